This design comes from an exercise in tuning for small area on the open sky130 flow, not from production work.
At most, simulation tests tie the RTL to the original design; equivalence was not proved.
The runs stand in the order in which they began. Some may have run side by side, so a run need not build on the results above it, and the first need not be the original design.
Some runs may be left out. An edit can pass the tests and still lose a function that they never use.
Function not checked in runs 5 to 10: the RTL went through the layout flow alone.
In runs 9 to 13, 15 and 16 the design's own scripts or RTL, not TritonCTS, make the clock network.
The flow treats the clock pin as an ideal source. Dropping or thinning the clock tree relies on that and would not hold on a real chip.

--- run.sh ---
#!/bin/bash
# synth_recipe.tcl (not shown) runs the flow's synth.tcl, then flattens the netlist and writes it again
# the make line also repeats each setting of config.mk as NAME=value (left out here)
make -C /OpenROAD-flow-scripts/flow DESIGN_CONFIG=/design/flow/config.mk WORK_HOME=/design/flow/orfs CLKGATE_MAP_FILE= SYNTH_SCRIPT=/design/flow/synth_recipe.tcl finish
--- config.mk ---
export PLATFORM = sky130hd
export DESIGN_NAME = uart_tx
export DESIGN_NICKNAME = uart_tx
export VERILOG_FILES = /design/flow/design.v
export SDC_FILE = /design/flow/constraint.sdc
export NUM_CORES = 4
export LEC_CHECK = 0
export CAP_MARGIN = 20
export CORE_MARGIN = 2
export CORE_UTILIZATION = 40
export SLEW_MARGIN = 20
--- constraint.sdc ---
create_clock -name core_clock -period 10.0 [get_ports {clock}]
set_input_delay 2.0000 -clock core_clock [delete_from_list [all_inputs] [get_ports {clock}]]
set_output_delay 2.0000 -clock core_clock [all_outputs]
set_load 0.01 [all_outputs]
--- design.v ---
module uart(
    input clk, reset, txStart, result,
    input [2:0] imageID,
    input [3:0] acc_1, acc_2, acc_3,
    input [3:0] bb1_1, bb1_2, bb1_3, bb1_4, bb1_5, bb1_6,
    input [3:0] bb2_1, bb2_2, bb2_3, bb2_4, bb2_5, bb2_6,
    output reg txOut, txDone
);
parameter cpb = 868;
parameter   idle = 2'b00, start = 2'b01,
            send = 2'b10, stop = 2'b11;
parameter   c0 = 8'b00110000, c1 = 8'b00110001, 
            c2 = 8'b00110010, c3 = 8'b00110011,
            c4 = 8'b00110100, c5 = 8'b00110101,
            c6 = 8'b00110110, c7 = 8'b00110111,
            c8 = 8'b00111000, c9 = 8'b00111001,
            cHash = 8'b00100011, cDash = 8'b00101101,
            cDot = 8'b00101110, cLine = 8'b00001010;
reg [9:0] counter;
reg [7:0] msg;
reg [4:0] dataIndex, imgid, tresult;
reg [3:0] track;
reg [2:0] bitIndex;
reg [1:0] state;
function [7:0] asciiChooser(input [3:0] number); begin
    case(number)
        0: asciiChooser = c0;
        1: asciiChooser = c1;
        2: asciiChooser = c2;
        3: asciiChooser = c3;
        4: asciiChooser = c4;
        5: asciiChooser = c5;
        6: asciiChooser = c6;
        7: asciiChooser = c7;
        8: asciiChooser = c8;
        9: asciiChooser = c9;
        default: asciiChooser = c0;
    endcase
end
endfunction
always @(posedge clk) begin
    if(reset) begin
        counter = 0; msg = 0; dataIndex = 0; imgid = 0; txDone = 0;
        track = 0; state = 0; bitIndex = 0; tresult = 0; txOut = 0;
    end
    else if(txStart && !txDone) begin
        counter = counter + 1'b1;
        case(state)
            idle: begin
                counter = counter + 1'b1;
                if (counter < cpb) txOut = 1;
                else begin
                    counter = 0; state = start;
                end
                tresult = result; imgid = imageID;
            end
            start: begin
                if(counter < cpb) txOut = 0;
                else if(counter > cpb-1) begin
                    counter = 0; state = send;
                end
            end
            send: begin
                case(dataIndex)
                    0:  msg = cHash;
                    1:  msg = asciiChooser(imageID);  
                    2:  msg = cDash;
                    3:  msg = asciiChooser(result);  
                    4:  msg = cDash;
                    5:  msg = asciiChooser(acc_1);  
                    6:  msg = asciiChooser(acc_2);
                    7:  msg = cDot;
                    8:  msg = asciiChooser(acc_3);
                    9:  msg = cDash;
                    10: msg = asciiChooser(bb1_1);  
                    11: msg = asciiChooser(bb1_2);
                    12: msg = asciiChooser(bb1_3);
                    13: msg = cDash;
                    14: msg = asciiChooser(bb1_4);  
                    15: msg = asciiChooser(bb1_5);
                    16: msg = asciiChooser(bb1_6);
                    17: msg = cDash;
                    18: msg = asciiChooser(bb2_1);  
                    19: msg = asciiChooser(bb2_2);
                    20: msg = asciiChooser(bb2_3);
                    21: msg = cDash;
                    22: msg = asciiChooser(bb2_4);  
                    23: msg = asciiChooser(bb2_5);
                    24: msg = asciiChooser(bb2_6);
                    25: msg = cHash;
                    26: msg = cLine;
                    default: msg = cHash;
                endcase
                if(counter < cpb) txOut = msg[bitIndex];
                else if(bitIndex < 8) begin
                    counter = 0;
                    if(bitIndex != 7) bitIndex = bitIndex + 1'b1;
                    else begin
                        counter = 0; bitIndex = 0; state = stop;
                        dataIndex = dataIndex + 1'b1;
                    end
                    if(dataIndex == 27) begin
                        dataIndex = 0; txDone = 1;
                    end
                end
            end
            stop: begin
                if(counter < cpb) txOut = 1;
                else begin
                    counter = 0; state = idle;
                end
            end
        endcase
    end
end
endmodule
module uart_tx(
    input clock, reset, result, compute,
    input [2:0] imgID,
    input [9:0] accuracy,
    input [8:0] bbx1, bby1, bbx2, bby2,
    output tx, txComplete
);
parameter init = 2'b00, choose = 2'b01, convert = 2'b10, done = 2'b11;
reg [9:0] no;
reg [3:0] acc1, acc2, acc3, trackVar, mod;
reg [3:0] bb11, bb12, bb13, bb14, bb15, bb16;
reg [3:0] bb21, bb22, bb23, bb24, bb25, bb26;
reg [2:0] counter, track;
reg [1:0] state;
reg txTransmit;
always @(posedge clock) begin
    if(reset) begin state = init; txTransmit <= 0; end
    else if(compute) begin
        case(state)
            init: begin
                no = 15; acc1 <= 0; acc2 <= 0; acc3 <= 0; trackVar = 0; mod = 0;
                bb11 <= 0; bb12 <= 0; bb13 <= 0; bb14 <= 0; bb15 <= 0; bb16 <= 0;
                bb21 <= 0; bb22 <= 0; bb23 <= 0; bb24 <= 0; bb25 <= 0; bb26 <= 0;
                counter = 0; state = choose; track = 0; txTransmit <= 0;
            end
            choose: begin
                case(track)
                    0: no = accuracy;
                    1: no = bbx1;
                    2: no = bby1;
                    3: no = bbx2;
                    4: no = bby2;
                    default: state = done;
                endcase
                if(track <= 4) state = convert;
                else state = done;
            end
            convert: begin
                if(counter != 3) begin
                    mod = no%10; no = no/10; counter = counter + 1'b1;
                    case(trackVar)
                        0:  acc1 <= mod;
                        1:  acc2 <= mod;
                        2:  acc3 <= mod;
                        3:  bb11 <= mod; 
                        4:  bb12 <= mod;
                        5:  bb13 <= mod;
                        6:  bb14 <= mod;
                        7:  bb15 <= mod;
                        8:  bb16 <= mod;
                        9:  bb21 <= mod;
                        10: bb22 <= mod;
                        11: bb23 <= mod;
                        12: bb24 <= mod;
                        13: bb25 <= mod;
                        14: bb26 <= mod;
                        default: state = done;
                    endcase
                    trackVar = trackVar + 1'b1;
                end
                else begin
                    counter = 0; track = track + 1'b1; state = choose;
                end
            end
            done: begin
                txTransmit <= 1;
            end
        endcase
    end
end
wire txOut, txDone;
uart uart_inst(
    clock, reset, txTransmit,
    result, imgID, acc3, acc2, acc1,
    bb13, bb12, bb11, bb16, bb15, bb14,
    bb23, bb22, bb21, bb26, bb25, bb24,
    txOut, txDone
);
assign tx = txOut;
assign txComplete = txDone;
endmodule
==> results of run 1 <==
through the flow:
stage               instance area, µm²  setup slack, ns   util  std cells  hold WS [ns]
floorplan                         9860             4.39      -       1086         0.464
global placement                 10600             3.41  0.437       1400         0.495
CTS                              11200             3.18  0.461       1433         0.519
global route                     11200             2.63  0.461       1433         0.542
finish                           11200             3.14  0.461       1433         0.517
detailed placement               10600             3.23  0.437       1401         0.505
routing by layer:
| layer | global-route usage | vias up | share of wire |
|---|---|---|---|
| met2 | 0.321 | 206 | 0.46 |
| met4 | 0.0519 | 0 | 0.013 |
| met5 | 0 | - | 0 |
| met3 | 0.0334 | 25 | 0.044 |
| met1 | 0.266 | 3897 | 0.48 |
| li1 | - | 4116 | - |
worst reg2reg max path, cell delays in order (launching register included):
cell       delay [ns]
edfxtp_1         0.58
nor2_2           0.30
inv_1            0.13
ha_1             0.43
and2b_4          0.26
a2111oi_2        0.37
o22ai_1          0.23
a31oi_1          0.30
o31ai_2          0.16
o41ai_1          0.67
xnor2_1          0.19
o32ai_1          0.12
o21bai_2         0.26
or3_1            0.49
xnor2_1          0.28
inv_1            0.10
ha_1             0.20
a21oi_1          0.21
a2111o_1         0.66
inv_1            0.53
worst max path at each step:
stage / start / end / slack, ns / depth (start not counted)
floorplan: no[8] / acc1[2] / 4.39 / 19
global placement: no[7] / bb24[3] / 3.41 / 19
detailed placement: no[7] / bb15[3] / 3.23 / 19
CTS: no[7] / bb15[3] / 3.18 / 19
global route: no[7] / bb13[3] / 2.63 / 19
finish: no[7] / bb26[3] / 3.14 / 19
layout make-up:
cell class | instances | area, µm²
Timing Repair Buffer | 66 | 631
Clock buffer | 18 | 429
Multi-Input combinational cell | 797 | 5280
Fill cell | 2346 | 13100
Inverter | 49 | 184
Sequential cell | 165 | 4100
Tap cell | 324 | 405
Clock inverter | 14 | 159
cells in the final DEF (no fill, tap or decap), types with 17 or more instances in the layout:
master	count
a21o_1	18
a21oi_1	41
a31oi_1	29
clkbuf_16	17
clkdlybuf4s50_1	54
dfxtp_1	85
edfxtp_1	80
ha_1	32
inv_1	48
nand2_1	93
nand3_1	44
nand3b_1	34
nor2_1	86
nor3_1	22
o211ai_1	26
o21ai_0	71
o31ai_1	38
logic make-up after synthesis:
kind of cell               Yosys count  share of synthesized area
muxes                               18                     0.0203
DFF                                165                      0.416
and+or+nand+nor                    370                      0.191
buffers and inverters              124                     0.0492
AOI/OAI and AO/OA                  349                      0.257
adders and majority gates           33                     0.0418
xor gates and xnor gates            27                     0.0247
==> impl_summary.txt, run 1 <==
----------------------------------------------------
[Status]
  Run status ... finished clean

[Worst hold path]
  Endpoint of the worst hold path ... uart_inst.txOut
  Cell count of the worst hold path ... 2
  Class of the most critical hold timing path ... reg2reg
  Hold wc startpoint ... uart_inst.txOut

[CTS]
  Number of H-tree branching levels ... 4
  Worst-skew pair later-pin latency ... 0.44 ns
  Clock tree from TritonCTS ... yes
  Sink count of the clock tree ... 165
  Clk buf depth ... 2
  Library cell used as clock root buffer ... clkbuf_16
  Cts repair resizes ... 0
  TritonCTS buffer count ... 17
  Clk slew on worst S/H paths ... 0.07 ns
  Number of hold buffers added after CTS ... 0
  Post-CTS setup buffer count ... 0

[Worst setup path]
  Critical Path, Cell by Cell ... nor2_2 -> inv_1 -> ha_1 -> and2b_4 -> a2111oi_2 -> o22ai_1 -> a31oi_1 -> o31ai_2 -> o41ai_1 -> xnor2_1 -> o32ai_1 -> o21bai_2 -> or3_1 -> xnor2_1 -> inv_1 -> ha_1 -> a21oi_1 -> a2111o_1 -> inv_1
  WP buf/inv ... 3
  Nature of the critical path endpoint ... flop
  Reg2Reg Capture Point ... bb26[3]
  R2R setup slack ... 3.14 ns
  Beginning of the worst register-to-register path ... no[7]
  Arrival time reported for the critical path endpoint ... 6.91 ns
  CP delay by family, top ... compound AO/OA/AOI/OAI gates
  Cell with the most instances on the worst path ... inv_1
  Setup CP Type ... reg2reg
  Worst EP required ... 10.05 ns
  Crit path max fanout ... 16
  CP Launch Type ... flop
  Cell at the slowest stage of the critical path ... o41ai_1
  Largest incremental delay on the critical path ... 0.67 ns
  Reg2reg path depth ... 19

[Detailed routing]
  Initial detailed-routing violation count ... 627
  Post-route ant nets ... 0
  Routed length per placed instance ... 17.6 µm
  First-pass iteration count of the detailed router ... 5
  Number of vias per cell ... 5.75
  Drc violations ... 0
  Total number of vias ... 8244
  Routed wire length ... 25300 µm

[Synth]
  Number of distinct library cell variants in the gate-level netlist after synthesis ... 95
  Sequential share of the synthesized area ... 0.416
  Gate Count Post-Synth ... 1086
  Most instantiated cells after synthesis ... 93 x nand2_1, 86 x nor2_1, 85 x dfxtp_1
  Post-synthesis instance area ... 9860 µm²
  Share of the synthesized area in the top cell type ... 0.244
  #FFs+latches synth ... 165
  Cell type contributing the most total cell area after synthesis ... edfxtp_1
  Top cells by area, synth ... edfxtp_1 24%, dfxtp_1 17%, ha_1 4.1%, o21ai_0 3.6%, nand2_1 3.5%
  Synthesized netlist net count ... 1171
  Yosys Warn Count ... 2
  Most common cell in the synthesized netlist ... nand2_1
  Number of enable flip-flop cells after synthesis ... 80
  Async set or reset register ratio after synthesis ... 0
  Avg Cell Area, Syn ... 9.08 µm²
  Flip-flop cell with the highest count after synthesis ... dfxtp_1

[Die]
  Effective utilization at floorplan ... 0.407
  Die X-Extent ... 161 µm
  Total die area ... 25900 µm²
  Y dimension of the die ... 161 µm
  Std cell rows ... 57
  Core Area ... 24200 µm²
  I/O Pins ... 55

[Layout]
  ANT cells ... 0
  Synthesis-to-layout area growth ... 13.5%
  Nets ... 1181
  Proportion of layout cells with a drive suffix above 1 ... 0.0775

[GRT]
  Pin count of the biggest net entering global routing ... 42
  GRT Residual Overflow ... 0
  Vias in the first global route ... 7670
  GR Util All Layers ... 0.195
  Antenna violations before repair ... 0
  First-pass GRT wire length ... 40400 µm

[Job]
  Number of maximum-capacitance constraint violations ... 0

[STA]
  Max-slew headroom ... 0.284
  Hold Vio Cnt, Final ... 0
  Number of max-slew violations in the final report ... 0
  Setup TNS ... 0 ns
  Post-route clock period utilization ... 0.686
  Final setup vio count ... 0
  Shortest period the worst path allows ... 6.86 ns
  F_max ... 146 MHz
  Pin slew with the least headroom to its limit ... 1.07 ns
  RSZ-0062 raised after global routing ... false
  Final clock skew ... 0.0144 ns

[Place]
  IO Port Bufs ... 54
  Routability Congestion ... 0.908
  HPWL reported at the end of detailed placement ... 17500 µm

----------------------------------------------------
Power of run 1 is not shown: the default activity estimate is doubtful for this run.
==> run 2: changes to the inputs <==
==> design.v (replaced) <==
module uart_tx(
    input clock, reset, result, compute,
    input [2:0] imgID,
    input [9:0] accuracy,
    input [8:0] bbx1, bby1, bbx2, bby2,
    output tx, txComplete
);
reg go, done, txo;
reg [4:0] cc;       
reg [3:0] sl;       
reg [9:0] bc;       
reg [9:0] n;        
reg [3:0] d;        
reg [8:0] w1, w2, w3, w4;
wire term = bc[9] & bc[8] & bc[6] & bc[5] & bc[1] & bc[0];    
wire isH = (cc == 5) | (cc == 10) | (cc == 14) | (cc == 18) | (cc == 22);
wire isT = (cc == 6) | (cc == 11) | (cc == 15) | (cc == 19) | (cc == 23);
wire isO = (cc == 8) | (cc == 12) | (cc == 16) | (cc == 20) | (cc == 24);
wire [9:0] cst = isH ? 10'd100 : isT ? 10'd10 : 10'd1;
wire [10:0] diff = {1'b0, n} - {1'b0, cst};
wire ge = ~diff[10];
reg [7:0] msg;
always @* begin
    case (cc)
        0, 25:  msg = 8'h23;
        1:      msg = {5'b00110, imgID};
        3:      msg = {7'b0011000, result};
        7:      msg = 8'h2e;
        26:     msg = 8'h0a;
        2, 4, 9, 13, 17, 21: msg = 8'h2d;
        default: msg = {4'b0011, d};
    endcase
end
reg bitval;
always @* begin
    case (sl)
        0, 10:  bitval = 1'b1;
        1:      bitval = 1'b0;
        default: bitval = msg[sl[2:0] - 3'd2];
    endcase
end
reg [8:0] wsel;
always @* begin
    case (cc[3:2])
        2'b10: wsel = w1;
        2'b11: wsel = w2;
        2'b00: wsel = w3;
        default: wsel = w4;
    endcase
end
always @(posedge clock) begin
    if (reset) begin
        go <= 1'b0; done <= 1'b0; txo <= 1'b0;
        cc <= 5'd0; sl <= 4'd0; bc <= 10'd434;
    end else if (!go) begin
        if (compute) begin
            cc <= cc + 5'd1;
            if (cc == 5'd1)  n  <= accuracy;
            if (cc == 5'd6)  w1 <= bbx1;
            if (cc == 5'd11) w2 <= bby1;
            if (cc == 5'd16) w3 <= bbx2;
            if (cc == 5'd21) w4 <= bby2;
            if (cc == 5'd27) begin go <= 1'b1; cc <= 5'd0; end
        end
    end else if (!done) begin
        if (term) begin
            if (sl == 4'd10) begin
                sl <= 4'd0; cc <= cc + 5'd1; bc <= 10'd434;
            end else begin
                sl <= sl + 4'd1; bc <= 10'd0;
            end
            if (sl == 4'd9 && cc == 5'd26) done <= 1'b1;
        end else begin
            bc <= bc + 10'd1;
            txo <= bitval;
        end
        if (sl == 4'd10) begin
            d <= 4'd0;
            if (isO) n <= {1'b0, wsel};
        end else if (sl == 4'd0 && (isH | isT | isO) && ge) begin
            n <= diff[9:0];
            d <= (d == 4'd9) ? 4'd0 : d + 4'd1;
        end
    end
end
assign tx = txo;
assign txComplete = done;
endmodule
==> run 2 against run 1 <==
  * Synthesized cell count is 65% lower
  * Wire length is 62% lower
  * Core utilization is 3.7 points higher
  * Non-clock buffer count is 9 lower
  * Register-to-register slack better by 2.2 ns
  * First-iteration DRC count is 69% lower
  * Highest routed layer unchanged
  * Final cell count is 61% lower
==> impl_summary.txt, run 2 <==
----------------------------------------------------
[CTS]
  Library cell used as clock root buffer ... clkbuf_8
  Post-CTS setup buffer count ... 0
  Worst-skew pair later-pin latency ... 0.37 ns
  Clk slew on worst S/H paths ... 0.09 ns
  TritonCTS buffer count ... 9
  Clock tree from TritonCTS ... yes
  Clk buf depth ... 2
  Number of hold buffers added after CTS ... 0
  Cts repair resizes ... 0
  Number of H-tree branching levels ... 3
  Sink count of the clock tree ... 72

[STA]
  F_max ... 213 MHz
  Setup TNS ... 0 ns
  Pin slew with the least headroom to its limit ... 0.976 ns
  Post-route clock period utilization ... 0.469
  Max-slew headroom ... 0.349
  Shortest period the worst path allows ... 4.69 ns
  Final clock skew ... 0.0159 ns
  Hold Vio Cnt, Final ... 0
  Final setup vio count ... 0
  RSZ-0062 raised after global routing ... false
  Number of max-slew violations in the final report ... 0

[GRT]
  GR Util All Layers ... 0.195
  Vias in the first global route ... 3011
  GRT Residual Overflow ... 0
  Pin count of the biggest net entering global routing ... 28
  Antenna violations before repair ... 0
  First-pass GRT wire length ... 15600 µm

[Place]
  Routability Congestion ... 0.885
  HPWL reported at the end of detailed placement ... 6780 µm
  IO Port Bufs ... 54

[Synth]
  Number of distinct library cell variants in the gate-level netlist after synthesis ... 61
  Cell type contributing the most total cell area after synthesis ... edfxtp_1
  Yosys Warn Count ... 1
  Sequential share of the synthesized area ... 0.491
  Post-synthesis instance area ... 3960 µm²
  Share of the synthesized area in the top cell type ... 0.379
  Flip-flop cell with the highest count after synthesis ... edfxtp_1
  Gate Count Post-Synth ... 379
  Most common cell in the synthesized netlist ... edfxtp_1
  Most instantiated cells after synthesis ... 50 x edfxtp_1, 42 x nor2_1, 31 x a21oi_1
  #FFs+latches synth ... 72
  Synthesized netlist net count ... 448
  Avg Cell Area, Syn ... 10.4 µm²
  Number of enable flip-flop cells after synthesis ... 50
  Top cells by area, synth ... edfxtp_1 38%, dfxtp_1 11%, mux4_2 5.1%, ha_1 4.7%, nor2_1 4.0%
  Async set or reset register ratio after synthesis ... 0

[Detailed routing]
  Routed length per placed instance ... 16.9 µm
  Total number of vias ... 3127
  Routed wire length ... 9530 µm
  Drc violations ... 0
  First-pass iteration count of the detailed router ... 5
  Number of vias per cell ... 5.53
  Initial detailed-routing violation count ... 192
  Post-route ant nets ... 0

[Layout]
  Nets ... 496
  Leading cell type in the layout, fill and taps excluded ... clkdlybuf4s50_1
  Regs by FF count ... bc: 10 flops, n: 10 flops
  Synthesis-to-layout area growth ... 22.1%
  Proportion of layout cells with a drive suffix above 1 ... 0.0995
  Commonest cells after routing, fill and taps aside ... 54 x clkdlybuf4s50_1, 50 x edfxtp_1, 42 x nor2_1
  ANT cells ... 0
  Total of fill cells in the finished design ... 873

[Die]
  Std cell rows ... 36
  Effective utilization at floorplan ... 0.409
  Core Area ... 9680 µm²
  Y dimension of the die ... 103 µm
  Total die area ... 10700 µm²
  I/O Pins ... 55
  Die X-Extent ... 103 µm

[Status]
  Run status ... finished clean

[Worst setup path]
  WP buf/inv ... 2
  Setup CP Type ... reg2reg
  Cell at the slowest stage of the critical path ... dfxtp_1
  CP Launch Type ... flop
  Largest incremental delay on the critical path ... 0.97 ns
  Nature of the critical path endpoint ... flop
  Worst EP required ... 10.07 ns
  Critical Path, Cell by Cell ... nand3b_1 -> a21oi_1 -> a311oi_1 -> nand2b_1 -> inv_1 -> fa_1 -> nor2b_1 -> o2111a_1 -> o41ai_1 -> a2111oi_0 -> o21ai_0 -> a221oi_1 -> buf_4
  CP delay by family, top ... compound AO/OA/AOI/OAI gates
  Arrival time reported for the critical path endpoint ... 4.76 ns
  Crit path max fanout ... 27

[Job]
  Number of maximum-capacitance constraint violations ... 0

[Worst hold path]
  Class of the most critical hold timing path ... reg2reg

----------------------------------------------------
[run 2: final timing paths]
kind	startpoint	endpoint	slack (ns)	cells past startpoint
setup / recovery	cc[2]	n[6]	5.31	13
hold / removal	bc[4]	bc[4]	0.50	2
setup reg to reg	cc[2]	n[6]	5.31	13
hold reg to reg	bc[4]	bc[4]	0.50	2
[run 2: final cells by class]
| cell class | count | area, µm² | area share |
|---|---|---|---|
| clock buffer | 9 | 124 | 0.0256 |
| clock inverter | 7 | 71.3 | 0.0148 |
| inverter | 15 | 56.3 | 0.0117 |
| multi-input combinational | 272 | 1910 | 0.395 |
| sequential | 72 | 1940 | 0.402 |
| tap | 133 | 166 | 0.0344 |
| timing repair buffer | 57 | 563 | 0.117 |
[run 2: stage by stage]
stage | instances | worst slack (ns) | area, µm² | util | hold WS [ns]
after global placement | 548 | 5.62 | 4600 | 0.475 | 0.479
final | 565 | 5.31 | 4830 | 0.499 | 0.501
after floorplan | 379 | 5.56 | 3960 | - | 0.458
after CTS | 564 | 5.39 | 4800 | 0.495 | 0.503
after detailed placement | 548 | 5.39 | 4600 | 0.475 | 0.481
after global routing | 565 | 5.03 | 4830 | 0.499 | 0.542
[run 2: worst reg2reg max path: stages, from the launching register on]
cell       delay [ns]
dfxtp_1          0.97
nand3b_1         0.33
a21oi_1          0.12
a311oi_1         0.43
nand2b_1         0.22
inv_1            0.07
fa_1             0.41
nor2b_1          0.21
o2111a_1         0.24
o41ai_1          0.09
a2111oi_0        0.59
o21ai_0          0.19
a221oi_1         0.28
buf_4            0.26
[run 2: cell families after synthesis]
logic type	after synthesis	share of synthesized area
compound gates	93	0.157
flops	72	0.491
simple gates	143	0.182
fa+ha+maj	16	0.0525
mux	12	0.0594
xor+xnor	8	0.0177
buf+inv	35	0.0405
[run 2: layer usage]
metal,GRT usage,share of wire,vias to the layer above
met3,0.0491,0.057,14
met5,0,0,-
met2,0.316,0.47,82
met1,0.261,0.46,1493
met4,0.0557,0.015,0
li1,-,-,1538
Power of run 2 is not shown: the default activity estimate is doubtful for this run.
==> run 3: changes to the inputs <==
==> flow/run.sh (new file) <==
#!/bin/bash
# Standard layout, but with the smallest buffer on the ports.
export BUFFER_PORTS_ARGS="-buffer_cell sky130_fd_sc_hd__buf_1"
bash standard.sh > standard.log 2>&1
==> standard.sh (new file) <==
#!/bin/bash
# synth_recipe.tcl (not shown) runs the flow's synth.tcl, then flattens the netlist and writes it again
# the make line also repeats each setting of config.mk as NAME=value (left out here)
make -C /OpenROAD-flow-scripts/flow DESIGN_CONFIG=/design/flow/config.mk WORK_HOME=/design/flow/orfs CLKGATE_MAP_FILE= SYNTH_SCRIPT=/design/flow/synth_recipe.tcl "${@:-finish}"
--- a/config.mk
+++ b/config.mk
@@ -7,5 +7,5 @@
 export LEC_CHECK = 0
 export CAP_MARGIN = 20
 export CORE_MARGIN = 2
-export CORE_UTILIZATION = 40
+export CORE_UTILIZATION = 70
 export SLEW_MARGIN = 20
removed: run.sh
==> run 3 against run 2 <==
  * Synthesized cell count unchanged
  * Critical path depth unchanged
  * Core utilization up 31 points
  * Final cell count down 11%
  * Area after synthesis unchanged
  * Cell area down 8.8%
  * Critical path type unchanged
  * Setup slack worse by 0.030 ns
  * Largest cell class unchanged
  * Register-to-register slack worse by 0.03 ns
  * Clock-buffer cell count up 4
==> impl_summary.txt, run 3 <==
----------------------------------------------------
[STA]
  F_max ... 212 MHz
  RSZ-0062 raised after global routing ... false
  Shortest period the worst path allows ... 4.72 ns
  Post-route clock period utilization ... 0.472
  Max-slew headroom ... 0.313
  Setup TNS ... 0 ns
  Final clock skew ... 0.0110 ns
  Hold Vio Cnt, Final ... 0
  Pin slew with the least headroom to its limit ... 1.03 ns
  Number of max-slew violations in the final report ... 0
  Final setup vio count ... 0

[CTS]
  Clk slew on worst S/H paths ... 0.08 ns
  Post-CTS setup buffer count ... 0
  TritonCTS buffer count ... 9
  Worst-skew pair later-pin latency ... 0.35 ns
  Clk buf depth ... 2
  Number of hold buffers added after CTS ... 0
  Library cell used as clock root buffer ... clkbuf_8
  Clock tree from TritonCTS ... yes
  Cts repair resizes ... 0
  Sink count of the clock tree ... 72
  Number of H-tree branching levels ... 3

[Worst setup path]
  R2R setup slack ... 5.28 ns
  Critical Path, Cell by Cell ... nand3b_1 -> a21oi_1 -> a311oi_1 -> nand2b_1 -> inv_1 -> fa_1 -> nor2b_1 -> o2111a_1 -> o41ai_1 -> a2111oi_0 -> o21ai_0 -> a221oi_1 -> buf_4
  WP buf/inv ... 2
  Crit path max fanout ... 27
  Worst EP required ... 10.05 ns
  CP delay by family, top ... compound AO/OA/AOI/OAI gates
  Cell at the slowest stage of the critical path ... dfxtp_1
  Setup CP Type ... reg2reg
  Arrival time reported for the critical path endpoint ... 4.77 ns
  CP Launch Type ... flop
  Largest incremental delay on the critical path ... 0.96 ns
  Nature of the critical path endpoint ... flop

[GRT]
  GRT Residual Overflow ... 0
  First-pass GRT wire length ... 14800 µm
  Vias in the first global route ... 3010
  GR Util All Layers ... 0.314
  Antenna violations before repair ... 0
  Pin count of the biggest net entering global routing ... 28

[Layout]
  Commonest cells after routing, fill and taps aside ... 53 x buf_1, 50 x edfxtp_1, 42 x nor2_1
  Total of fill cells in the finished design ... 342
  Proportion of layout cells with a drive suffix above 1 ... 0.0949
  Synthesis-to-layout area growth ... 11.3%
  Regs by FF count ... bc: 10 flops, n: 10 flops
  Leading cell type in the layout, fill and taps excluded ... buf_1
  ANT cells ... 0
  Area of combinational cells with multiple inputs ... 1920 µm²
  Nets ... 496
  Register Area ... 1940 µm²

[Synth]
  Share of the synthesized area in the top cell type ... 0.379
  Async set or reset register ratio after synthesis ... 0
  Avg Cell Area, Syn ... 10.4 µm²
  Sequential share of the synthesized area ... 0.491
  Flip-flop cell with the highest count after synthesis ... edfxtp_1
  Synthesized netlist net count ... 448
  Most common cell in the synthesized netlist ... edfxtp_1
  Number of enable flip-flop cells after synthesis ... 50
  Cell type contributing the most total cell area after synthesis ... edfxtp_1
  Yosys Warn Count ... 1
  Post-synthesis instance area ... 3960 µm²
  #FFs+latches synth ... 72
  Number of distinct library cell variants in the gate-level netlist after synthesis ... 61
  Gate Count Post-Synth ... 379
  Top cells by area, synth ... edfxtp_1 38%, dfxtp_1 11%, mux4_2 5.1%, ha_1 4.7%, nor2_1 4.0%
  Most instantiated cells after synthesis ... 50 x edfxtp_1, 42 x nor2_1, 31 x a21oi_1

[Job]
  Number of maximum-capacitance constraint violations ... 0

[Die]
  Effective utilization at floorplan ... 0.723
  I/O Pins ... 55
  Y dimension of the die ... 79.2 µm
  Die X-Extent ... 79.2 µm
  Core Area ... 5470 µm²
  Std cell rows ... 27
  Total die area ... 6270 µm²

[Detailed routing]
  Routed wire length ... 9350 µm
  WL met2 ... 4590 µm
  Number of vias per cell ... 6.59
  Met3 wirelength from detailed routing ... 795 µm
  Drc violations ... 0
  Total number of vias ... 3320
  Met1 Routed Length ... 3700 µm
  First-pass iteration count of the detailed router ... 6
  Initial detailed-routing violation count ... 335
  Max Used Layer ... met4
  Post-route ant nets ... 0
  Routed length per placed instance ... 18.5 µm

[Place]
  IO Port Bufs ... 54
  Routability Congestion ... 0.904
  HPWL reported at the end of detailed placement ... 6490 µm

[Worst hold path]
  Class of the most critical hold timing path ... reg2reg

[Status]
  Run status ... finished clean

----------------------------------------------------
run 3: layer usage:
metal  global-route usage  vias to the layer above
met4                0.129                        0
li1                     -                     1535
met1                0.419                     1563
met2                0.507                      189
met5                    0                        -
met3               0.0614                       33
run 3: area by class of cell:
type | instances | share of cell area
Clock buffer | 13 | 0.0361
Sequential cell | 72 | 0.441
Clock inverter | 3 | 0.00369
Tap cell | 72 | 0.0204
Timing Repair Buffer | 57 | 0.0514
Inverter | 15 | 0.0128
Multi-Input combinational cell | 272 | 0.435
run 3: per-stage QoR:
step	cell area [µm²]	util	setup slack [ns]	hold slack [ns]	cells
2_1_floorplan	3960	-	5.56	0.458	379
3_3_place_gp	4190	0.766	5.71	0.477	488
3_5_place_dp	4190	0.766	5.44	0.484	488
4_1_cts	4370	0.798	5.45	0.497	504
5_1_grt	4410	0.805	5.00	0.526	504
6_report	4410	0.805	5.28	0.498	504
run 3: worst paths after layout:
path                              end  start  cells after the start
worst max-delay path             n[8]  cc[2]                     13
worst min-delay path            bc[2]  bc[2]                      2
worst max register to register   n[8]  cc[2]                     13
worst min register to register  bc[2]  bc[2]                      2
run 3: kinds of logic after synthesis:
family,after synthesis,synth area share
and+or+nand+nor,143,0.182
AOI/OAI and AO/OA,93,0.157
DFF,72,0.491
buffers and inverters,35,0.0405
adders and majority gates,16,0.0525
muxes,12,0.0594
xor gates and xnor gates,8,0.0177
run 3: tightest hold or removal path, cell delays in order (launching register included):
cell	delay [ns]
dfxtp_1	0.34
nand2_1	0.07
a21oi_1	0.05
Power of run 3 is not shown: the default activity estimate is doubtful for this run.
==> run 4: changes to the inputs <==
==> flow/run.sh (replaced) <==
#!/bin/bash
# Standard layout with the smallest port buffers and a lighter clock tree.
export BUFFER_PORTS_ARGS="-buffer_cell sky130_fd_sc_hd__buf_1"
export CTS_ARGS="-sink_clustering_enable -repair_clock_nets -sink_clustering_size 30 -sink_clustering_max_diameter 100 -buf_list sky130_fd_sc_hd__clkbuf_4 -dont_use_dummy_load"
bash standard.sh > standard.log 2>&1
--- a/config.mk
+++ b/config.mk
@@ -5,7 +5,8 @@
 export SDC_FILE = /design/flow/constraint.sdc
 export NUM_CORES = 4
 export LEC_CHECK = 0
+export ABC_AREA = 1
 export CAP_MARGIN = 20
 export CORE_MARGIN = 2
-export CORE_UTILIZATION = 70
+export CORE_UTILIZATION = 85
 export SLEW_MARGIN = 20
==> run 4 against run 3 <==
  * Still clean on timing, DRC and antenna
  * Global-route usage is 13 points higher
  * Register-to-register slack better by 0.95 ns
  * Wire length rose by 22%
  * Critical path type unchanged
==> impl_summary.txt, run 4 <==
----------------------------------------------------
[Synth]
  Cell type contributing the most total cell area after synthesis ... edfxtp_1
  Post-synthesis instance area ... 4050 µm²
  Most instantiated cells after synthesis ... 99 x nand2_1, 52 x inv_1, 50 x edfxtp_1
  Share of the synthesized area in the top cell type ... 0.371
  #FFs+latches synth ... 72
  Number of enable flip-flop cells after synthesis ... 50
  Synthesized netlist net count ... 544
  Yosys Warn Count ... 1
  Most common cell in the synthesized netlist ... nand2_1
  Avg Cell Area, Syn ... 8.52 µm²
  Top cells by area, synth ... edfxtp_1 37%, dfxtp_1 11%, nand2_1 9.2%, inv_1 4.8%, ha_1 4.6%
  Number of distinct library cell variants in the gate-level netlist after synthesis ... 39
  Flip-flop cell with the highest count after synthesis ... edfxtp_1
  Sequential share of the synthesized area ... 0.480
  Gate Count Post-Synth ... 475
  Async set or reset register ratio after synthesis ... 0

[Worst setup path]
  R2R setup slack ... 6.23 ns
  Nature of the critical path endpoint ... flop
  Beginning of the worst register-to-register path ... cc[0]
  Setup CP Type ... reg2reg
  Largest incremental delay on the critical path ... 0.64 ns
  Reg2Reg Capture Point ... n[7]
  Critical Path, Cell by Cell ... ha_1 -> inv_1 -> nor2_1 -> ha_1 -> nor4_2 -> nor2_1 -> inv_1 -> ha_1 -> inv_1 -> nor3_1 -> nand3_1 -> nand4_1 -> nand3_1 -> nand2_1 -> nand3_1 -> nor2_1
  Cell at the slowest stage of the critical path ... nor2_1
  Arrival time reported for the critical path endpoint ... 3.82 ns
  Worst EP required ... 10.05 ns
  CP Launch Type ... flop
  Crit path max fanout ... 10
  Reg2reg path depth ... 16

[CTS]
  Clk buf depth ... 2
  Number of hold buffers added after CTS ... 0
  TritonCTS buffer count ... 9
  Library cell used as clock root buffer ... clkbuf_4
  Post-CTS setup buffer count ... 0
  Clock tree from TritonCTS ... yes
  Worst-skew pair later-pin latency ... 0.43 ns
  Cts repair resizes ... 0
  Number of H-tree branching levels ... 3
  Clk slew on worst S/H paths ... 0.09 ns
  Sink count of the clock tree ... 72

[Worst hold path]
  Hold wc startpoint ... bc[0]
  Cell count of the worst hold path ... 2
  Endpoint of the worst hold path ... bc[0]
  Class of the most critical hold timing path ... reg2reg

[Layout]
  Commonest cells after routing, fill and taps aside ... 99 x nand2_1, 54 x buf_1, 52 x inv_1
  Proportion of layout cells with a drive suffix above 1 ... 0.0890
  Final design area excluding fillers ... 4330 µm²
  Leading cell type in the layout, fill and taps excluded ... nand2_1
  Nets ... 599
  Regs by FF count ... bc: 10 flops, n: 10 flops
  ANT cells ... 0
  Synthesis-to-layout area growth ... 6.98%

[GRT]
  Antenna violations before repair ... 0
  First-pass GRT wire length ... 17600 µm
  GRT Residual Overflow ... 0
  Pin count of the biggest net entering global routing ... 20
  GR Util All Layers ... 0.448
  Vias in the first global route ... 3779

[STA]
  Setup TNS ... 0 ns
  Final clock skew ... 0.0339 ns
  Pin slew with the least headroom to its limit ... 0.867 ns
  Hold Vio Cnt, Final ... 0
  Number of max-slew violations in the final report ... 0
  F_max ... 265 MHz
  Max-slew headroom ... 0.417
  Final setup margin ... 6.23 ns
  RSZ-0062 raised after global routing ... false
  Final setup vio count ... 0
  Post-route clock period utilization ... 0.377
  Shortest period the worst path allows ... 3.77 ns

[Detailed routing]
  Routed length per placed instance ... 19.6 µm
  Initial detailed-routing violation count ... 682
  Total number of vias ... 4018
  Post-route ant nets ... 0
  Routed wire length ... 11400 µm
  Number of vias per cell ... 6.90
  First-pass iteration count of the detailed router ... 7
  Drc violations ... 0

[Place]
  Setup slack at placement ... 5.99 ns
  Routability Congestion ... 0.946
  HPWL reported at the end of detailed placement ... 7850 µm
  IO Port Bufs ... 54
  Placed Instance Area ... 4260 µm²

[Die]
  Effective utilization at floorplan ... 0.869
  Core Area ... 4660 µm²
  Std cell rows ... 25
  Die X-Extent ... 73.0 µm
  Total die area ... 5330 µm²
  I/O Pins ... 55
  Y dimension of the die ... 73.0 µm

[Job]
  Number of maximum-capacitance constraint violations ... 0

[Status]
  Run status ... finished clean

----------------------------------------------------
[run 4: cell types whose count changed in the layout (fill, tap and decap cells not counted), moves of 11 or more]
cell      before  now
nand2_1       30   99
inv_1         15   52
nand3_1       14   33
nand4_1        1   15
clkbuf_8      11    0
[run 4: stage by stage]
step | std cells | utilization | hold slack, ns
global route | 582 | 0.929 | 0.531
finish | 582 | 0.929 | 0.527
detailed placement | 573 | 0.914 | 0.505
CTS | 582 | 0.928 | 0.517
floorplan | 475 | - | 0.456
global placement | 573 | 0.914 | 0.474
[run 4: area by class of cell]
class,count,area [µm²]
Clock buffer,9,67.6
Timing Repair Buffer,55,210
Inverter,62,239
Tap cell,54,67.6
Fill cell,156,329
Sequential cell,72,1940
Multi-Input combinational cell,330,1810
[run 4: logic make-up after synthesis]
family / synth area share
xor+xnor: 0.0151
flops: 0.480
fa+ha+maj: 0.0513
compound gates: 0.101
simple gates: 0.276
buf+inv: 0.0773
[run 4: critical path: cells and delay by family (launching register included)]
| kind | cells | cell delay (ns) |
|---|---|---|
| simple gates | 10 | 2.04 |
| fa+ha+maj | 3 | 0.61 |
| flops | 1 | 0.35 |
| buf+inv | 3 | 0.39 |
[run 4: worst max path at each step]
stage               endpoint  slack [ns]  startpoint
floorplan              w4[0]        6.21       reset
global placement       w2[1]        6.14       reset
detailed placement     w2[2]        5.99       reset
CTS                     n[7]        6.32       cc[0]
global route            n[8]        6.00       cc[2]
finish                  n[7]        6.23       cc[0]
[run 4: metal layers]
metal / vias up / part of all wire / track usage
met5: - / 0 / 0
met1: 1754 / 0.34 / 0.503
met3: 129 / 0.12 / 0.120
li1: 1714 / - / -
met4: 0 / 0.082 / 0.335
met2: 421 / 0.46 / 0.727
Power of run 4 is not shown: the default activity estimate is doubtful for this run.
==> run 5: changes to the inputs <==
==> design.v (replaced) <==
module uart_tx(
    input clock, reset, result, compute,
    input [2:0] imgID,
    input [9:0] accuracy,
    input [8:0] bbx1, bby1, bbx2, bby2,
    output tx, txComplete
);
localparam CONV = 4'd5, DONE = 4'd4, IDLE = 4'd6, START = 4'd7, STOP = 4'd0;
localparam [4:0] R = 27;
localparam [4:0] K_ACC = R+1, K_X1 = R+6, K_Y1 = R+11, K_X2 = R+16, K_Y2 = R+21, K_GO = R+27;
localparam [4:0] C0 = R+28, C1 = R+29, C2 = R+30, C3 = R+31, C4 = R+32,
    C5 = R+33, C6 = R+34, C7 = R+35, C8 = R+36, C9 = R+37, C10 = R+38,
    C11 = R+39, C12 = R+40, C13 = R+41, C14 = R+42, C15 = R+43, C16 = R+44,
    C17 = R+45, C18 = R+46, C19 = R+47, C20 = R+48, C21 = R+49, C22 = R+50,
    C23 = R+51, C24 = R+52, C25 = R+53, C26 = R+54;
reg txo;
reg [4:0] cc;
reg [3:0] sl;
reg [9:0] bc;       
reg [9:0] n;        
reg [3:0] d;        
reg [8:0] w1, w2, w3, w4;
localparam [9:0] BC_FULL = 10'd128, BC_HALF = 10'd224;
wire term = (bc[9:3] == 7'b1011110) & (bc[1:0] == 2'b01);
wire [9:0] bc_next = {bc[8:0], bc[9] ^ bc[6]};
wire isH = (cc == C5) | (cc == C10) | (cc == C14) | (cc == C18) | (cc == C22);
wire isT = (cc == C6) | (cc == C11) | (cc == C15) | (cc == C19) | (cc == C23);
wire isO = (cc == C8) | (cc == C12) | (cc == C16) | (cc == C20) | (cc == C24);
wire [9:0] cst = isH ? 10'd100 : 10'd10;
wire dig = isH | isT;
wire [10:0] diff = {1'b0, n} - {1'b0, cst};
wire ge = ~diff[10];
reg [7:0] msg;
always @* begin
    case (cc)
        C0, C25: msg = 8'h23;
        C1:      msg = {5'b00110, imgID};
        C3:      msg = {7'b0011000, result};
        C7:      msg = 8'h2e;
        C26:     msg = 8'h0a;
        C2, C4, C9, C13, C17, C21: msg = 8'h2d;
        C8, C12, C16, C20, C24: msg = {4'b0011, n[3:0]};
        default: msg = {4'b0011, d};
    endcase
end
wire bitval = sl[3] ? msg[sl[2:0]] : (sl != START);
reg [8:0] wsel;
always @* begin
    case (cc)
        C8:  wsel = w1;
        C12: wsel = w2;
        C16: wsel = w3;
        default: wsel = w4;
    endcase
end
always @(posedge clock) begin
    if (reset) begin
        txo <= 1'b0; cc <= R; sl <= CONV; bc <= BC_HALF;
    end else if (sl == CONV) begin
        if (compute) begin
            cc <= cc + 5'd1;
            if (cc == K_ACC) n  <= accuracy;
            if (cc == K_X1)  w1 <= bbx1;
            if (cc == K_Y1)  w2 <= bby1;
            if (cc == K_X2)  w3 <= bbx2;
            if (cc == K_Y2)  w4 <= bby2;
            if (cc == K_GO)  sl <= IDLE;
        end
    end else if (sl != DONE) begin
        if (term) begin
            if (sl == STOP) begin
                sl <= IDLE; cc <= cc + 5'd1; bc <= BC_HALF;
            end else begin
                sl <= sl + 4'd1; bc <= BC_FULL;
            end
            if (sl == 4'd15 && cc == C26) sl <= DONE;
        end else begin
            bc <= bc_next;
            txo <= bitval;
        end
        if (sl == STOP) begin
            d <= 4'd0;
            if (isO) n <= {1'b0, wsel};
        end else if (sl == IDLE && dig && ge) begin
            n <= diff[9:0];
            d <= (d == 4'd9) ? 4'd0 : d + 4'd1;
        end
    end
end
assign tx = txo;
assign txComplete = (sl == DONE);
endmodule
==> flow/run.sh (replaced) <==
#!/bin/bash
# The standard layout (standard.sh) with three changes:
#  - synthesis maps the logic with an area-oriented ABC script,
#  - the port buffers are the smallest buffer, buf_1,
#  - the clock tree uses clkbuf_4 buffers and no dummy loads.
set -e
W=$PWD
export AREA_ABC_SCRIPT=$W/flow/area.abc
export BUFFER_PORTS_ARGS="-buffer_cell sky130_fd_sc_hd__buf_1"
export CTS_ARGS="-sink_clustering_enable -repair_clock_nets -sink_clustering_size 30 -sink_clustering_max_diameter 100 -buf_list ${CTS_BUFS:-sky130_fd_sc_hd__clkbuf_4} -dont_use_dummy_load"
bash standard.sh SYNTH_SCRIPT=$W/flow/synth.tcl finish > $W/standard.log 2>&1
==> flow/area.abc (new file) <==
strash
&get -n
&fraig -x
&put
scorr
dc2
strash
&get -n
&dch -f
&nf -a -R 1000
&put
==> flow/synth.tcl (new file) <==
# The standard flow's synthesis script (synth_recipe.tcl), with ABC's mapping script
# replaced by an area-oriented one (flow/area.abc).
proc synth {args} { yosys synth -nofsm -noshare {*}$args }
proc abc {args} {
  set i [lsearch $args -script]
  if {$i >= 0} { lset args [expr {$i+1}] $::env(AREA_ABC_SCRIPT) }
  yosys abc {*}$args
}
source $::env(SCRIPTS_DIR)/synth.tcl
# left out here: clear keep_hierarchy, flatten, clean up, hide names made inside functions, write 1_2_yosys.v
--- a/config.mk
+++ b/config.mk
@@ -5,7 +5,6 @@
 export SDC_FILE = /design/flow/constraint.sdc
 export NUM_CORES = 4
 export LEC_CHECK = 0
-export ABC_AREA = 1
 export CAP_MARGIN = 20
 export CORE_MARGIN = 2
 export CORE_UTILIZATION = 85
==> run 5 against run 4 <==
  * The flow now stops in global routing (5_1_grt)
  * Synthesized cell count decreased by 33%
  * Area after synthesis decreased by 16%
==> impl_summary.txt, run 5 <==
----------------------------------------------------
[Status]
  Run status ... stopped before the end
  Stop stage ... global routing (5_1_grt)
  First error message ... [ERROR GRT-0232] Routing congestion too high. Check the congestion heatmap in the GUI.

[Synth]
  Cell type contributing the most total cell area after synthesis ... edfxtp_1
  Flip-flop cell with the highest count after synthesis ... edfxtp_1
  Number of enable flip-flop cells after synthesis ... 50
  Yosys Warn Count ... 1
  Gate Count Post-Synth ... 319
  Share of the synthesized area in compound gates (AO/OA/AOI/OAI) ... 0.180
  Mux contribution to synthesized area ... 0
  Post-synthesis instance area ... 3410 µm²
  Most instantiated cells after synthesis ... 50 x edfxtp_1, 44 x nand2_1, 31 x a21oi_1
  Post-synthesis share of cell area spent on and, or, nand and nor gates ... 0.149
  Top cells by area, synth ... edfxtp_1 44%, dfxtp_1 12%, ha_1 6.2%, nand2_1 4.8%, a21oi_1 4.5%
  #FFs+latches synth ... 70
  Share of the synthesized area in the top cell type ... 0.440
  Async set or reset register ratio after synthesis ... 0
  Main combinational cell family by area after synthesis ... compound AO/OA/AOI/OAI gates
  Sequential share of the synthesized area ... 0.558
  Number of distinct library cell variants in the gate-level netlist after synthesis ... 36
  Synthesized netlist net count ... 390
  Avg Cell Area, Syn ... 10.7 µm²
  Most common cell in the synthesized netlist ... edfxtp_1
  Xor and xnor fraction of the mapped netlist area ... 0.0308
  Arithmetic-cell share of the synthesized area counting full adders, half adders and majority gates ... 0.0682

[CTS]
  Library cell used as clock root buffer ... clkbuf_4
  Clk buf depth ... 2
  Post-CTS setup buffer count ... 0
  Number of hold buffers added after CTS ... 0
  Sink count of the clock tree ... 70
  TritonCTS buffer count ... 9
  Number of H-tree branching levels ... 3
  Cts repair resizes ... 0

[Place]
  IO Port Bufs ... 54
  Dpl cells ... 425
  HPWL reported at the end of detailed placement ... 7030 µm
  Routability Congestion ... 0.987

[Die]
  Effective utilization at floorplan ... 0.865
  Std cell rows ... 23
  I/O Pins ... 55
  Die X-Extent ... 67.3 µm
  Y dimension of the die ... 67.3 µm

[GRT]
  GRT Residual Overflow ... 16
  Pin count of the biggest net entering global routing ... 19
  GR Util All Layers ... 0.770

----------------------------------------------------
[run 5: cell types whose count changed after synthesis, moves of 10 or more]
cell / before / now
nand2_1: 99 / 44
inv_1: 52 / 0
nand3_1: 33 / 4
nor2_1: 49 / 26
a22oi_1: 0 / 11
clkinv_1: 2 / 13
nand4_1: 15 / 5
[run 5: per-layer routing]
layer	GRT overflow	track usage
met1	0	0.787
met2	10	0.915
met3	0	0.630
met4	6	0.768
met5	0	0.188
[run 5: worst min-delay path by stage]
stage | startpoint | end | cells after the start
after global placement | bc[2] | bc[2] | 2
after detailed placement | bc[2] | bc[2] | 2
after floorplan | bc[2] | bc[2] | 2
after CTS | bc[2] | bc[2] | 2
[run 5: metrics by stage]
stage	setup WS (ns)	cell area (µm²)
after floorplan	6.46	3410
after global placement	5.95	3700
after detailed placement	5.84	3710
after CTS	5.74	3780
[run 5: cells by family after synthesis]
| group | count (synthesis) |
|---|---|
| buffers and inverters | 13 |
| xor gates and xnor gates | 12 |
| and+or+nand+nor | 111 |
| AOI/OAI and AO/OA | 95 |
| DFF | 70 |
| adders and majority gates | 18 |
==> run 6: changes to the inputs <==
==> flow/run.sh (replaced) <==
#!/bin/bash
# The standard layout (standard.sh) with three changes:
#  - synthesis maps the logic with an area-oriented ABC script,
#  - the port buffers are the smallest buffer, buf_1,
#  - the clock tree uses clkbuf_8 buffers and no dummy loads.
set -e
W=$PWD
export AREA_ABC_SCRIPT=$W/flow/area.abc
export BUFFER_PORTS_ARGS="-buffer_cell sky130_fd_sc_hd__buf_1"
export CTS_ARGS="-sink_clustering_enable -repair_clock_nets -sink_clustering_size 30 -sink_clustering_max_diameter 100 -buf_list ${CTS_BUFS:-sky130_fd_sc_hd__clkbuf_8} -dont_use_dummy_load"
bash standard.sh SYNTH_SCRIPT=$W/flow/synth.tcl finish > $W/standard.log 2>&1
==> run 6 against run 5 <==
  * The run again fails in global routing (5_1_grt)
  * Synthesized cell count unchanged
  * Area after synthesis did not move
==> impl_summary.txt, run 6 <==
----------------------------------------------------
[Status]
  Stop stage ... global routing (5_1_grt)
  Run status ... stopped before the end
  First error message ... [ERROR GRT-0232] Routing congestion too high. Check the congestion heatmap in the GUI.

[GRT]
  GR Util All Layers ... 0.765
  GRT Residual Overflow ... 25
  Pin count of the biggest net entering global routing ... 19

[Die]
  Y dimension of the die ... 67.3 µm
  I/O Pins ... 55
  Effective utilization at floorplan ... 0.865
  Std cell rows ... 23
  Die X-Extent ... 67.3 µm

[CTS]
  Clk buf depth ... 2
  Cts repair resizes ... 0
  Sink count of the clock tree ... 70
  Post-CTS setup buffer count ... 0
  Library cell used as clock root buffer ... clkbuf_8
  TritonCTS buffer count ... 9
  Number of hold buffers added after CTS ... 0
  Number of H-tree branching levels ... 3

[Synth]
  Number of distinct library cell variants in the gate-level netlist after synthesis ... 36
  Share of the synthesized area in the top cell type ... 0.440
  Top cells by area, synth ... edfxtp_1 44%, dfxtp_1 12%, ha_1 6.2%, nand2_1 4.8%, a21oi_1 4.5%
  Gate Count Post-Synth ... 319
  #FFs+latches synth ... 70
  Avg Cell Area, Syn ... 10.7 µm²
  Most instantiated cells after synthesis ... 50 x edfxtp_1, 44 x nand2_1, 31 x a21oi_1
  Yosys Warn Count ... 1
  Synthesized netlist net count ... 390
  Number of enable flip-flop cells after synthesis ... 50
  Flip-flop cell with the highest count after synthesis ... edfxtp_1
  Post-synthesis instance area ... 3410 µm²
  Sequential share of the synthesized area ... 0.558
  Async set or reset register ratio after synthesis ... 0
  Cell type contributing the most total cell area after synthesis ... edfxtp_1
  Most common cell in the synthesized netlist ... edfxtp_1

[Place]
  IO Port Bufs ... 54
  Dpl cells ... 425
  HPWL reported at the end of detailed placement ... 7030 µm
  Placed Instance Area ... 3710 µm²
  Routability Congestion ... 0.987

----------------------------------------------------
==> run 6: through the flow <==
step	hold slack, ns	worst slack (ns)
2_1_floorplan	0.430	6.46
3_3_place_gp	0.451	5.95
3_5_place_dp	0.453	5.84
4_1_cts	0.470	5.78
==> run 6: routing by layer <==
layer / overflow / GRT usage
met1: 0 / 0.765
met2: 11 / 0.936
met3: 0 / 0.590
met4: 14 / 0.839
met5: 0 / 0
==> run 6: cell families after synthesis <==
logic type / after synthesis / share of synthesized area
AO/OA/AOI/OAI: 95 / 0.180
XOR/XNOR: 12 / 0.0308
adder cells (fa/ha/maj): 18 / 0.0682
buffers and inverters: 13 / 0.0143
flip-flops: 70 / 0.558
AND/OR/NAND/NOR: 111 / 0.149
==> run 6: worst max-delay path by stage <==
stage,from,endpoint,slack [ns],depth (start not counted)
2_1_floorplan,reset,w1[0],6.46,3
3_3_place_gp,reset,w3[1],5.95,4
3_5_place_dp,reset,w1[5],5.84,4
4_1_cts,cc[0],n[5],5.78,16
==> run 7: changes to the inputs <==
==> flow/run.sh (replaced) <==
#!/bin/bash
# The standard layout (standard.sh) with three changes:
#  - synthesis maps the logic with an area-oriented ABC script,
#  - the port buffers are the smallest buffer, buf_1,
#  - the clock tree uses clkbuf_4 buffers and no dummy loads.
set -e
W=$PWD
export AREA_ABC_SCRIPT=$W/flow/area.abc
export BUFFER_PORTS_ARGS="-buffer_cell sky130_fd_sc_hd__buf_1"
export CTS_ARGS="-sink_clustering_enable -repair_clock_nets -sink_clustering_size 30 -sink_clustering_max_diameter 100 -buf_list ${CTS_BUFS:-sky130_fd_sc_hd__clkbuf_4} -dont_use_dummy_load"
bash standard.sh SYNTH_SCRIPT=$W/flow/synth.tcl finish > $W/standard.log 2>&1
--- a/config.mk
+++ b/config.mk
@@ -7,5 +7,5 @@
 export LEC_CHECK = 0
 export CAP_MARGIN = 20
 export CORE_MARGIN = 2
-export CORE_UTILIZATION = 85
+export CORE_UTILIZATION = 75
 export SLEW_MARGIN = 20
==> run 7 against run 6 <==
  * Now clean on timing, DRC and antenna
  * Synthesized cell count unchanged
  * Area after synthesis unchanged
==> impl_summary.txt, run 7 <==
----------------------------------------------------
[GRT]
  First-pass GRT wire length ... 13400 µm
  Pin count of the biggest net entering global routing ... 19
  Vias in the first global route ... 2942
  GRT Residual Overflow ... 0
  GR Util All Layers ... 0.349
  Antenna violations before repair ... 0

[Worst hold path]
  Hold wc startpoint ... bc[1]
  Class of the most critical hold timing path ... reg2reg
  Endpoint of the worst hold path ... bc[2]
  Cell count of the worst hold path ... 2

[Synth]
  Number of distinct library cell variants in the gate-level netlist after synthesis ... 36
  Sequential share of the synthesized area ... 0.558
  #FFs+latches synth ... 70
  Async set or reset register ratio after synthesis ... 0
  Yosys Warn Count ... 1
  Gate Count Post-Synth ... 319
  Share of the synthesized area in the top cell type ... 0.440
  Number of enable flip-flop cells after synthesis ... 50
  Avg Cell Area, Syn ... 10.7 µm²
  Synthesized netlist net count ... 390
  Most common cell in the synthesized netlist ... edfxtp_1
  Top cells by area, synth ... edfxtp_1 44%, dfxtp_1 12%, ha_1 6.2%, nand2_1 4.8%, a21oi_1 4.5%
  Most instantiated cells after synthesis ... 50 x edfxtp_1, 44 x nand2_1, 31 x a21oi_1
  Post-synthesis instance area ... 3410 µm²
  Cell type contributing the most total cell area after synthesis ... edfxtp_1
  Flip-flop cell with the highest count after synthesis ... edfxtp_1

[Worst setup path]
  Worst EP required ... 10.17 ns
  CP Launch Type ... flop
  Crit path max fanout ... 9
  Reg2reg path depth ... 16
  Nature of the critical path endpoint ... flop
  Setup CP Type ... reg2reg
  Arrival time reported for the critical path endpoint ... 4.11 ns
  Beginning of the worst register-to-register path ... cc[0]
  Reg2Reg Capture Point ... n[9]
  R2R setup slack ... 6.06 ns

[Place]
  Placed Instance Area ... 3720 µm²
  HPWL reported at the end of detailed placement ... 6150 µm
  Dpl cells ... 427
  Routability Congestion ... 0.986
  IO Port Bufs ... 54

[CTS]
  Number of hold buffers added after CTS ... 0
  Cts repair resizes ... 0
  TritonCTS buffer count ... 9
  Clk slew on worst S/H paths ... 0.11 ns
  Clock tree from TritonCTS ... yes
  Number of H-tree branching levels ... 3
  Library cell used as clock root buffer ... clkbuf_4
  Worst-skew pair later-pin latency ... 0.41 ns
  Sink count of the clock tree ... 70
  Clk buf depth ... 2
  Post-CTS setup buffer count ... 0

[Detailed routing]
  Routed wire length ... 8300 µm
  Post-route ant nets ... 0
  First-pass iteration count of the detailed router ... 7
  Drc violations ... 0
  Total number of vias ... 2932
  Number of vias per cell ... 6.72
  Initial detailed-routing violation count ... 369
  Routed length per placed instance ... 19.0 µm

[Job]
  Number of maximum-capacitance constraint violations ... 0

[STA]
  Shortest period the worst path allows ... 3.94 ns
  RSZ-0062 raised after global routing ... false
  Worst-case hold slack ... 0.484 ns
  Final clock skew ... 0.0189 ns
  Final setup vio count ... 0
  Setup TNS ... 0 ns
  Number of max-slew violations in the final report ... 0
  F_max ... 254 MHz
  Hold Vio Cnt, Final ... 0
  Pin slew with the least headroom to its limit ... 1.04 ns
  Post-route clock period utilization ... 0.394
  Max-slew headroom ... 0.301

[Layout]
  Total of fill cells in the finished design ... 223
  Synthesis-to-layout area growth ... 11.3%
  Commonest cells after routing, fill and taps aside ... 54 x buf_1, 50 x edfxtp_1, 44 x nand2_1
  Post-route insts no fill ... 436
  Nets ... 457
  ANT cells ... 0
  Leading cell type in the layout, fill and taps excluded ... buf_1
  Proportion of layout cells with a drive suffix above 1 ... 0.0365
  Regs by FF count ... bc: 10 flops, n: 10 flops
  Final design area excluding fillers ... 3800 µm²

[Die]
  Std cell rows ... 24
  I/O Pins ... 55
  Effective utilization at floorplan ... 0.783
  Y dimension of the die ... 71.4 µm
  Die X-Extent ... 71.4 µm
  Total die area ... 5100 µm²
  Core Area ... 4350 µm²

[Status]
  Run status ... finished clean

----------------------------------------------------
-- run 7: cell counts after synthesis --
Identical to the previous run, type by type.
-- run 7: layout make-up --
cell class,instances,area [µm²],share of cell area
clock buffers,9,67.6,0.0178
inverters,13,48.8,0.0129
multi-input cells,236,1500,0.394
flip-flops and latches,70,1900,0.501
well taps,52,65.1,0.0171
repair buffers,56,218,0.0574
-- run 7: worst max path at each step --
| stage | depth (start not counted) | start | endpoint | slack (ns) |
|---|---|---|---|---|
| detailed placement | 4 | reset | w4[8] | 5.89 |
| finish | 16 | cc[0] | n[9] | 6.06 |
| floorplan | 3 | reset | w1[0] | 6.46 |
| CTS | 16 | cc[0] | n[5] | 6.12 |
| global route | 16 | cc[0] | n[5] | 5.71 |
| global placement | 4 | reset | w2[8] | 5.92 |
-- run 7: critical path, cell delays in order (launching register included) --
cell       delay [ns]
dfxtp_1          0.44
clkinv_1         0.13
ha_1             0.24
nand2_1          0.19
nor2_1           0.08
a21oi_1          0.53
ha_1             0.35
nor2b_1          0.12
o21ai_0          0.18
nand2_1          0.07
a21oi_1          0.26
nor2b_1          0.08
nor3_1           0.23
nand2b_1         0.12
o2111ai_1        0.34
a211oi_1         0.14
buf_4            0.20
-- run 7: kinds of logic (layout without fill, tap and decap cells) --
logic type / after synthesis / after routing / synth area share
and+or+nand+nor: 111 / 111 / 0.149
AOI/OAI and AO/OA: 95 / 95 / 0.180
DFF: 70 / 70 / 0.558
adders and majority gates: 18 / 18 / 0.0682
buffers and inverters: 13 / 78 / 0.0143
xor gates and xnor gates: 12 / 12 / 0.0308
-- run 7: metrics by stage --
stage | setup WS (ns) | util
floorplan | 6.46 | -
global placement | 5.92 | 0.849
detailed placement | 5.89 | 0.854
CTS | 6.12 | 0.870
global route | 5.71 | 0.872
finish | 6.06 | 0.872
-- run 7: metal layers --
metal / wire length, µm / GRT usage / part of all wire / vias up
met3: 908 / 0.0816 / 0.11 / 28
met1: 3070 / 0.435 / 0.37 / 1343
met2: 4150 / 0.584 / 0.50 / 213
met4: 165 / 0.157 / 0.020 / 0
met5: 0 / 0 / 0 / -
li1: - / - / - / 1348
Power of run 7 is not shown: the default activity estimate is doubtful for this run.
==> run 8: changes to the inputs <==
==> flow/run.sh (replaced) <==
#!/bin/bash
# The standard layout (standard.sh) with three changes:
#  - synthesis maps the logic with an area-oriented ABC script,
#  - the port buffers are the smallest buffer, buf_1,
#  - the clock tree uses clkbuf_8 buffers and no dummy loads.
set -e
W=$PWD
export AREA_ABC_SCRIPT=$W/flow/area.abc
export BUFFER_PORTS_ARGS="-buffer_cell sky130_fd_sc_hd__buf_1"
export CTS_ARGS="-sink_clustering_enable -repair_clock_nets -sink_clustering_size 30 -sink_clustering_max_diameter 100 -buf_list ${CTS_BUFS:-sky130_fd_sc_hd__clkbuf_8} -dont_use_dummy_load"
bash standard.sh SYNTH_SCRIPT=$W/flow/synth.tcl finish > $W/standard.log 2>&1
--- a/config.mk
+++ b/config.mk
@@ -7,5 +7,5 @@
 export LEC_CHECK = 0
 export CAP_MARGIN = 20
 export CORE_MARGIN = 2
-export CORE_UTILIZATION = 75
+export CORE_UTILIZATION = 68
 export SLEW_MARGIN = 20
==> run 8 against run 7 <==
  * Still clean on timing, DRC and antenna
  * Non-clock buffer count up 2
  * Synthesized cell count unchanged
  * Global-route usage down 4.6 points
  * Core utilization down 6.1 points
  * Maximum frequency up 1.5%
  * Wire length down 3.6%
  * Sequential share of layout area down 1.1 points
  * Setup slack better by 0.058 ns
  * Worst hold slack worse by 0.022 ns
  * Flip-flop and latch count unchanged
  * Clock-buffer cell count unchanged
  * Critical path depth unchanged
  * Largest cell class unchanged
==> impl_summary.txt, run 8 <==
----------------------------------------------------
[Status]
  Run status ... finished clean

[Die]
  I/O Pins ... 55
  Total die area ... 5600 µm²
  Core Area ... 4790 µm²
  Y dimension of the die ... 74.8 µm
  Die X-Extent ... 74.8 µm
  Std cell rows ... 25
  Effective utilization at floorplan ... 0.713

[CTS]
  Clk buf depth ... 2
  Number of H-tree branching levels ... 3
  Clock tree from TritonCTS ... yes
  Sink count of the clock tree ... 70
  Library cell used as clock root buffer ... clkbuf_8
  Post-CTS setup buffer count ... 0
  Clk slew on worst S/H paths ... 0.06 ns
  TritonCTS buffer count ... 9
  Number of hold buffers added after CTS ... 0
  Cts repair resizes ... 0
  Worst-skew pair later-pin latency ... 0.34 ns

[STA]
  Final setup vio count ... 0
  Number of max-slew violations in the final report ... 0
  Max-slew headroom ... 0.466
  RSZ-0062 raised after global routing ... false
  Pin slew with the least headroom to its limit ... 0.801 ns
  Final clock skew ... 0.0195 ns
  Post-route clock period utilization ... 0.388
  Shortest period the worst path allows ... 3.88 ns
  Hold Vio Cnt, Final ... 0
  F_max ... 258 MHz
  Setup TNS ... 0 ns

[Worst hold path]
  Class of the most critical hold timing path ... reg2reg
  Hold wc startpoint ... bc[2]
  Endpoint of the worst hold path ... bc[2]
  Cell count of the worst hold path ... 2

[Synth]
  Gate Count Post-Synth ... 319
  Synthesized netlist net count ... 390
  Number of enable flip-flop cells after synthesis ... 50
  Top cells by area, synth ... edfxtp_1 44%, dfxtp_1 12%, ha_1 6.2%, nand2_1 4.8%, a21oi_1 4.5%
  Cell type contributing the most total cell area after synthesis ... edfxtp_1
  Most common cell in the synthesized netlist ... edfxtp_1
  Share of the synthesized area in the top cell type ... 0.440
  Most instantiated cells after synthesis ... 50 x edfxtp_1, 44 x nand2_1, 31 x a21oi_1
  Post-synthesis instance area ... 3410 µm²
  Flip-flop cell with the highest count after synthesis ... edfxtp_1
  #FFs+latches synth ... 70
  Async set or reset register ratio after synthesis ... 0
  Sequential share of the synthesized area ... 0.558
  Number of distinct library cell variants in the gate-level netlist after synthesis ... 36
  Yosys Warn Count ... 1
  Avg Cell Area, Syn ... 10.7 µm²

[Layout]
  Commonest cells after routing, fill and taps aside ... 54 x buf_1, 50 x edfxtp_1, 44 x nand2_1
  Leading cell type in the layout, fill and taps excluded ... buf_1
  Synthesis-to-layout area growth ... 13.7%
  Proportion of layout cells with a drive suffix above 1 ... 0.0389
  ANT cells ... 0
  Total of fill cells in the finished design ... 313
  Nets ... 459
  Regs by FF count ... bc: 10 flops, n: 10 flops

[Worst setup path]
  R2R setup slack ... 6.12 ns
  CP Launch Type ... flop
  Reg2Reg Capture Point ... n[2]
  Crit path max fanout ... 9
  Beginning of the worst register-to-register path ... cc[0]
  Nature of the critical path endpoint ... flop
  Arrival time reported for the critical path endpoint ... 3.96 ns
  Setup CP Type ... reg2reg
  Worst EP required ... 10.08 ns
  Reg2reg path depth ... 16

[Detailed routing]
  Total number of vias ... 2881
  Routed wire length ... 8000 µm
  Routed length per placed instance ... 17.7 µm
  Initial detailed-routing violation count ... 361
  Number of vias per cell ... 6.36
  Post-route ant nets ... 0
  First-pass iteration count of the detailed router ... 5
  Drc violations ... 0

[GRT]
  GRT Residual Overflow ... 0
  Antenna violations before repair ... 0
  Vias in the first global route ... 2666
  First-pass GRT wire length ... 12400 µm
  GR Util All Layers ... 0.304
  Pin count of the biggest net entering global routing ... 19

[Job]
  Number of maximum-capacitance constraint violations ... 0

[Place]
  HPWL reported at the end of detailed placement ... 5760 µm
  Routability Congestion ... 0.904
  IO Port Bufs ... 54

----------------------------------------------------
[run 8: changes by cell type in the layout (fill, tap and decap cells not counted), sizes merged]
cell / previous run / this run
buf: 56 / 58
[run 8: critical path: stages, from the launching register on]
cell	delay, ns
dfxtp_1	0.42
clkinv_1	0.13
ha_1	0.24
nand2_1	0.20
nor2_1	0.10
a21oi_1	0.49
ha_1	0.34
nor2b_1	0.12
o21ai_0	0.21
nand2_1	0.08
a21oi_1	0.25
nor2b_1	0.08
nor3_1	0.24
nand2b_1	0.11
o2111ai_1	0.27
a211oi_1	0.13
buf_4	0.21
[run 8: layer usage]
layer  track usage  vias up  part of all wire
met5             0        -                 0
met4         0.139        0             0.029
met3        0.0629       31             0.076
met2         0.501      158              0.49
met1         0.388     1339              0.40
li1              -     1353                 -
[run 8: cells by family after synthesis]
| family | Yosys count | synth area share |
|---|---|---|
| AND/OR/NAND/NOR | 111 | 0.149 |
| AO/OA/AOI/OAI | 95 | 0.180 |
| flip-flops | 70 | 0.558 |
| adder cells (fa/ha/maj) | 18 | 0.0682 |
| buffers and inverters | 13 | 0.0143 |
| XOR/XNOR | 12 | 0.0308 |
[run 8: worst max-delay path by stage]
stage               startpoint  endpoint  slack, ns  cells after the start
finish                   cc[0]      n[2]       6.12                     16
global route             cc[0]      n[6]       5.68                     16
CTS                      cc[0]      n[2]       6.16                     16
detailed placement       reset     w1[4]       5.94                      4
global placement         reset     w4[0]       6.06                      4
floorplan                reset     w1[0]       6.46                      3
[run 8: through the flow]
step	setup WS (ns)	area (µm²)	instances	util	hold slack [ns]
2_1_floorplan	6.46	3410	319	-	0.430
3_3_place_gp	6.06	3730	443	0.780	0.451
3_5_place_dp	5.94	3730	443	0.780	0.452
4_1_cts	6.16	3860	452	0.806	0.463
5_1_grt	5.68	3880	453	0.810	0.480
6_report	6.12	3880	453	0.810	0.462
[run 8: cell type report]
class	instances	area, µm²	share of cell area
clock buffers	9	124	0.0319
inverters	13	48.8	0.0126
multi-input cells	236	1490	0.384
well taps	67	83.8	0.0216
repair buffers	58	230	0.0594
flip-flops and latches	70	1900	0.490
Power of run 8 is not shown: the default activity estimate is doubtful for this run.
==> run 9: changes to the inputs <==
==> flow/run.sh (replaced) <==
#!/bin/bash
# The standard layout (standard.sh) with these changes:
#  - synthesis maps the logic with an area-oriented ABC script (flow/area.abc),
#  - the port buffers are the smallest buffer, buf_1,
#  - the clock port drives four clkbuf_8 leaf buffers, one per quadrant of
#    the registers (flow/pre_cts.tcl), instead of TritonCTS's tree.
set -e
W=$PWD
export FLOW_DIR_OWN=$W/flow
export AREA_ABC_SCRIPT=$W/flow/area.abc
export BUFFER_PORTS_ARGS="-buffer_cell sky130_fd_sc_hd__buf_1"
export PRE_CTS_TCL=$W/flow/pre_cts.tcl
bash standard.sh SYNTH_SCRIPT=$W/flow/synth.tcl finish > $W/standard.log 2>&1
==> flow/leafbuf.tcl (new file) <==
proc leaf_split {pts axis parts} {
  if {$parts <= 1} { return [list $pts] }
  set idx [expr {$axis == 0 ? 1 : 2}]
  set pts [lsort -integer -index $idx $pts]
  set h [expr {[llength $pts] / 2}]
  set a [lrange $pts 0 [expr {$h - 1}]]
  set b [lrange $pts $h end]
  set p2 [expr {$parts / 2}]
  return [concat [leaf_split $a [expr {1 - $axis}] $p2] [leaf_split $b [expr {1 - $axis}] $p2]]
}
proc leaf_clock_buffers {portnet bufcell k} {
  set block [ord::get_db_block]
  set clknet [$block findNet $portnet]
  set master [[ord::get_db] findMaster $bufcell]
  set pts {}
  foreach it [$clknet getITerms] {
    set b [[$it getInst] getBBox]
    lappend pts [list $it [expr {([$b xMin] + [$b xMax]) / 2}] [expr {([$b yMin] + [$b yMax]) / 2}]]
  }
  set g 0
  foreach grp [leaf_split $pts 1 $k] {
    set inst [odb::dbInst_create $block $master clkleaf_buf_$g]
    set net [odb::dbNet_create $block clkleaf_net_$g]
    $net setSigType CLOCK
    set sx 0; set sy 0
    foreach p $grp {
      set it [lindex $p 0]
      $it disconnect
      $it connect $net
      set sx [expr {$sx + [lindex $p 1]}]; set sy [expr {$sy + [lindex $p 2]}]
    }
    [$inst findITerm A] connect $clknet
    [$inst findITerm X] connect $net
    $inst setLocation [expr {$sx / [llength $grp]}] [expr {$sy / [llength $grp]}]
    $inst setPlacementStatus PLACED
    incr g
  }
}
==> flow/pre_cts.tcl (new file) <==
# Sourced by ORFS's cts.tcl before its clock tree synthesis: the clock port
# drives four clkbuf_8 leaf buffers, one per quadrant of the registers, and
# TritonCTS is skipped.
source $::env(FLOW_DIR_OWN)/leafbuf.tcl
leaf_clock_buffers clock sky130_fd_sc_hd__clkbuf_8 4
proc clock_tree_synthesis {args} { puts "clock tree built by flow/pre_cts.tcl" }
==> run 9 against run 8 <==
  * First-iteration DRC count fell by 1.9%
  * Maximum frequency up 0.46%
  * Critical path depth unchanged
  * Die area is the same
  * Final cell count is 1.3% lower
  * Setup slack better by 0.018 ns
  * Synthesized cell count unchanged
  * Wire length shrank 2.1%
  * Global-route usage is 2.1 points lower
  * Worst hold slack improved by 0.0012 ns
  * Still clean on timing, DRC and antenna
  * Area after synthesis did not move
  * Flip-flop and latch count is the same
==> impl_summary.txt, run 9 <==
----------------------------------------------------
[Synth]
  Sequential share of the synthesized area ... 0.558
  #FFs+latches synth ... 70
  Top cells by area, synth ... edfxtp_1 44%, dfxtp_1 12%, ha_1 6.2%, nand2_1 4.8%, a21oi_1 4.5%
  Arithmetic-cell share of the synthesized area counting full adders, half adders and majority gates ... 0.0682
  Share of the synthesized area in the top cell type ... 0.440
  Post-synthesis share of cell area spent on and, or, nand and nor gates ... 0.149
  Xor and xnor fraction of the mapped netlist area ... 0.0308
  Main combinational cell family by area after synthesis ... compound AO/OA/AOI/OAI gates
  Mux contribution to synthesized area ... 0
  Number of enable flip-flop cells after synthesis ... 50
  Yosys Warn Count ... 1
  Number of distinct library cell variants in the gate-level netlist after synthesis ... 36
  Cell type contributing the most total cell area after synthesis ... edfxtp_1
  Synthesized netlist net count ... 390
  Post-synthesis instance area ... 3410 µm²
  Most instantiated cells after synthesis ... 50 x edfxtp_1, 44 x nand2_1, 31 x a21oi_1
  Flip-flop cell with the highest count after synthesis ... edfxtp_1
  Most common cell in the synthesized netlist ... edfxtp_1
  Async set or reset register ratio after synthesis ... 0
  Share of the synthesized area in compound gates (AO/OA/AOI/OAI) ... 0.180
  Avg Cell Area, Syn ... 10.7 µm²
  Gate Count Post-Synth ... 319

[GRT]
  Pin count of the biggest net entering global routing ... 19
  GR Util All Layers ... 0.282
  Antenna violations before repair ... 0
  Vias in the first global route ... 2642
  GRT Residual Overflow ... 0
  First-pass GRT wire length ... 12100 µm

[CTS]
  Clk slew on worst S/H paths ... 0.11 ns
  Cts repair resizes ... 0
  Worst-skew pair later-pin latency ... 0.17 ns
  Post-CTS setup buffer count ... 0
  Number of hold buffers added after CTS ... 0

[Detailed routing]
  Total number of vias ... 2858
  Routed wire length ... 7830 µm
  First-pass iteration count of the detailed router ... 7
  Number of vias per cell ... 6.39
  Routed length per placed instance ... 17.5 µm
  Initial detailed-routing violation count ... 354
  Drc violations ... 0
  Post-route ant nets ... 0

[Layout]
  Leading cell type in the layout, fill and taps excluded ... buf_1
  Synthesis-to-layout area growth ... 11.6%
  ANT cells ... 0
  Proportion of layout cells with a drive suffix above 1 ... 0.0237
  Regs by FF count ... bc: 10 flops, n: 10 flops
  Commonest cells after routing, fill and taps aside ... 54 x buf_1, 50 x edfxtp_1, 44 x nand2_1
  Nets ... 453

[Worst setup path]
  CP Launch Type ... flop
  Worst EP required ... 9.94 ns
  Setup CP Type ... reg2reg
  Setup crit start ... cc[0]
  Arrival time reported for the critical path endpoint ... 3.80 ns
  Nature of the critical path endpoint ... flop
  Beginning of the worst register-to-register path ... cc[0]
  Crit path max fanout ... 9

[Place]
  HPWL reported at the end of detailed placement ... 5760 µm
  IO Port Bufs ... 54
  Routability Congestion ... 0.904

[Die]
  Std cell rows ... 25
  I/O Pins ... 55
  Die X-Extent ... 74.8 µm
  Y dimension of the die ... 74.8 µm
  Effective utilization at floorplan ... 0.713
  Core Area ... 4790 µm²
  Total die area ... 5600 µm²

[Worst hold path]
  Hold wc startpoint ... bc[2]
  Class of the most critical hold timing path ... reg2reg

[Job]
  Number of maximum-capacitance constraint violations ... 0

[STA]
  Final setup vio count ... 0
  Setup TNS ... 0 ns
  Pin slew with the least headroom to its limit ... 1.10 ns
  Post-route clock period utilization ... 0.387
  Number of max-slew violations in the final report ... 0
  RSZ-0062 raised after global routing ... false
  Final clock skew ... 0.0196 ns
  Hold Vio Cnt, Final ... 0
  Max-slew headroom ... 0.262
  Shortest period the worst path allows ... 3.87 ns
  F_max ... 259 MHz

[Status]
  Run status ... finished clean

----------------------------------------------------
-- run 9: worst paths after layout --
| path | end | slack (ns) | cells after the start |
|---|---|---|---|
| worst max-delay path | n[4] | 6.13 | 16 |
| worst min-delay path | bc[2] | 0.46 | 2 |
| worst max register to register | n[4] | 6.13 | 16 |
| worst min register to register | bc[2] | 0.46 | 2 |
-- run 9: kinds of logic after synthesis --
group,Yosys count
compound gates,95
xor+xnor,12
fa+ha+maj,18
buf+inv,13
flops,70
simple gates,111
-- run 9: cell type report --
type                       instances  area, µm²
sequential                        70       1900
multi-input combinational        236       1490
fill                             322        981
timing repair buffer              57        225
tap                               67       83.8
buffer                             4       55.1
inverter                          13       48.8
-- run 9: critical path, cell delays in order (launching register included) --
cell and delay [ns]:
dfxtp_1 0.43, clkinv_1 0.13, ha_1 0.24, nand2_1 0.21
nor2_1 0.09, a21oi_1 0.50, ha_1 0.34, nor2b_1 0.12
o21ai_0 0.21, nand2_1 0.08, a21oi_1 0.25, nor2b_1 0.08
nor3_1 0.24, nand2b_1 0.11, o2111ai_1 0.27, a211oi_1 0.13
buf_4 0.21
-- run 9: per-layer routing --
| layer | track usage | vias up | routed length, µm |
|---|---|---|---|
| li1 | - | 1347 | - |
| met1 | 0.375 | 1341 | 3160 |
| met2 | 0.505 | 147 | 3940 |
| met3 | 0.0254 | 23 | 553 |
| met4 | 0.0675 | 0 | 181 |
| met5 | 0 | - | 0 |
-- run 9: metrics by stage --
step	worst slack, ns	hold WS [ns]	util	area (µm²)	cells
after global routing	5.68	0.485	0.795	3800	447
after detailed placement	5.94	0.452	0.780	3730	443
after floorplan	6.46	0.430	-	3410	319
after CTS	5.94	0.454	0.791	3790	447
after global placement	6.06	0.451	0.780	3730	443
final	6.13	0.463	0.795	3800	447
Power of run 9 is not shown: the default activity estimate is doubtful for this run.
==> run 10: changes to the inputs <==
--- a/design.v
+++ b/design.v
@@ -6,13 +6,9 @@
     output tx, txComplete
 );
 localparam CONV = 4'd5, DONE = 4'd4, IDLE = 4'd6, START = 4'd7, STOP = 4'd0;
-localparam [4:0] R = 27;
-localparam [4:0] K_ACC = R+1, K_X1 = R+6, K_Y1 = R+11, K_X2 = R+16, K_Y2 = R+21, K_GO = R+27;
-localparam [4:0] C0 = R+28, C1 = R+29, C2 = R+30, C3 = R+31, C4 = R+32,
-    C5 = R+33, C6 = R+34, C7 = R+35, C8 = R+36, C9 = R+37, C10 = R+38,
-    C11 = R+39, C12 = R+40, C13 = R+41, C14 = R+42, C15 = R+43, C16 = R+44,
-    C17 = R+45, C18 = R+46, C19 = R+47, C20 = R+48, C21 = R+49, C22 = R+50,
-    C23 = R+51, C24 = R+52, C25 = R+53, C26 = R+54;
+localparam [4:0] R = 30;
+localparam [4:0] K_ACC = 28, K_X1 = 13, K_Y1 = 26, K_X2 = 16, K_Y2 = 18, K_GO = 19;
+localparam [4:0] C0 = 7, C1 = 15, C2 = 31, C3 = 30, C4 = 28, C5 = 24, C6 = 17, C7 = 3, C8 = 6, C9 = 13, C10 = 27, C11 = 23, C12 = 14, C13 = 29, C14 = 26, C15 = 21, C16 = 10, C17 = 20, C18 = 8, C19 = 16, C20 = 1, C21 = 2, C22 = 4, C23 = 9, C24 = 18, C25 = 5, C26 = 11;
 reg txo;
 reg [4:0] cc;
 reg [3:0] sl;
@@ -58,7 +54,7 @@
         txo <= 1'b0; cc <= R; sl <= CONV; bc <= BC_HALF;
     end else if (sl == CONV) begin
         if (compute) begin
-            cc <= cc + 5'd1;
+            cc <= {cc[3:0], cc[4] ^ cc[2]};
             if (cc == K_ACC) n  <= accuracy;
             if (cc == K_X1)  w1 <= bbx1;
             if (cc == K_Y1)  w2 <= bby1;
@@ -69,7 +65,7 @@
     end else if (sl != DONE) begin
         if (term) begin
             if (sl == STOP) begin
-                sl <= IDLE; cc <= cc + 5'd1; bc <= BC_HALF;
+                sl <= IDLE; cc <= {cc[3:0], cc[4] ^ cc[2]}; bc <= BC_HALF;
             end else begin
                 sl <= sl + 4'd1; bc <= BC_FULL;
             end
==> run 10 against run 9 <==
  * Cell area is 1.8% lower
  * Final cell count shrank 1.3%
  * Setup slack better by 0.092 ns
  * First-iteration DRC count grew 5.4%
  * Worst hold slack better by 0.0026 ns
  * Register-to-register slack better by 0.09 ns
  * Core utilization is 0.95 points lower
  * Critical path depth shrank 5
  * Maximum frequency rose by 2.4%
  * Via count is 4.5% lower
==> impl_summary.txt, run 10 <==
----------------------------------------------------
[Synth]
  Most common cell in the synthesized netlist ... edfxtp_1
  Post-synthesis share of cell area spent on and, or, nand and nor gates ... 0.155
  Sequential share of the synthesized area ... 0.566
  Most instantiated cells after synthesis ... 50 x edfxtp_1, 37 x nand2_1, 34 x a21oi_1
  Flip-flop cell with the highest count after synthesis ... edfxtp_1
  Share of the synthesized area in the top cell type ... 0.447
  Number of enable flip-flop cells after synthesis ... 50
  #FFs+latches synth ... 70
  Yosys Warn Count ... 1
  Top cells by area, synth ... edfxtp_1 45%, dfxtp_1 12%, a21oi_1 5.1%, nand2_1 4.1%, ha_1 4.1%
  Cell type contributing the most total cell area after synthesis ... edfxtp_1
  Post-synthesis instance area ... 3360 µm²
  Xor and xnor fraction of the mapped netlist area ... 0.0261
  Gate Count Post-Synth ... 314
  Async set or reset register ratio after synthesis ... 0
  Number of distinct library cell variants in the gate-level netlist after synthesis ... 47
  Avg Cell Area, Syn ... 10.7 µm²
  Mux contribution to synthesized area ... 0
  Share of the synthesized area in compound gates (AO/OA/AOI/OAI) ... 0.197
  Arithmetic-cell share of the synthesized area counting full adders, half adders and majority gates ... 0.0469
  Synthesized netlist net count ... 379
  Main combinational cell family by area after synthesis ... compound AO/OA/AOI/OAI gates

[Status]
  Run status ... finished clean

[GRT]
  Antenna violations before repair ... 0
  GR Util All Layers ... 0.274
  Pin count of the biggest net entering global routing ... 24
  GRT Residual Overflow ... 0
  Vias in the first global route ... 2513
  First-pass GRT wire length ... 11700 µm

[CTS]
  Cts repair resizes ... 0
  Number of hold buffers added after CTS ... 0
  Worst-skew pair later-pin latency ... 0.17 ns
  Clk slew on worst S/H paths ... 0.11 ns
  Post-CTS setup buffer count ... 0

[Layout]
  Synthesis-to-layout area growth ... 11.1%
  Commonest cells after routing, fill and taps aside ... 54 x buf_1, 50 x edfxtp_1, 37 x nand2_1
  Leading cell type in the layout, fill and taps excluded ... buf_1
  Final design area excluding fillers ... 3730 µm²
  Post-route insts no fill ... 441
  Nets ... 441
  Total of fill cells in the finished design ... 334
  ANT cells ... 0
  Proportion of layout cells with a drive suffix above 1 ... 0.0241
  Regs by FF count ... bc: 10 flops, n: 10 flops

[Worst hold path]
  Class of the most critical hold timing path ... reg2reg

[Place]
  Placed Instance Area ... 3670 µm²
  HPWL reported at the end of detailed placement ... 5350 µm
  Routability Congestion ... 0.906
  IO Port Bufs ... 54
  Dpl cells ... 437

[Die]
  Total die area ... 5520 µm²
  I/O Pins ... 55
  Die X-Extent ... 74.3 µm
  Y dimension of the die ... 74.3 µm
  Effective utilization at floorplan ... 0.707
  Std cell rows ... 25
  Core Area ... 4750 µm²

[STA]
  Hold Vio Cnt, Final ... 0
  Post-route clock period utilization ... 0.377
  RSZ-0062 raised after global routing ... false
  Worst-case hold slack ... 0.466 ns
  Pin slew with the least headroom to its limit ... 1.02 ns
  Setup TNS ... 0 ns
  Max-slew headroom ... 0.316
  Number of max-slew violations in the final report ... 0
  F_max ... 265 MHz
  Final clock skew ... 0.0169 ns
  Shortest period the worst path allows ... 3.77 ns
  Final setup vio count ... 0

[Worst setup path]
  Largest incremental delay on the critical path ... 0.73 ns
  Cell at the slowest stage of the critical path ... dfxtp_1
  Critical Path, Cell by Cell ... or3_1 -> or2_0 -> nand3_1 -> nor4_1 -> a222oi_1 -> a21oi_1 -> nor2_1 -> o21ai_0 -> o311ai_0 -> a22o_1 -> a211oi_1
  Setup CP Type ... reg2reg
  CP Launch Type ... flop
  Nature of the critical path endpoint ... flop
  Worst EP required ... 10.09 ns
  Arrival time reported for the critical path endpoint ... 3.86 ns
  Crit path max fanout ... 20

[Detailed routing]
  Number of vias per cell ... 6.19
  Post-route ant nets ... 0
  Routed wire length ... 7190 µm
  Drc violations ... 0
  First-pass iteration count of the detailed router ... 5
  Total number of vias ... 2730
  Routed length per placed instance ... 16.3 µm
  Initial detailed-routing violation count ... 373

[Job]
  Number of maximum-capacitance constraint violations ... 0

----------------------------------------------------
run 10: changes by cell type after synthesis, moves of 4 or more:
| cell | change |
|---|---|
| nor3_1 | -5 |
| a22o_1 | +5 |
| nor2_1 | +6 |
| nand2_1 | -7 |
| nand3_1 | +4 |
| clkinv_1 | -4 |
| ha_1 | -6 |
| xor2_1 | -5 |
run 10: per-stage QoR:
step | setup WS [ns] | utilization
finish | 6.23 | 0.786
global route | 5.81 | 0.786
floorplan | 6.47 | -
detailed placement | 6.27 | 0.773
CTS | 6.26 | 0.784
global placement | 6.07 | 0.772
run 10: metal layers:
layer,share of wire,global-route usage,up-vias
met1,0.43,0.398,1238
met3,0.083,0.0230,9
met5,0,0,-
met4,0.014,0.0397,0
met2,0.48,0.468,151
li1,-,-,1332
run 10: cell families after synthesis:
logic type      count (synthesis)
compound gates                101
buf+inv                         9
fa+ha+maj                      12
simple gates                  112
xor+xnor                       10
flops                          70
run 10: final cells by class:
cell class	count	area (µm²)	share of cell area
Buffer	4	55.1	0.0147
Tap cell	67	83.8	0.0224
Multi-Input combinational cell	235	1440	0.386
Inverter	9	33.8	0.00905
Timing Repair Buffer	56	218	0.0583
Sequential cell	70	1900	0.509
run 10: worst paths after layout:
kind | endpoint | slack [ns] | from | cells past startpoint
max | txo | 6.23 | cc[4] | 11
min | bc[2] | 0.47 | bc[1] | 2
max reg2reg | txo | 6.23 | cc[4] | 11
min reg2reg | bc[2] | 0.47 | bc[1] | 2
run 10: worst max-delay path, delay by kind of cell (launching register included):
family / cells / cell delay [ns]
AOI/OAI and AO/OA: 6 / 1.12
DFF: 1 / 0.73
and+or+nand+nor: 5 / 1.84
Power of run 10 is not shown: the default activity estimate is doubtful for this run.
==> run 11: changes to the inputs <==
--- a/design.v
+++ b/design.v
@@ -8,7 +8,10 @@
 localparam CONV = 4'd5, DONE = 4'd4, IDLE = 4'd6, START = 4'd7, STOP = 4'd0;
 localparam [4:0] R = 30;
 localparam [4:0] K_ACC = 28, K_X1 = 13, K_Y1 = 26, K_X2 = 16, K_Y2 = 18, K_GO = 19;
-localparam [4:0] C0 = 7, C1 = 15, C2 = 31, C3 = 30, C4 = 28, C5 = 24, C6 = 17, C7 = 3, C8 = 6, C9 = 13, C10 = 27, C11 = 23, C12 = 14, C13 = 29, C14 = 26, C15 = 21, C16 = 10, C17 = 20, C18 = 8, C19 = 16, C20 = 1, C21 = 2, C22 = 4, C23 = 9, C24 = 18, C25 = 5, C26 = 11;
+localparam [4:0] C0 = 7, C1 = 15, C2 = 31, C3 = 30, C4 = 28, C5 = 24, C6 = 17,
+    C7 = 3, C8 = 6, C9 = 13, C10 = 27, C11 = 23, C12 = 14, C13 = 29,
+    C14 = 26, C15 = 21, C16 = 10, C17 = 20, C18 = 8, C19 = 16, C20 = 1,
+    C21 = 2, C22 = 4, C23 = 9, C24 = 18, C25 = 5, C26 = 11;
 reg txo;
 reg [4:0] cc;
 reg [3:0] sl;
==> run 11 against run 10 <==
  * Still clean on timing, DRC and antenna
  * Final cell count did not move
  * Critical path depth did not move
  * Die area did not move
  * Highest routed layer unchanged
==> impl_summary.txt, run 11 <==
----------------------------------------------------
[STA]
  Shortest period the worst path allows ... 3.77 ns
  Hold Vio Cnt, Final ... 0
  Number of max-slew violations in the final report ... 0
  Final setup vio count ... 0
  Setup TNS ... 0 ns
  F_max ... 265 MHz
  Post-route clock period utilization ... 0.377
  Max-slew headroom ... 0.316
  Final clock skew ... 0.0169 ns
  RSZ-0062 raised after global routing ... false
  Pin slew with the least headroom to its limit ... 1.02 ns

[Detailed routing]
  Number of vias per cell ... 6.19
  First-pass iteration count of the detailed router ... 5
  Routed length per placed instance ... 16.3 µm
  Total number of vias ... 2730
  Drc violations ... 0
  Post-route ant nets ... 0
  Initial detailed-routing violation count ... 373
  Routed wire length ... 7190 µm

[Synth]
  Most common cell in the synthesized netlist ... edfxtp_1
  Cell type contributing the most total cell area after synthesis ... edfxtp_1
  Gate Count Post-Synth ... 314
  Flip-flop cell with the highest count after synthesis ... edfxtp_1
  Sequential share of the synthesized area ... 0.566
  Number of distinct library cell variants in the gate-level netlist after synthesis ... 47
  Synthesized netlist net count ... 379
  #FFs+latches synth ... 70
  Async set or reset register ratio after synthesis ... 0
  Share of the synthesized area in the top cell type ... 0.447
  Yosys Warn Count ... 1
  Avg Cell Area, Syn ... 10.7 µm²
  Post-synthesis instance area ... 3360 µm²
  Most instantiated cells after synthesis ... 50 x edfxtp_1, 37 x nand2_1, 34 x a21oi_1
  Number of enable flip-flop cells after synthesis ... 50
  Top cells by area, synth ... edfxtp_1 45%, dfxtp_1 12%, a21oi_1 5.1%, nand2_1 4.1%, ha_1 4.1%

[Layout]
  Leading cell type in the layout, fill and taps excluded ... buf_1
  Nets ... 441
  Synthesis-to-layout area growth ... 11.1%
  ANT cells ... 0
  Proportion of layout cells with a drive suffix above 1 ... 0.0241
  Regs by FF count ... bc: 10 flops, n: 10 flops
  Commonest cells after routing, fill and taps aside ... 54 x buf_1, 50 x edfxtp_1, 37 x nand2_1

[Place]
  HPWL reported at the end of detailed placement ... 5350 µm
  IO Port Bufs ... 54
  Routability Congestion ... 0.906

[Worst setup path]
  R2R setup slack ... 6.23 ns
  CP Launch Type ... flop
  Setup crit start ... cc[4]
  Reg2reg path depth ... 11
  Setup CP Type ... reg2reg
  Arrival time reported for the critical path endpoint ... 3.86 ns
  Worst Setup EP ... txo
  Crit path max fanout ... 20
  Reg2Reg Capture Point ... txo
  Nature of the critical path endpoint ... flop
  Worst EP required ... 10.09 ns
  Beginning of the worst register-to-register path ... cc[4]

[CTS]
  Clk slew on worst S/H paths ... 0.11 ns
  Worst-skew pair later-pin latency ... 0.17 ns
  Post-CTS setup buffer count ... 0
  Cts repair resizes ... 0
  Number of hold buffers added after CTS ... 0

[Status]
  Run status ... finished clean

[Die]
  Y dimension of the die ... 74.3 µm
  Core Area ... 4750 µm²
  I/O Pins ... 55
  Effective utilization at floorplan ... 0.707
  Std cell rows ... 25
  Die X-Extent ... 74.3 µm
  Total die area ... 5520 µm²

[Worst hold path]
  Class of the most critical hold timing path ... reg2reg

[GRT]
  First-pass GRT wire length ... 11700 µm
  GRT Residual Overflow ... 0
  Pin count of the biggest net entering global routing ... 24
  Antenna violations before repair ... 0
  GR Util All Layers ... 0.274
  Vias in the first global route ... 2513

[Job]
  Number of maximum-capacitance constraint violations ... 0

----------------------------------------------------
## run 11: cell counts in the layout (fill, tap and decap cells not counted)
No cell type changed its count.
## run 11: worst min path at each step
stage | from | endpoint | slack (ns) | depth (start not counted)
after global placement | bc[2] | bc[2] | 0.44 | 2
after floorplan | bc[2] | bc[2] | 0.43 | 2
after global routing | bc[1] | bc[2] | 0.48 | 2
after CTS | bc[2] | bc[2] | 0.45 | 2
after detailed placement | bc[2] | bc[2] | 0.45 | 2
final | bc[1] | bc[2] | 0.47 | 2
## run 11: layer usage
metal	wire (µm)	vias up	GRT usage
li1	-	1332	-
met1	3070	1238	0.398
met2	3420	151	0.468
met3	597	9	0.0230
met4	101	0	0.0397
met5	0	-	0
## run 11: logic make-up after synthesis
kind of cell,after synthesis,share of synthesized area
and+or+nand+nor,112,0.155
AOI/OAI and AO/OA,101,0.197
DFF,70,0.566
adders and majority gates,12,0.0469
xor gates and xnor gates,10,0.0261
buffers and inverters,9,0.0100
## run 11: through the flow
stage / area, µm² / setup slack (ns) / std cells / utilization / hold slack (ns)
2_1_floorplan: 3360 / 6.47 / 314 / - / 0.425
5_1_grt: 3730 / 5.81 / 441 / 0.786 / 0.484
3_3_place_gp: 3670 / 6.07 / 437 / 0.772 / 0.441
4_1_cts: 3730 / 6.26 / 441 / 0.784 / 0.450
3_5_place_dp: 3670 / 6.27 / 437 / 0.773 / 0.450
6_report: 3730 / 6.23 / 441 / 0.786 / 0.466
## run 11: cell type report
type,count,area (µm²)
sequential,70,1900
fill,334,1020
inverter,9,33.8
buffer,4,55.1
timing repair buffer,56,218
multi-input combinational,235,1440
tap,67,83.8
## run 11: critical path, stage by stage (launching register included)
cell      delay (ns)
dfxtp_1         0.73
or3_1           0.28
or2_0           0.52
nand3_1         0.37
nor4_1          0.61
a222oi_1        0.14
a21oi_1         0.20
nor2_1          0.06
o21ai_0         0.15
o311ai_0        0.17
a22o_1          0.23
a211oi_1        0.23
Power of run 11 is not shown: the default activity estimate is doubtful for this run.
==> run 12: changes to the inputs <==
--- a/flow/run.sh
+++ b/flow/run.sh
@@ -1,6 +1,7 @@
 #!/bin/bash
 # The standard layout (standard.sh) with these changes:
-#  - synthesis maps the logic with an area-oriented ABC script (flow/area.abc),
+#  - synthesis maps the logic with an area-oriented ABC script (flow/area.abc,
+#    which runs &deepsyn for up to 120 s),
 #  - the port buffers are the smallest buffer, buf_1,
 #  - the clock port drives four clkbuf_8 leaf buffers, one per quadrant of
 #    the registers (flow/pre_cts.tcl), instead of TritonCTS's tree.
==> flow/area.abc (replaced) <==
strash
&get -n
&fraig -x
&put
scorr
dc2
strash
&get -n
&deepsyn -T 120
&put
strash
&get -n
&dch -f
&nf -R 1000
&put
--- a/config.mk
+++ b/config.mk
@@ -7,5 +7,5 @@
 export LEC_CHECK = 0
 export CAP_MARGIN = 20
 export CORE_MARGIN = 2
-export CORE_UTILIZATION = 68
+export CORE_UTILIZATION = 75
 export SLEW_MARGIN = 20
==> run 12 against run 11 <==
  * Still clean on timing, DRC and antenna
  * Worst hold slack worse by 0.0059 ns
  * Core utilization up 10 points
  * Maximum frequency down 5.8%
  * Flip-flop and latch count unchanged
  * Largest cell class unchanged
==> impl_summary.txt, run 12 <==
----------------------------------------------------
[Place]
  HPWL reported at the end of detailed placement ... 6050 µm
  IO Port Bufs ... 54
  Placed Instance Area ... 3550 µm²
  Routability Congestion ... 0.969

[Worst setup path]
  Crit path max fanout ... 13
  Setup crit start ... reset
  Reg2Reg Capture Point ... n[8]
  CP Launch Type ... primary input
  Worst Setup EP ... cc[3]
  Reg2reg path depth ... 16
  Setup CP Type ... in2reg
  R2R setup slack ... 6.28 ns
  Arrival time reported for the critical path endpoint ... 4.05 ns
  Nature of the critical path endpoint ... flop
  Beginning of the worst register-to-register path ... cc[2]
  Worst EP required ... 10.04 ns

[Synth]
  Main combinational cell family by area after synthesis ... compound AO/OA/AOI/OAI gates
  Most instantiated cells after synthesis ... 50 x edfxtp_1, 32 x nand2_1, 27 x nor2_1
  Xor and xnor fraction of the mapped netlist area ... 0.0188
  Yosys Warn Count ... 1
  Flip-flop cell with the highest count after synthesis ... edfxtp_1
  Avg Cell Area, Syn ... 11.3 µm²
  #FFs+latches synth ... 70
  Sequential share of the synthesized area ... 0.582
  Share of the synthesized area in compound gates (AO/OA/AOI/OAI) ... 0.182
  Most common cell in the synthesized netlist ... edfxtp_1
  Share of the synthesized area in the top cell type ... 0.460
  Number of enable flip-flop cells after synthesis ... 50
  Cell type contributing the most total cell area after synthesis ... edfxtp_1
  Arithmetic-cell share of the synthesized area counting full adders, half adders and majority gates ... 0.0483
  Mux contribution to synthesized area ... 0
  Post-synthesis share of cell area spent on and, or, nand and nor gates ... 0.158
  Synthesized netlist net count ... 355
  Top cells by area, synth ... edfxtp_1 46%, dfxtp_1 12%, ha_1 4.2%, nand2_1 3.7%, nor2_1 3.1%
  Post-synthesis instance area ... 3270 µm²
  Number of distinct library cell variants in the gate-level netlist after synthesis ... 41
  Gate Count Post-Synth ... 290
  Async set or reset register ratio after synthesis ... 0

[Detailed routing]
  First-pass iteration count of the detailed router ... 5
  Routed length per placed instance ... 22.0 µm
  Drc violations ... 0
  Total number of vias ... 2814
  WL met2 ... 4280 µm
  Post-route ant nets ... 0
  Number of vias per cell ... 7.04
  Met3 wirelength from detailed routing ... 961 µm
  Max Used Layer ... met4
  Routed wire length ... 8780 µm
  Met1 Routed Length ... 3090 µm
  Initial detailed-routing violation count ... 525

[STA]
  Max-slew headroom ... 0.465
  Final setup vio count ... 0
  Pin slew with the least headroom to its limit ... 0.798 ns
  Number of max-slew violations in the final report ... 0
  Final clock skew ... 0.0224 ns
  RSZ-0062 raised after global routing ... false
  Shortest period the worst path allows ... 4.01 ns
  Hold Vio Cnt, Final ... 0
  Post-route clock period utilization ... 0.401
  F_max ... 250 MHz
  Setup TNS ... 0 ns

[Die]
  Std cell rows ... 23
  Core Area ... 4090 µm²
  Die X-Extent ... 70.0 µm
  Effective utilization at floorplan ... 0.799
  Y dimension of the die ... 70.0 µm
  Total die area ... 4900 µm²
  I/O Pins ... 55

[CTS]
  Clk slew on worst S/H paths ... 0.12 ns
  Number of hold buffers added after CTS ... 0
  Post-CTS setup buffer count ... 0
  Cts repair resizes ... 0
  Worst-skew pair later-pin latency ... 0.17 ns

[Layout]
  ANT cells ... 0
  Nets ... 417
  Leading cell type in the layout, fill and taps excluded ... buf_1
  Proportion of layout cells with a drive suffix above 1 ... 0.0229
  Commonest cells after routing, fill and taps aside ... 54 x buf_1, 50 x edfxtp_1, 32 x nand2_1
  Synthesis-to-layout area growth ... 10.9%
  Utilization of the core after routing ... 0.886
  Final design area excluding fillers ... 3620 µm²
  Regs by FF count ... bc: 10 flops, n: 10 flops

[GRT]
  Pin count of the biggest net entering global routing ... 19
  First-pass GRT wire length ... 14000 µm
  Antenna violations before repair ... 0
  GRT Residual Overflow ... 0
  Vias in the first global route ... 2767
  GR Util All Layers ... 0.367

[Job]
  Number of maximum-capacitance constraint violations ... 0

[Worst hold path]
  Cell count of the worst hold path ... 2
  Class of the most critical hold timing path ... reg2reg

[Status]
  Run status ... finished clean

----------------------------------------------------
-- run 12: cell types whose count changed in the layout (fill, tap and decap cells not counted), moves of 5 or more --
| cell | previous run | this run |
|---|---|---|
| o21ai_0 | 18 | 13 |
| xnor2_1 | 8 | 3 |
| o22ai_1 | 1 | 10 |
| a22oi_1 | 13 | 1 |
| a21oi_1 | 34 | 15 |
| nor2_1 | 32 | 27 |
| nand2_1 | 37 | 32 |
-- run 12: critical path, stage by stage --
cell and delay, ns:
buf_1 0.39, or2_0 0.45, a21boi_0 0.66, nand2b_1 0.28
o22a_1 0.25
-- run 12: worst min path at each step --
stage | startpoint | to | slack (ns)
after floorplan | bc[7] | bc[7] | 0.43
after CTS | bc[2] | bc[2] | 0.46
after detailed placement | bc[2] | bc[2] | 0.46
final | bc[4] | bc[5] | 0.46
after global routing | bc[4] | bc[5] | 0.50
after global placement | bc[7] | bc[7] | 0.45
-- run 12: metal layers --
layer,vias to the layer above,track usage
met5,-,0
met4,0,0.137
met3,46,0.0606
met2,238,0.644
met1,1284,0.458
li1,1246,-
-- run 12: layout make-up --
cell class                 count  area [µm²]
multi-input combinational    211        1350
buffer                         4        55.1
timing repair buffer          56         218
inverter                       9        33.8
tap                           50        62.6
sequential                    70        1900
fill                         199         465
-- run 12: metrics by stage --
step	hold slack, ns	instances	setup WS [ns]
6_report	0.460	400	5.99
5_1_grt	0.496	400	5.82
4_1_cts	0.464	400	5.92
3_5_place_dp	0.462	396	5.92
3_3_place_gp	0.451	396	6.06
2_1_floorplan	0.433	290	6.29
-- run 12: cell families (layout without fill, tap and decap cells) --
kind of cell	after synthesis	in the layout
xor gates and xnor gates	7	7
and+or+nand+nor	109	109
buffers and inverters	9	69
DFF	70	70
adders and majority gates	12	12
AOI/OAI and AO/OA	83	83
Power of run 12 is not shown: the default activity estimate is doubtful for this run.
==> run 13: changes to the inputs <==
--- a/config.mk
+++ b/config.mk
@@ -7,5 +7,5 @@
 export LEC_CHECK = 0
 export CAP_MARGIN = 20
 export CORE_MARGIN = 2
-export CORE_UTILIZATION = 75
+export CORE_UTILIZATION = 80
 export SLEW_MARGIN = 20
==> run 13 against run 12 <==
  * Worst hold slack better by 0.026 ns
  * Maximum frequency down 2.4%
  * First-iteration DRC count is 5.3% lower
  * Still clean
  * Largest cell class unchanged
  * Final cell count increased by 0.25%
  * Core utilization rose by 2.6 points
  * Register-to-register slack got worse by 0.27 ns
  * Setup slack lost 0.10 ns
  * Cell area is essentially flat
  * Flip-flop and latch count is the same
==> impl_summary.txt, run 13 <==
----------------------------------------------------
[STA]
  Final clock skew ... 0.0185 ns
  F_max ... 244 MHz
  Setup TNS ... 0 ns
  Final setup vio count ... 0
  Max-slew headroom ... 0.440
  Pin slew with the least headroom to its limit ... 0.834 ns
  Post-route clock period utilization ... 0.411
  Shortest period the worst path allows ... 4.11 ns
  Hold Vio Cnt, Final ... 0
  RSZ-0062 raised after global routing ... false
  Number of max-slew violations in the final report ... 0

[GRT]
  Pin count of the biggest net entering global routing ... 19
  GR Util All Layers ... 0.416
  GRT Residual Overflow ... 0
  Antenna violations before repair ... 0
  Vias in the first global route ... 2752
  First-pass GRT wire length ... 13800 µm

[Layout]
  Post-route insts no fill ... 401
  Synthesis-to-layout area growth ... 11.0%
  Nets ... 418
  Commonest cells after routing, fill and taps aside ... 54 x buf_1, 50 x edfxtp_1, 32 x nand2_1
  Final design area excluding fillers ... 3620 µm²
  Proportion of layout cells with a drive suffix above 1 ... 0.0228
  ANT cells ... 0
  Regs by FF count ... bc: 10 flops, n: 10 flops
  Leading cell type in the layout, fill and taps excluded ... buf_1

[Synth]
  Xor and xnor fraction of the mapped netlist area ... 0.0188
  Post-synthesis instance area ... 3270 µm²
  Number of enable flip-flop cells after synthesis ... 50
  Post-synthesis share of cell area spent on and, or, nand and nor gates ... 0.158
  Yosys Warn Count ... 1
  Arithmetic-cell share of the synthesized area counting full adders, half adders and majority gates ... 0.0483
  Synthesized netlist net count ... 355
  Mux contribution to synthesized area ... 0
  Top cells by area, synth ... edfxtp_1 46%, dfxtp_1 12%, ha_1 4.2%, nand2_1 3.7%, nor2_1 3.1%
  Number of distinct library cell variants in the gate-level netlist after synthesis ... 41
  Most instantiated cells after synthesis ... 50 x edfxtp_1, 32 x nand2_1, 27 x nor2_1
  Gate Count Post-Synth ... 290
  Avg Cell Area, Syn ... 11.3 µm²
  Share of the synthesized area in compound gates (AO/OA/AOI/OAI) ... 0.182
  Cell type contributing the most total cell area after synthesis ... edfxtp_1
  Flip-flop cell with the highest count after synthesis ... edfxtp_1
  Async set or reset register ratio after synthesis ... 0
  Main combinational cell family by area after synthesis ... compound AO/OA/AOI/OAI gates
  Most common cell in the synthesized netlist ... edfxtp_1
  Share of the synthesized area in the top cell type ... 0.460
  #FFs+latches synth ... 70
  Sequential share of the synthesized area ... 0.582

[Place]
  IO Port Bufs ... 54
  Routability Congestion ... 0.961
  Dpl cells ... 397
  HPWL reported at the end of detailed placement ... 6160 µm
  Placed Instance Area ... 3560 µm²

[Die]
  Y dimension of the die ... 67.9 µm
  I/O Pins ... 55
  Std cell rows ... 23
  Effective utilization at floorplan ... 0.822
  Die X-Extent ... 67.9 µm
  Core Area ... 3970 µm²
  Total die area ... 4610 µm²

[Detailed routing]
  Total number of vias ... 2931
  Number of vias per cell ... 7.31
  Post-route ant nets ... 0
  Drc violations ... 0
  Routed length per placed instance ... 23.0 µm
  Initial detailed-routing violation count ... 497
  First-pass iteration count of the detailed router ... 6
  Routed wire length ... 9230 µm

[Status]
  Run status ... finished clean

[Worst setup path]
  Arrival time reported for the critical path endpoint ... 4.17 ns
  Worst EP required ... 10.06 ns
  Reg2reg path depth ... 16
  CP Launch Type ... primary input
  Nature of the critical path endpoint ... flop
  Crit path max fanout ... 13
  R2R setup slack ... 6.01 ns
  Beginning of the worst register-to-register path ... cc[2]
  Reg2Reg Capture Point ... n[8]
  Setup CP Type ... in2reg

[CTS]
  Clk slew on worst S/H paths ... 0.11 ns
  Cts repair resizes ... 0
  Worst-skew pair later-pin latency ... 0.17 ns
  Post-CTS setup buffer count ... 0
  Number of hold buffers added after CTS ... 0

[Worst hold path]
  Cell count of the worst hold path ... 1
  Class of the most critical hold timing path ... reg2reg
  Endpoint of the worst hold path ... bc[3]
  Hold wc startpoint ... bc[2]

[Job]
  Number of maximum-capacitance constraint violations ... 0

----------------------------------------------------
-- run 13: cell families (layout without fill, tap and decap cells) --
| group | Yosys count | in the layout |
|---|---|---|
| flip-flops | 70 | 70 |
| adder cells (fa/ha/maj) | 12 | 12 |
| AND/OR/NAND/NOR | 109 | 109 |
| XOR/XNOR | 7 | 7 |
| buffers and inverters | 9 | 70 |
| AO/OA/AOI/OAI | 83 | 83 |
-- run 13: per-layer routing --
metal,wire (µm),global-route usage,share of wire
met5,0,0,0
met4,583,0.163,0.063
met3,1210,0.0970,0.13
met2,4380,0.701,0.48
met1,3050,0.526,0.33
-- run 13: area by class of cell --
type,instances,area [µm²]
Timing Repair Buffer,57,225
Sequential cell,70,1900
Tap cell,50,62.6
Buffer,4,55.1
Fill cell,157,348
Inverter,9,33.8
Multi-Input combinational cell,211,1350
-- run 13: critical path, cell delays in order --
cell      delay [ns]
buf_1           0.42
or2_0           0.44
a21boi_0        0.70
nand2b_1        0.32
o22a_1          0.28
-- run 13: how the worst max path moves through the flow --
stage,start,end,depth (start not counted)
final,reset,cc[1],5
after global routing,reset,cc[1],5
after CTS,reset,cc[1],5
after detailed placement,reset,cc[4],5
after global placement,reset,w3[2],3
after floorplan,compute,w3[0],3
-- run 13: through the flow --
step | hold WS (ns) | util | worst slack (ns)
2_1_floorplan | 0.433 | - | 6.29
5_1_grt | 0.496 | 0.912 | 5.81
6_report | 0.486 | 0.912 | 5.89
3_3_place_gp | 0.452 | 0.896 | 6.14
3_5_place_dp | 0.459 | 0.896 | 5.95
4_1_cts | 0.458 | 0.910 | 5.87
Power of run 13 is not shown: the default activity estimate is doubtful for this run.
==> run 14: changes to the inputs <==
--- a/config.mk
+++ b/config.mk
@@ -7,5 +7,5 @@
 export LEC_CHECK = 0
 export CAP_MARGIN = 20
 export CORE_MARGIN = 2
-export CORE_UTILIZATION = 80
+export CORE_UTILIZATION = 88
 export SLEW_MARGIN = 20
==> run 14 against run 13 <==
  * The flow now stops in global placement without I/O (3_1_place_gp_skip_io)
  * Synthesized cell count unchanged
  * Area after synthesis unchanged
==> impl_summary.txt, run 14 <==
----------------------------------------------------
[Die]
  Die X-Extent ... 64.9 µm
  Y dimension of the die ... 64.9 µm
  Std cell rows ... 22
  Effective utilization at floorplan ... 0.906

[Synth]
  Async set or reset register ratio after synthesis ... 0
  Cell type contributing the most total cell area after synthesis ... edfxtp_1
  Top cells by area, synth ... edfxtp_1 46%, dfxtp_1 12%, ha_1 4.2%, nand2_1 3.7%, nor2_1 3.1%
  Most instantiated cells after synthesis ... 50 x edfxtp_1, 32 x nand2_1, 27 x nor2_1
  Number of distinct library cell variants in the gate-level netlist after synthesis ... 41
  Sequential share of the synthesized area ... 0.582
  Yosys Warn Count ... 1
  Synthesized netlist net count ... 355
  Post-synthesis instance area ... 3270 µm²
  Avg Cell Area, Syn ... 11.3 µm²
  Gate Count Post-Synth ... 290
  #FFs+latches synth ... 70
  Most common cell in the synthesized netlist ... edfxtp_1
  Flip-flop cell with the highest count after synthesis ... edfxtp_1
  Share of the synthesized area in the top cell type ... 0.460
  Number of enable flip-flop cells after synthesis ... 50

[Status]
  Run status ... stopped before the end
  First error message ... [ERROR GPL-0301] Utilization 100.205 % exceeds 100%.
  Stop stage ... global placement without I/O (3_1_place_gp_skip_io)

----------------------------------------------------
-- run 14: cell counts after synthesis --
Identical to the previous run, type by type.
-- run 14: cell families after synthesis --
logic type               after synthesis  share of synthesized area
XOR/XNOR                               7                     0.0188
adder cells (fa/ha/maj)               12                     0.0483
flip-flops                            70                      0.582
buffers and inverters                  9                     0.0103
AND/OR/NAND/NOR                      109                      0.158
AO/OA/AOI/OAI                         83                      0.182
==> run 15: changes to the inputs <==
--- a/design.v
+++ b/design.v
@@ -5,13 +5,14 @@
     input [8:0] bbx1, bby1, bbx2, bby2,
     output tx, txComplete
 );
-localparam CONV = 4'd5, DONE = 4'd4, IDLE = 4'd6, START = 4'd7, STOP = 4'd0;
-localparam [4:0] R = 30;
-localparam [4:0] K_ACC = 28, K_X1 = 13, K_Y1 = 26, K_X2 = 16, K_Y2 = 18, K_GO = 19;
-localparam [4:0] C0 = 7, C1 = 15, C2 = 31, C3 = 30, C4 = 28, C5 = 24, C6 = 17,
-    C7 = 3, C8 = 6, C9 = 13, C10 = 27, C11 = 23, C12 = 14, C13 = 29,
-    C14 = 26, C15 = 21, C16 = 10, C17 = 20, C18 = 8, C19 = 16, C20 = 1,
-    C21 = 2, C22 = 4, C23 = 9, C24 = 18, C25 = 5, C26 = 11;
+localparam [3:0] CONV = 4'd5, IDLE = 4'd11, START = 4'd6, D0 = 4'd12, D1 = 4'd9, D2 = 4'd2, D3 = 4'd4,
+    D4 = 4'd8, D5 = 4'd1, D6 = 4'd3, D7 = 4'd7, STOP = 4'd15, DONE = 4'd14;
+localparam [4:0] R = 5;
+localparam [4:0] K_ACC = 10, K_X1 = 29, K_Y1 = 17, K_X2 = 30, K_Y2 = 13, K_GO = 8;
+localparam [4:0] C0 = 16, C1 = 1, C2 = 2, C3 = 5, C4 = 10, C5 = 21, C6 = 11,
+    C7 = 23, C8 = 14, C9 = 29, C10 = 27, C11 = 22, C12 = 12, C13 = 24,
+    C14 = 17, C15 = 3, C16 = 7, C17 = 15, C18 = 31, C19 = 30, C20 = 28,
+    C21 = 25, C22 = 19, C23 = 6, C24 = 13, C25 = 26, C26 = 20;
 reg txo;
 reg [4:0] cc;
 reg [3:0] sl;
@@ -19,9 +20,9 @@
 reg [9:0] n;        
 reg [3:0] d;        
 reg [8:0] w1, w2, w3, w4;
-localparam [9:0] BC_FULL = 10'd128, BC_HALF = 10'd224;
-wire term = (bc[9:3] == 7'b1011110) & (bc[1:0] == 2'b01);
-wire [9:0] bc_next = {bc[8:0], bc[9] ^ bc[6]};
+localparam [9:0] BC_FULL = 10'd1, BC_HALF = 10'd99;
+wire term = ({bc[9], bc[7], bc[5], bc[4], bc[3], bc[2], bc[1], bc[0]} == 8'b00000000);
+wire [9:0] bc_next = {bc[8:0], bc[9] ^ bc[2]};
 wire isH = (cc == C5) | (cc == C10) | (cc == C14) | (cc == C18) | (cc == C22);
 wire isT = (cc == C6) | (cc == C11) | (cc == C15) | (cc == C19) | (cc == C23);
 wire isO = (cc == C8) | (cc == C12) | (cc == C16) | (cc == C20) | (cc == C24);
@@ -42,7 +43,21 @@
         default: msg = {4'b0011, d};
     endcase
 end
-wire bitval = sl[3] ? msg[sl[2:0]] : (sl != START);
+reg bitval;
+always @* begin
+    case (sl)
+        D0: bitval = msg[0];
+        D1: bitval = msg[1];
+        D2: bitval = msg[2];
+        D3: bitval = msg[3];
+        D4: bitval = msg[4];
+        D5: bitval = msg[5];
+        D6: bitval = msg[6];
+        D7: bitval = msg[7];
+        START: bitval = 1'b0;
+        default: bitval = 1'b1;
+    endcase
+end
 reg [8:0] wsel;
 always @* begin
     case (cc)
@@ -57,7 +72,7 @@
         txo <= 1'b0; cc <= R; sl <= CONV; bc <= BC_HALF;
     end else if (sl == CONV) begin
         if (compute) begin
-            cc <= {cc[3:0], cc[4] ^ cc[2]};
+            cc <= {cc[3:0], cc[4] ^ cc[1]};
             if (cc == K_ACC) n  <= accuracy;
             if (cc == K_X1)  w1 <= bbx1;
             if (cc == K_Y1)  w2 <= bby1;
@@ -68,11 +83,11 @@
     end else if (sl != DONE) begin
         if (term) begin
             if (sl == STOP) begin
-                sl <= IDLE; cc <= {cc[3:0], cc[4] ^ cc[2]}; bc <= BC_HALF;
+                sl <= IDLE; cc <= {cc[3:0], cc[4] ^ cc[1]}; bc <= BC_HALF;
             end else begin
-                sl <= sl + 4'd1; bc <= BC_FULL;
+                sl <= {sl[2:0], sl[3] ^ sl[0]}; bc <= BC_FULL;
             end
-            if (sl == 4'd15 && cc == C26) sl <= DONE;
+            if (sl == D7 && cc == C26) sl <= DONE;
         end else begin
             bc <= bc_next;
             txo <= bitval;
--- a/config.mk
+++ b/config.mk
@@ -7,5 +7,5 @@
 export LEC_CHECK = 0
 export CAP_MARGIN = 20
 export CORE_MARGIN = 2
-export CORE_UTILIZATION = 88
+export CORE_UTILIZATION = 80
 export SLEW_MARGIN = 20
==> run 15 against run 14 <==
  * Now clean on timing, DRC and antenna
  * Synthesized cell count down 2.8%
  * Area after synthesis down 2.6%
==> impl_summary.txt, run 15 <==
----------------------------------------------------
[Status]
  Run status ... finished clean

[STA]
  Shortest period the worst path allows ... 4.93 ns
  Final clock skew ... 0.0233 ns
  Number of max-slew violations in the final report ... 0
  RSZ-0062 raised after global routing ... false
  Max-slew headroom ... 0.242
  Hold Vio Cnt, Final ... 0
  F_max ... 203 MHz
  Setup TNS ... 0 ns
  Final setup margin ... 5.07 ns
  Post-route clock period utilization ... 0.493
  Pin slew with the least headroom to its limit ... 1.13 ns
  Final setup vio count ... 0

[Job]
  Number of maximum-capacitance constraint violations ... 0

[Detailed routing]
  Total number of vias ... 2951
  Routed length per placed instance ... 23.6 µm
  First-pass iteration count of the detailed router ... 10
  Post-route ant nets ... 0
  Number of vias per cell ... 7.55
  Initial detailed-routing violation count ... 779
  Routed wire length ... 9240 µm
  Drc violations ... 0

[Synth]
  Top cells by area, synth ... edfxtp_1 47%, dfxtp_1 13%, nand2_1 4.1%, nor2_1 3.3%, a21oi_1 3.0%
  #FFs+latches synth ... 70
  Cell type contributing the most total cell area after synthesis ... edfxtp_1
  Number of enable flip-flop cells after synthesis ... 50
  Flip-flop cell with the highest count after synthesis ... edfxtp_1
  Number of distinct library cell variants in the gate-level netlist after synthesis ... 39
  Most common cell in the synthesized netlist ... edfxtp_1
  Async set or reset register ratio after synthesis ... 0
  Main combinational cell family by area after synthesis ... compound AO/OA/AOI/OAI gates
  Sequential share of the synthesized area ... 0.598
  Arithmetic-cell share of the synthesized area counting full adders, half adders and majority gates ... 0.0338
  Xor and xnor fraction of the mapped netlist area ... 0.0220
  Post-synthesis share of cell area spent on and, or, nand and nor gates ... 0.155
  Mux contribution to synthesized area ... 0.00669
  Post-synthesis instance area ... 3180 µm²
  Share of the synthesized area in the top cell type ... 0.472
  Gate Count Post-Synth ... 282
  Most instantiated cells after synthesis ... 50 x edfxtp_1, 35 x nand2_1, 28 x nor2_1
  Share of the synthesized area in compound gates (AO/OA/AOI/OAI) ... 0.176
  Avg Cell Area, Syn ... 11.3 µm²
  Yosys Warn Count ... 1
  Synthesized netlist net count ... 343

[Worst setup path]
  Reg2Reg Capture Point ... n[2]
  R2R setup slack ... 5.07 ns
  Nature of the critical path endpoint ... flop
  CP Launch Type ... flop
  Setup CP Type ... reg2reg
  Beginning of the worst register-to-register path ... cc[2]
  Arrival time reported for the critical path endpoint ... 4.86 ns
  Reg2reg path depth ... 17
  Setup crit start ... cc[2]
  Crit path max fanout ... 12
  Worst EP required ... 9.94 ns

[CTS]
  Number of hold buffers added after CTS ... 0
  Cts repair resizes ... 0
  Post-CTS setup buffer count ... 0
  Clk slew on worst S/H paths ... 0.12 ns
  Worst-skew pair later-pin latency ... 0.17 ns

[Die]
  Die X-Extent ... 67.1 µm
  I/O Pins ... 55
  Core Area ... 3740 µm²
  Y dimension of the die ... 67.1 µm
  Total die area ... 4500 µm²
  Effective utilization at floorplan ... 0.850
  Std cell rows ... 22

[GRT]
  GRT Residual Overflow ... 0
  GR Util All Layers ... 0.434
  Vias in the first global route ... 2786
  Antenna violations before repair ... 0
  First-pass GRT wire length ... 14100 µm
  Pin count of the biggest net entering global routing ... 19

[Place]
  IO Port Bufs ... 54
  Placed Instance Area ... 3470 µm²
  Dpl cells ... 387
  Routability Congestion ... 0.964
  Setup slack at placement ... 5.38 ns
  HPWL reported at the end of detailed placement ... 6620 µm

[Worst hold path]
  Cell count of the worst hold path ... 1
  Hold wc startpoint ... bc[8]
  Class of the most critical hold timing path ... reg2reg
  Endpoint of the worst hold path ... bc[9]

[Layout]
  Leading cell type in the layout, fill and taps excluded ... buf_1
  Post-route insts no fill ... 391
  Proportion of layout cells with a drive suffix above 1 ... 0.0204
  ANT cells ... 0
  Final design area excluding fillers ... 3520 µm²
  Synthesis-to-layout area growth ... 10.7%
  Nets ... 406
  Regs by FF count ... bc: 10 flops, n: 10 flops
  Commonest cells after routing, fill and taps aside ... 54 x buf_1, 50 x edfxtp_1, 35 x nand2_1

----------------------------------------------------
-- run 15: changes by cell type after synthesis, sizes merged, moves of 4 or more --
cell,change
o22ai,-7
ha,-4
a21oi,+4
nand3,-4
a222oi,-5
a22oi,+4
and2,-4
-- run 15: logic make-up after synthesis --
kind of cell | after synthesis
AO/OA/AOI/OAI | 80
XOR/XNOR | 8
adder cells (fa/ha/maj) | 8
buffers and inverters | 8
flip-flops | 70
multiplexers | 2
AND/OR/NAND/NOR | 106
-- run 15: how the worst max path moves through the flow --
stage | slack, ns | endpoint | cells past startpoint
2_1_floorplan | 5.78 | n[0] | 17
3_3_place_gp | 5.78 | n[5] | 17
3_5_place_dp | 5.38 | n[6] | 17
4_1_cts | 5.31 | n[2] | 17
5_1_grt | 4.95 | n[3] | 17
6_report | 5.07 | n[2] | 17
-- run 15: final cells by class --
type / count / area (µm²)
repair buffers: 57 / 225
well taps: 48 / 60.1
flip-flops and latches: 70 / 1900
fillers: 107 / 221
plain buffers: 4 / 55.1
inverters: 8 / 30.0
multi-input cells: 204 / 1250
-- run 15: per-stage QoR --
stage	util	hold slack [ns]
6_report	0.941	0.482
2_1_floorplan	-	0.443
3_5_place_dp	0.926	0.459
5_1_grt	0.941	0.483
4_1_cts	0.941	0.452
3_3_place_gp	0.926	0.454
-- run 15: routing by layer --
layer / GRT usage / part of all wire / up-vias
met5: 0 / 0 / -
met3: 0.0591 / 0.13 / 82
met4: 0.179 / 0.063 / 0
met2: 0.764 / 0.49 / 335
met1: 0.536 / 0.31 / 1326
li1: - / - / 1208
-- run 15: critical path: stages, from the launching register on --
cell,delay (ns)
dfxtp_1,0.59
nand2_1,0.18
or2_0,0.33
and3_1,0.24
nor3_1,0.38
and3_1,0.26
clkinv_1,0.21
ha_1,0.33
nor2b_1,0.14
o21ai_0,0.25
nand2_1,0.13
a21o_1,0.25
a211o_1,0.34
o31ai_1,0.25
nor3_1,0.07
o21ai_0,0.25
o21ai_0,0.25
buf_4,0.24
Power of run 15 is not shown: the default activity estimate is doubtful for this run.
==> run 16: changes to the inputs <==
--- a/design.v
+++ b/design.v
@@ -20,9 +20,9 @@
 reg [9:0] n;        
 reg [3:0] d;        
 reg [8:0] w1, w2, w3, w4;
-localparam [9:0] BC_FULL = 10'd1, BC_HALF = 10'd99;
-wire term = ({bc[9], bc[7], bc[5], bc[4], bc[3], bc[2], bc[1], bc[0]} == 8'b00000000);
-wire [9:0] bc_next = {bc[8:0], bc[9] ^ bc[2]};
+localparam [9:0] BC_FULL = 10'd128, BC_HALF = 10'd224;
+wire term = (bc[9:3] == 7'b1011110) & (bc[1:0] == 2'b01);
+wire [9:0] bc_next = {bc[8:0], bc[9] ^ bc[6]};
 wire isH = (cc == C5) | (cc == C10) | (cc == C14) | (cc == C18) | (cc == C22);
 wire isT = (cc == C6) | (cc == C11) | (cc == C15) | (cc == C19) | (cc == C23);
 wire isO = (cc == C8) | (cc == C12) | (cc == C16) | (cc == C20) | (cc == C24);
==> run 16 against run 15 <==
  * Area after synthesis grew 0.63%
  * Flip-flop and latch count did not move
  * Setup slack got worse by 0.81 ns
  * First-iteration DRC count is 4.5% lower
  * Global-route usage rose by 6.4 points
  * Die area up 0.60%
==> impl_summary.txt, run 16 <==
----------------------------------------------------
[STA]
  F_max ... 174 MHz
  Final setup vio count ... 0
  RSZ-0062 raised after global routing ... false
  Hold Vio Cnt, Final ... 0
  Post-route clock period utilization ... 0.574
  Number of max-slew violations in the final report ... 0
  Max-slew headroom ... 0.234
  Shortest period the worst path allows ... 5.74 ns
  Final clock skew ... 0.0173 ns
  Setup TNS ... 0 ns
  Worst-case hold slack ... 0.522 ns
  Pin slew with the least headroom to its limit ... 1.14 ns
  Final setup margin ... 4.26 ns

[Synth]
  Share of the synthesized area in the top cell type ... 0.469
  Top cells by area, synth ... edfxtp_1 47%, dfxtp_1 13%, nor2_1 4.2%, nand2_1 4.0%, a22o_1 2.7%
  #FFs+latches synth ... 70
  Post-synthesis instance area ... 3200 µm²
  Number of enable flip-flop cells after synthesis ... 50
  Synthesized netlist net count ... 349
  Most common cell in the synthesized netlist ... edfxtp_1
  Avg Cell Area, Syn ... 11.1 µm²
  Number of distinct library cell variants in the gate-level netlist after synthesis ... 44
  Arithmetic-cell share of the synthesized area counting full adders, half adders and majority gates ... 0.0336
  Xor and xnor fraction of the mapped netlist area ... 0.0246
  Yosys Warn Count ... 1
  Share of the synthesized area in compound gates (AO/OA/AOI/OAI) ... 0.163
  Cell type contributing the most total cell area after synthesis ... edfxtp_1
  Mux contribution to synthesized area ... 0.00977
  Most instantiated cells after synthesis ... 50 x edfxtp_1, 36 x nor2_1, 34 x nand2_1
  Gate Count Post-Synth ... 288
  Async set or reset register ratio after synthesis ... 0
  Sequential share of the synthesized area ... 0.594
  Post-synthesis share of cell area spent on and, or, nand and nor gates ... 0.166
  Flip-flop cell with the highest count after synthesis ... edfxtp_1
  Main combinational cell family by area after synthesis ... simple AND/OR/NAND/NOR gates

[GRT]
  Antenna violations before repair ... 0
  Vias in the first global route ... 3076
  GRT Residual Overflow ... 0
  First-pass GRT wire length ... 16000 µm
  Pin count of the biggest net entering global routing ... 19
  GR Util All Layers ... 0.498

[Detailed routing]
  Initial detailed-routing violation count ... 744
  Number of vias per cell ... 7.71
  Total number of vias ... 3037
  Drc violations ... 0
  Routed wire length ... 10300 µm
  Post-route ant nets ... 0
  Routed length per placed instance ... 26.2 µm
  First-pass iteration count of the detailed router ... 8

[Worst setup path]
  Worst EP required ... 9.94 ns
  Critical Path, Cell by Cell ... nor2b_1 -> or3b_1 -> o21ai_0 -> a311oi_1 -> nand3_1 -> ha_1 -> nor2b_1 -> o21ai_0 -> nand2_1 -> a21o_1 -> a211o_1 -> o311a_1 -> o211ai_1 -> a21oi_1 -> a31o_1 -> and2_0
  Beginning of the worst register-to-register path ... cc[0]
  Setup CP Type ... reg2reg
  Largest incremental delay on the critical path ... 0.78 ns
  WP buf/inv ... 0
  Nature of the critical path endpoint ... flop
  CP Launch Type ... flop
  R2R setup slack ... 4.26 ns
  Cell at the slowest stage of the critical path ... a311oi_1
  Reg2Reg Capture Point ... n[0]
  Arrival time reported for the critical path endpoint ... 5.68 ns
  Crit path max fanout ... 11
  CP delay by family, top ... compound AO/OA/AOI/OAI gates
  Reg2reg path depth ... 16

[Place]
  Placed Instance Area ... 3480 µm²
  Routability Congestion ... 0.993
  IO Port Bufs ... 54
  Setup slack at placement ... 4.90 ns
  HPWL reported at the end of detailed placement ... 6470 µm

[Layout]
  Proportion of layout cells with a drive suffix above 1 ... 0.0173
  Final design area excluding fillers ... 3550 µm²
  Leading cell type in the layout, fill and taps excluded ... buf_1
  Synthesis-to-layout area growth ... 10.9%
  Regs by FF count ... bc: 10 flops, n: 10 flops
  ANT cells ... 0
  Nets ... 409
  Commonest cells after routing, fill and taps aside ... 54 x buf_1, 50 x edfxtp_1, 36 x nor2_1

[CTS]
  Clk slew on worst S/H paths ... 0.11 ns
  Number of hold buffers added after CTS ... 0
  Cts repair resizes ... 0
  Post-CTS setup buffer count ... 0
  Worst-skew pair later-pin latency ... 0.17 ns

[Worst hold path]
  Hold wc startpoint ... txo
  Class of the most critical hold timing path ... reg2reg
  Cell count of the worst hold path ... 2
  Endpoint of the worst hold path ... txo

[Job]
  Number of maximum-capacitance constraint violations ... 0

[Die]
  Die X-Extent ... 67.3 µm
  Effective utilization at floorplan ... 0.855
  Total die area ... 4520 µm²
  Y dimension of the die ... 67.3 µm
  Std cell rows ... 22
  Core Area ... 3740 µm²
  I/O Pins ... 55

[Status]
  Run status ... finished clean

----------------------------------------------------
-- run 16: cell count changes after synthesis, moves of 4 or more --
| cell | change |
|---|---|
| nor2_1 | +8 |
| nor3_1 | -4 |
| a22oi_1 | -4 |
| a221o_1 | -5 |
| a21oi_1 | -6 |
| a221oi_1 | -7 |
| o22ai_1 | +9 |
-- run 16: worst max-delay path by stage --
stage / from / slack, ns / to / cells past startpoint
floorplan: cc[0] / 5.73 / n[0] / 16
global placement: cc[0] / 5.28 / n[0] / 16
detailed placement: cc[0] / 4.90 / n[0] / 16
CTS: cc[0] / 4.61 / n[0] / 16
global route: cc[0] / 4.08 / n[0] / 16
finish: cc[0] / 4.26 / n[0] / 16
-- run 16: final cells by class --
cell class / instances / area, µm²
flip-flops and latches: 70 / 1900
multi-input cells: 210 / 1300
repair buffers: 54 / 203
fillers: 101 / 194
well taps: 48 / 60.1
plain buffers: 4 / 55.1
inverters: 8 / 30.0
-- run 16: per-stage QoR --
stage | utilization | instances
after floorplan | - | 288
after global placement | 0.929 | 390
after detailed placement | 0.929 | 390
after CTS | 0.944 | 394
after global routing | 0.948 | 394
final | 0.948 | 394
-- run 16: tightest hold or removal path: stages, from the launching register on --
cell	delay [ns]
dfxtp_1	0.34
nand2_1	0.06
o21ai_0	0.08
-- run 16: kinds of logic (layout without fill, tap and decap cells) --
group | Yosys count | in the layout
AOI/OAI and AO/OA | 76 | 76
xor gates and xnor gates | 9 | 9
adders and majority gates | 8 | 8
buffers and inverters | 8 | 66
DFF | 70 | 70
muxes | 3 | 3
and+or+nand+nor | 114 | 114
-- run 16: metal layers --
layer / up-vias / global-route usage / share of wire
li1: 1218 / - / -
met3: 120 / 0.150 / 0.14
met4: 0 / 0.296 / 0.079
met1: 1312 / 0.584 / 0.31
met5: - / 0 / 0
met2: 387 / 0.812 / 0.46
Power of run 16 is not shown: the default activity estimate is doubtful for this run.

-- separate check: timing with driven ports --
The results above use ideal ports. As a check the final layouts listed here were re-extracted and re-timed, cells and wires unchanged. Step 1: set_driving_cell puts a clkbuf_16 on clock and a buf_2 on each other input, an assumption about the parent block. Step 2 adds t to the input delays and takes it off the output delays; t is the mean of the earliest and latest rising clock arrival at the registers after step 1. Input paths then give back, and output paths get back, about the clock's delay inside the block. a / b / c = ideal ports / drivers / drivers and shift; a / b = the first two.
run	shift t [ns]	setup WS [ns]	worst setup path at the end	worst slew at a driven data input, ns
run 1	0.477	3.144 / 3.144 / 3.144	register to register	0.05
run 2	0.392	5.315 / 5.315 / 5.315	register to register	0.04
run 3	0.376	5.285 / 5.285 / 5.285	register to register	0.04
run 4	0.444	6.232 / 6.232 / 6.224	input to register	0.06
run 7	0.426	6.059 / 6.059 / 5.866	input to register	0.04
run 8	0.357	6.117 / 6.117 / 6.114	input to register	0.03
run 9	0.215	6.135 / 6.135 / 6.117	input to register	0.04
run 10	0.217	6.227 / 6.227 / 6.227	register to register	0.04
run 11	0.217	6.227 / 6.227 / 6.227	register to register	0.04
run 12	0.216	5.994 / 6.028 / 5.811	input to register	0.06
run 13	0.217	5.894 / 5.924 / 5.707	input to register	0.05
run 15	0.221	5.074 / 5.074 / 5.074	register to register	0.05
run 16	0.219	4.261 / 4.261 / 4.261	register to register	0.05
After both steps every run listed still meets setup and hold. For run 7, which loses most, drivers alone change the setup slack by 0.000 ns; drivers and shift together by -0.193 ns.
